Context: an optimization exercise on an open-source flow, tuned for small area, a short achievable clock period and few clock cycles per item. The choices shown serve that exercise and are no tape-out recipe. At most, simulation tests tie the RTL to the original design; equivalence was not proved. Order is by start time. A run may have started before the one above it ended, and the first run may already hold edits. Some runs may be left out. An edit can pass the tests and still lose a function that they never use. For runs 2 and 3, only the layout was checked, not whether the RTL still works.

--- design/flow/design.v ---
`timescale 1ns / 1ps
module cordic_math_processor(
input clk,
input reset,
input start,
input [2:0] opcode,        
input [31:0] data_in,
output reg [31:0] result1,
output reg [31:0] result2,
output reg done
);
wire [31:0] sqrt_out;
wire sqrt_done;
wire signed [31:0] ln_out;
wire ln_done;
wire signed [31:0] exp_out;
wire exp_done;
wire signed [31:0] sinh_out;
wire signed [31:0] cosh_out;
wire hyp_done;
cordic_sqrt U1(
.clk(clk),
.reset(reset),
.start(start & (opcode==3'b000)),
.n_in(data_in),
.sqrt_out(sqrt_out),
.done(sqrt_done)
);
cordic_ln U2(
.clk(clk),
.reset(reset),
.start(start & (opcode==3'b001)),
.n_in(data_in),
.ln_out(ln_out),
.done(ln_done)
);
cordic_exp U3(
.clk(clk),
.reset(reset),
.start(start & (opcode==3'b010)),
.angle_in(data_in),
.exp_out(exp_out),
.done(exp_done)
);
cordic_hyperbolic U4(
.clk(clk),
.reset(reset),
.start(start & (opcode==3'b011)),
.angle_in(data_in),
.sinh(sinh_out),
.cosh(cosh_out),
.done(hyp_done)
);
always @(posedge clk or negedge reset)
begin
if(!reset)
begin
result1 <= 0;
result2 <= 0;
done <= 0;
end
else begin
case(opcode)
3'b000:
begin
result1 <= sqrt_out;
result2 <= 0;
done <= sqrt_done;
end
3'b001:
begin
result1 <= ln_out;
result2 <= 0;
done <= ln_done;
end
3'b010:
begin
result1 <= exp_out;
result2 <= 0;
done <= exp_done;
end
3'b011:
begin
result1 <= sinh_out;
result2 <= cosh_out;
done <= hyp_done;
end
default:
begin
result1 <= 0;
result2 <= 0;
done <= 0;
end
endcase
if(start)
done <= 0;
end
end
endmodule
module cordic_sqrt(
input clk,
input reset,
input start,
input [31:0] n_in,
output reg [31:0] sqrt_out,
output reg done
);
parameter ITER = 16;
parameter Q16 = 32'd65536;
parameter Q16_DIV4 = 32'd16384;
parameter INV_KH = 32'd79141;
reg signed [47:0] x;
reg signed [47:0] y;
reg signed [47:0] z;
reg signed [47:0] x_next;
reg signed [47:0] y_next;
reg signed [47:0] z_next;
reg [5:0] i;
reg repeat4;
reg [4:0] k;
wire [47:0] sqrt_norm = (x * INV_KH) >> 16;
reg signed [31:0] atanh_table [0:16];
initial begin
atanh_table[0]=0;
atanh_table[1]=35999;
atanh_table[2]=16739;
atanh_table[3]=8235;
atanh_table[4]=4101;
atanh_table[5]=2049;
atanh_table[6]=1024;
atanh_table[7]=512;
atanh_table[8]=256;
atanh_table[9]=128;
atanh_table[10]=64;
atanh_table[11]=32;
atanh_table[12]=16;
atanh_table[13]=8;
atanh_table[14]=4;
atanh_table[15]=2;
atanh_table[16]=1;
end
reg [31:0] norm_in;
reg [4:0] k_comb;
integer j;
always @(*) begin
norm_in = n_in;
k_comb = 0;
for(j=0;j<16;j=j+1)
if(norm_in >= Q16)
begin
norm_in = norm_in >> 2;
k_comb = k_comb + 1;
end
for(j=0;j<16;j=j+1)
if(norm_in < Q16_DIV4)
begin
norm_in = norm_in << 2;
k_comb = k_comb - 1;
end
end
always @(posedge clk or negedge reset)
begin
if(!reset)
begin
x <= 0;
y <= 0;
z <= 0;
i <= 0;
repeat4 <= 0;
k <= 0;
sqrt_out <= 0;
done <= 0;
end
else begin
if(start)
begin
x <= $signed({16'd0,norm_in}) + Q16_DIV4;
y <= $signed({16'd0,norm_in}) - Q16_DIV4;
z <= 0;
i <= 1;
repeat4 <= 0;
k <= k_comb;
done <= 0;
end
else if(i <= ITER)
begin
if(y[47] == 0)
begin
x_next = x - (y >>> i);
y_next = y - (x >>> i);
z_next = z + {{16{atanh_table[i][31]}},atanh_table[i]};
end
else
begin
x_next = x + (y >>> i);
y_next = y + (x >>> i);
z_next = z - {{16{atanh_table[i][31]}},atanh_table[i]};
end
x <= x_next;
y <= y_next;
z <= z_next;
if(i==4 && repeat4==0)
begin
repeat4 <= 1;
i <= 4;
end
else
i <= i + 1;
end
else
begin
if(k[4])
sqrt_out <= sqrt_norm >> (5'd0 - k);
else
sqrt_out <= sqrt_norm << k;
done <= 1;
end
end
end
endmodule
module cordic_ln(
input clk,
input reset,
input start,
input [31:0] n_in,
output reg signed [31:0] ln_out,
output reg done
);
parameter ITER = 16;
parameter Q16  = 32'd65536;
parameter LN2  = 32'd45426;
reg signed [47:0] x;
reg signed [47:0] y;
reg signed [47:0] z;
reg signed [47:0] x_next;
reg signed [47:0] y_next;
reg signed [47:0] z_next;
reg [5:0] i;
reg repeat4;
reg signed [31:0] shift_corr;
reg signed [31:0] atanh_table [0:16];
initial begin
atanh_table[0]  = 0;
atanh_table[1]  = 35999;
atanh_table[2]  = 16739;
atanh_table[3]  = 8235;
atanh_table[4]  = 4101;
atanh_table[5]  = 2049;
atanh_table[6]  = 1024;
atanh_table[7]  = 512;
atanh_table[8]  = 256;
atanh_table[9]  = 128;
atanh_table[10] = 64;
atanh_table[11] = 32;
atanh_table[12] = 16;
atanh_table[13] = 8;
atanh_table[14] = 4;
atanh_table[15] = 2;
atanh_table[16] = 1;
end
reg [31:0] norm_in;
reg signed [31:0] k;
integer j;
always @(*) begin
norm_in = n_in;
k = 0;
for(j=0;j<32;j=j+1)
if(norm_in > (2*Q16)) begin
norm_in = norm_in >> 1;
k = k + 1;
end
for(j=0;j<32;j=j+1)
if(norm_in < (Q16>>1)) begin
norm_in = norm_in << 1;
k = k - 1;
end
end
always @(posedge clk or negedge reset)
begin
if(!reset)
begin
x <= 0;
y <= 0;
z <= 0;
i <= 0;
repeat4 <= 0;
shift_corr <= 0;
done <= 0;
ln_out <= 0;
end
else begin
if(start)
begin
x <= {{16{norm_in[31]}}, norm_in} + Q16;
y <= {{16{norm_in[31]}}, norm_in} - Q16;
z <= 0;
i <= 1;
repeat4 <= 0;
shift_corr <= $signed(k) * $signed(LN2);
done <= 0;
end
else if(i <= ITER)
begin
if(y[47] == 0)
begin
x_next = x - (y >>> i);
y_next = y - (x >>> i);
z_next = z + atanh_table[i];
end
else
begin
x_next = x + (y >>> i);
y_next = y + (x >>> i);
z_next = z - atanh_table[i];
end
x <= x_next;
y <= y_next;
z <= z_next;
if(i == 4 && repeat4 == 0)
begin
repeat4 <= 1;
i <= 4;
end
else
i <= i + 1;
end
else
begin
ln_out <= (z[31:0] <<< 1) + shift_corr;
done <= 1;
end
end
end
endmodule
module cordic_exp(
input clk,
input reset,
input start,
input signed [31:0] angle_in,
output reg signed [31:0] exp_out,
output reg done
);
parameter ITER = 16;
reg signed [47:0] x;
reg signed [47:0] y;
reg signed [47:0] z;
reg signed [47:0] x_next;
reg signed [47:0] y_next;
reg signed [47:0] z_next;
reg [5:0] i;
reg repeat4;
reg signed [31:0] atanh_table [0:16];
initial begin
atanh_table[0]  = 0;
atanh_table[1]  = 35999;
atanh_table[2]  = 16739;
atanh_table[3]  = 8235;
atanh_table[4]  = 4101;
atanh_table[5]  = 2049;
atanh_table[6]  = 1024;
atanh_table[7]  = 512;
atanh_table[8]  = 256;
atanh_table[9]  = 128;
atanh_table[10] = 64;
atanh_table[11] = 32;
atanh_table[12] = 16;
atanh_table[13] = 8;
atanh_table[14] = 4;
atanh_table[15] = 2;
atanh_table[16] = 1;
end
always @(posedge clk or negedge reset)
begin
if(!reset)
begin
x <= 0;
y <= 0;
z <= 0;
i <= 0;
repeat4 <= 0;
done <= 0;
exp_out <= 0;
end
else begin
if(start)
begin
x <= 48'd79141;
y <= 0;
z <= {{16{angle_in[31]}}, angle_in};
i <= 1;
repeat4 <= 0;
done <= 0;
end
else if(i <= ITER)
begin
if(z[47] == 0)
begin
x_next = x + (y >>> i);
y_next = y + (x >>> i);
z_next = z - atanh_table[i];
end
else
begin
x_next = x - (y >>> i);
y_next = y - (x >>> i);
z_next = z + atanh_table[i];
end
x <= x_next;
y <= y_next;
z <= z_next;
if(i == 4 && repeat4 == 0)
begin
repeat4 <= 1;
i <= 4;
end
else
i <= i + 1;
end
else
begin
exp_out <= (x + y);
done <= 1;
end
end
end
endmodule
module cordic_hyperbolic(
input clk,
input reset,
input start,
input signed [31:0] angle_in,
output reg signed [31:0] sinh,
output reg signed [31:0] cosh,
output reg done
);
parameter ITER = 16;
reg signed [47:0] x;
reg signed [47:0] y;
reg signed [47:0] z;
reg signed [47:0] x_next;
reg signed [47:0] y_next;
reg signed [47:0] z_next;
reg [5:0] i;
reg repeat4;
reg signed [31:0] atanh_table [0:16];
initial begin
atanh_table[0]  = 0;
atanh_table[1]  = 35999;
atanh_table[2]  = 16739;
atanh_table[3]  = 8235;
atanh_table[4]  = 4101;
atanh_table[5]  = 2049;
atanh_table[6]  = 1024;
atanh_table[7]  = 512;
atanh_table[8]  = 256;
atanh_table[9]  = 128;
atanh_table[10] = 64;
atanh_table[11] = 32;
atanh_table[12] = 16;
atanh_table[13] = 8;
atanh_table[14] = 4;
atanh_table[15] = 2;
atanh_table[16] = 1;
end
always @(posedge clk or negedge reset)
begin
if(!reset)
begin
x <= 0;
y <= 0;
z <= 0;
i <= 0;
repeat4 <= 0;
done <= 0;
sinh <= 0;
cosh <= 0;
end
else begin
if(start)
begin
x <= 48'd79141;
y <= 0;
z <= {{16{angle_in[31]}}, angle_in};
i <= 1;
repeat4 <= 0;
done <= 0;
end
else if(i <= ITER)
begin
if(z[47] == 0)
begin
x_next = x + (y >>> i);
y_next = y + (x >>> i);
z_next = z - {{16{atanh_table[i][31]}}, atanh_table[i]};
end
else
begin
x_next = x - (y >>> i);
y_next = y - (x >>> i);
z_next = z + {{16{atanh_table[i][31]}}, atanh_table[i]};
end
x <= x_next;
y <= y_next;
z <= z_next;
if(i == 4 && repeat4 == 0)
begin
repeat4 <= 1;
i <= 4;
end
else
i <= i + 1;
end
else
begin
cosh <= x[31:0];
sinh <= y[31:0];
done <= 1;
end
end
end
endmodule
--- design/flow/run.sh ---
#!/bin/bash
# synth_recipe.tcl (not shown) runs the flow's synth.tcl, then flattens the netlist and writes it again
# the make line also repeats each setting of config.mk as NAME=value (left out here)
make -C /OpenROAD-flow-scripts/flow DESIGN_CONFIG=/design/flow/config.mk WORK_HOME=/design/flow/orfs CLKGATE_MAP_FILE= SYNTH_SCRIPT=/design/flow/synth_recipe.tcl finish
--- design/flow/constraint.sdc ---
create_clock -name core_clock -period 45.0 [get_ports {clk}]
set_input_delay 9.0000 -clock core_clock [delete_from_list [all_inputs] [get_ports {clk}]]
set_output_delay 9.0000 -clock core_clock [all_outputs]
set_load 0.01 [all_outputs]
--- design/flow/config.mk ---
export PLATFORM = sky130hd
export DESIGN_NAME = cordic_math_processor
export DESIGN_NICKNAME = cordic_math_processor
export VERILOG_FILES = /design/flow/design.v
export SDC_FILE = /design/flow/constraint.sdc
export NUM_CORES = 4
export LEC_CHECK = 0
export CAP_MARGIN = 20
export CORE_MARGIN = 2
export CORE_UTILIZATION = 40
export SLEW_MARGIN = 20
==> results.txt, run 1 <==
Outcome:
- The flow ran to the end and the layout has no timing, DRC or antenna violations.

Yosys:
- The cell area that synthesis handed to floorplanning was 126500 um2.
- By count the netlist is led by 2141 x nand2_1, 1564 x a21oi_1, 1423 x nor2_1.
- The cell count after synthesis came out at 16.61k.
- The largest area contributor in the synthesized netlist is dfrtp_1.
- The post-synthesis area per instance is 7.617 um2.
- The cell with the most instances after synthesis is nand2_1.
- The total number of yosys warnings is 5.
- Among all flip-flop cells after synthesis, the most frequent one is dfrtp_1.
- The proportion of netlist area held by the largest area contributor is 0.1588.
- The number of synthesized flops with an enable pin is 0.
- Counting flops with an async set or reset pin after synthesis yields a share of 1.000.
- The share of the Yosys chip area taken by registers is 0.1588.
- By area the synthesized netlist is led by dfrtp_1 16%, ha_1 10%, nand2_1 6.4%, a21oi_1 6.2%, fa_1 5.3%.
- The register bit total from synthesis is 803.
- The unique cell type count in the Yosys netlist is 133.

Finish:
- The core utilization of the finished layout is 0.4384.
- Of the cells placed in the final design, the portion with a size suffix greater than 1 is 0.09739.
- The post-layout instance area is 138100 um2.
- For this run, the number of standard cells in the final layout without fillers is 20.75k.
- The net count of the finished layout is 17.91k.
- From synthesis to final layout, the design area changed by 9.128%.

Critical path:
- The delay of the slowest cell on the worst path is 0.75 ns.
- Tracing the worst setup path back leads to its startpoint at data_in[26].
- The worst setup path is captured at a flop.
- In this run the critical register-to-register path is launched from U3.i[1].
- For the worst flop-to-flop path, the logic depth is 69.
- On the critical path, the stage with the largest delay is an instance of nor3_1.
- The required arrival time at the worst endpoint is 45.66 ns.
- Setup slack on the worst reg-to-reg path comes out at 30.55 ns.
- Following the worst setup path forward leads to its endpoint at U2.shift_corr[31].
- The destination of the worst register-to-register timing path is U3.x[47].
- The most repeated library cell on the critical path is ha_1.
- Along the worst path, the maximum fanout reaches 7.
- Data arrives at the worst endpoint at 43.59 ns.
- The critical path in this run is classified as in -> reg.
- The sort of element at the start of the critical path is a primary input.

Clock tree:
- The clock latency of the later-clocked register in the worst-skew pair is 0.79 ns.
- The maximum count of clock buffers along a single path is 3.
- TritonCTS built the clock tree.
- The H-tree was split into 3 levels.
- The number of hold buffers added after CTS is 0.
- The root buffer cell is clkbuf_16.
- After clock tree synthesis, the clock-pin slew on the worst setup and hold paths is 0.07 ns.
- The total CTS buffers is 99.
- For this design, the sink count on the clock tree is 803.

Detailed routing:
- In this run, the number of DRC markers left after iteration 0 of detailed routing was 12.14k.
- The antenna violation net count after detailed routing is 0.
- The routed layout has 123.1k vias.
- After detailed routing, the number of remaining DRC violations is 0.
- Wires add up to 458800 um.
- After detailed routing, the average wire length per cell comes to 22.11 um.
- The first-pass iteration count of the detailed router is 9.
- The via count normalized by instance count is 5.932.

Hold path:
- The tightest min-delay check is of the reg -> reg type.
- The cell depth of the worst hold path is 1.
- The startpoint identified for the worst hold timing path is U4.cosh[2].

STA:
- The final setup violation count is 0.
- The count of endpoints failing hold in the final timing report is 0.
- The headroom to the max-slew limit is 0.2585.
- The part of the cycle the worst path needs is 0.9541.
- Hold timing on the final database bottoms out at a slack of 0.4669 ns.
- Static timing analysis puts the maximum clock frequency at 23.29 MHz.
- Clock skew on the completed layout was measured at 0.07707 ns.
- Counting I/O delays and the setup requirement, the final critical path takes 42.93 ns.
- The pin slew with the least headroom to its limit is 1.101 ns.
- The number of pins exceeding their max-slew limit in the final report is 0.

Placed design:
- The count of buffers from port buffering is 102.
- The wire-length estimate of the detail-placed layout is 356400 um.
- In this run, placement finished with an instance count of 20.54k.
- The routability congestion estimate is 1.006.
- The instance area at placement is 134200 um2.

Global routing:
- The total congestion overflow after global routing is 0.
- The via count of the first global-routing pass is 116.6k.
- The met1 track demand over resource in global routing is 0.3803.
- The global-route wire length before repair is 705500 um.
- The global routing met3 resource utilization is 0.03741.
- The initial antenna violation count is 31.
- The most crowded layer after global routing is met2.
- In the global route stage, overall resource usage came out at 0.2754.
- The pin count of the biggest net entering global routing is 139.
- The met2 track demand over resource in global routing is 0.4321.

Floorplanning:
- The number of top-level design ports is 103.
- The die covers 320900 um2.
- The chip height is 566.5 um.
- The die outline width is 566.5 um.
- The number of placement rows is 206.
- The standard cell core area is 315000 um2.
- For this configuration, the core starts out at a cell density of 0.4018.

Flow run:
- The number of maximum-capacitance constraint violations is 0.
-- placed cells by master, fill, tap and decap left out, types with 409 or more instances in the layout --
cell     count
nand2_1   2131
a21oi_1   1554
nor2_1    1415
o21ai_0   1196
ha_1      1052
inv_1      915
dfrtp_1    774
xnor2_1    716
buf_4      663
mux2i_1    475
xor2_1     409
-- sequential cells by signal, indices dropped and copies added (netlist names), 31 cells and up --
register / flops
U2.ln_out: 31
U3.z: 48
U4.cosh: 32
U3.x: 48
U4.x: 48
U2.shift_corr: 31
U4.sinh: 32
U2.y: 48
U4.z: 48
U2.z: 31
U1.sqrt_out: 32
U1.x: 48
result2: 32
result1: 32
U3.exp_out: 32
U2.x: 48
U4.y: 48
U1.y: 48
U3.y: 48
-- routing by layer --
metal / vias up / share of wire
met2: 4218 / 0.44
li1: 58870 / -
met3: 759 / 0.067
met1: 59260 / 0.45
met4: 8 / 0.046
met5: - / 0.00012
-- layout make-up --
class | count | area (um2)
Clock buffer | 134 | 2840
Clock inverter | 52 | 744.5
Timing Repair Buffer | 768 | 6065
Antenna cell | 21 | 52.55
Multi-Input combinational cell | 13880 | 99510
Inverter | 934 | 3513
Sequential cell | 803 | 20170
Tap cell | 4160 | 5205
Fill cell | 32390 | 176900
-- how the worst min path moves through the flow --
stage | slack (ns) | to
6_report | 0.47 | result2[2]
5_1_grt | 0.49 | result2[22]
4_1_cts | 0.47 | result2[2]
3_5_place_dp | 0.46 | result2[2]
3_3_place_gp | 0.45 | result2[2]
2_1_floorplan | 0.44 | U4.cosh[0]
-- stage by stage --
stage | setup WS, ns | setup TNS [ns]
2_1_floorplan | 1.781 | 0
3_3_place_gp | 0.5655 | 0
3_5_place_dp | 0.5656 | 0
4_1_cts | 1.230 | 0
5_1_grt | -0.09423 | -0.09423
6_report | 2.067 | 0
-- worst max-delay path: cells and delay by family --
kind            cells  cell delay (ns)
fa+ha+maj          41            12.61
buf+inv            12             1.86
xor+xnor            3             0.41
compound gates     56            10.03
simple gates       39             7.74
mux                 8             1.93
-- logic make-up (layout without fill, tap and decap cells) --
logic type,count (synthesis),after routing,synth area share
flip-flops,803,803,0.1588
AND/OR/NAND/NOR,5481,5481,0.1984
other,2,24,0.00005935
multiplexers,955,955,0.1037
AO/OA/AOI/OAI,4880,4880,0.2391
XOR/XNOR,1168,1168,0.08403
adder cells (fa/ha/maj),1394,1394,0.1577
buffers and inverters,1930,1888,0.05824
-- what timing repair did --
item / CTS / global route
resized for setup: 0 / 43
setup endpoints to repair: 0 / 6
buffers inserted: 0 / 3
Testbench counts, summed over its fixed seeds: cycles 25,600, ops 1,280.
Power of run 1 is left out: the tool's default activity adds up to more than one toggle a clock period on the data nets, which glitch-free logic cannot reach.
==> run 2: changes to the inputs <==
==> design/flow/design.v (replaced) <==
`timescale 1ns / 1ps
module cordic_rca #(parameter W = 18) (
  input  [W-1:0] a,
  input  [W-1:0] b,
  input          ci,
  output [W-1:0] s
);
  wire [W:0] c;
  assign c[0] = ci;
  genvar g;
  generate
    for (g = 0; g < W; g = g + 1) begin : bit_
      assign s[g]   = a[g] ^ b[g] ^ c[g];
      assign c[g+1] = (a[g] & b[g]) | (a[g] & c[g]) | (b[g] & c[g]);
    end
  endgenerate
endmodule
module cordic_math_processor(
  input             clk,
  input             reset,
  input             start,
  input      [2:0]  opcode,
  input      [31:0] data_in,
  output reg [31:0] result1,
  output reg [31:0] result2,
  output reg        done
);
  localparam ST_IDLE = 3'd0, ST_PREP = 3'd1, ST_ITER = 3'd2, ST_XPOST = 3'd3,
             ST_LPOST = 3'd4, ST_MUL = 3'd5, ST_SHIFT = 3'd6;
  reg [2:0]  st;
  reg [4:0]  cnt;
  reg [3:0]  sh4;              
  reg        sh0;              
  reg        frst;             
  reg [1:0]  op;
  reg [5:0]  kk;               
  reg        kneg;             
  reg [17:0] x;                
  reg [17:0] y;                
  reg [25:0] z;                
  wire rot = op[1];
  wire [31:0] d = {x[7:0], z[23:0]};    
  wire [5:0] kbit = kk & (~kk + 6'd1);
  reg [15:0] atab;
  reg [21:0] ctab;
  always @(*) begin
    case (cnt)
      5'd0: atab = 16'd35999;  5'd1: atab = 16'd16739;  5'd2: atab = 16'd8235;
      5'd3: atab = 16'd4101;   5'd4: atab = 16'd4101;   5'd5: atab = 16'd2049;
      5'd6: atab = 16'd1024;   5'd7: atab = 16'd512;    5'd8: atab = 16'd256;
      5'd9: atab = 16'd128;    5'd10: atab = 16'd64;    5'd11: atab = 16'd32;
      5'd12: atab = 16'd16;    5'd13: atab = 16'd8;     5'd14: atab = 16'd4;
      5'd15: atab = 16'd2;     default: atab = 16'd1;
    endcase
    if (st == ST_LPOST) begin
      ctab = 22'd0;
      if (kbit[0]) ctab = ctab | 22'd45426;
      if (kbit[1]) ctab = ctab | 22'd90852;
      if (kbit[2]) ctab = ctab | 22'd181704;
      if (kbit[3]) ctab = ctab | 22'd363408;
      if (kbit[4]) ctab = ctab | 22'd726816;
      if (kbit[5]) ctab = ctab | 22'd1453632;
    end else if (op == 2'd1)
      ctab = {5'd0, atab, 1'b0};
    else
      ctab = {6'd0, atab};
  end
  wire        l16 = (d[31:16] == 16'd0);
  wire [31:0] na  = l16 ? {d[15:0], 16'd0} : d;
  wire        l8  = (na[31:24] == 8'd0);
  wire [31:0] nb  = l8 ? {na[23:0], 8'd0} : na;
  wire        l4  = (nb[31:28] == 4'd0);
  wire [31:0] nc  = l4 ? {nb[27:0], 4'd0} : nb;
  wire        l2  = (nc[31:30] == 2'd0);
  wire [31:0] ne  = l2 ? {nc[29:0], 2'd0} : nc;
  wire        l1  = ~ne[31];
  wire        nzero = (ne[31:30] == 2'd0);
  wire [31:0] nl  = l1 ? {ne[30:0], 1'b0} : ne;
  wire [4:0]  lsh = {l16, l8, l4, l2, l1};
  wire [3:0]  le2 = {l16, l8, l4, l2};
  reg  [17:0] x0, y0;
  reg  [5:0]  kn;
  always @(*) begin
    if (!op[0]) begin
      x0 = {1'b0, {1'b0, ne[31:30]} + 3'd1, ne[29:16]};
      y0 = {2'b00, ne[31:30] - 2'd1, ne[29:16]};
      kn = 6'd8 - {2'b00, le2};
      if (nzero) begin
        x0 = 18'd16384;
        y0 = -18'sd16384;
        kn = -6'sd16;
      end
    end else begin
      if (nzero) begin
        x0 = 18'd65536;
        y0 = -18'sd65536;
        kn = -6'sd32;
      end else if (l16) begin
        x0 = {2'b01, nl[31:16]};
        y0 = {2'b11, nl[31:16]};
        kn = 6'd16 - {1'b0, lsh};
      end else if (lsh <= 5'd14 && nl[30:14] == 17'd0) begin
        x0 = 18'd196608;
        y0 = 18'd65536;
        kn = 6'd14 - {1'b0, lsh};
      end else begin
        x0 = {2'b10, nl[30:15]};
        y0 = {2'b00, nl[30:15]};
        kn = 6'd15 - {1'b0, lsh};
      end
    end
  end
  wire [5:0] kabs = (op[0] & kn[5]) ? (6'd0 - kn) : kn;
  wire        dsat = ~((&d[31:17]) | ~(|d[31:17]));
  wire [21:0] zc   = dsat ? (d[31] ? -22'sd131072 : 22'sd131071) : {{4{d[17]}}, d[17:0]};
  wire it   = (st == ST_ITER);
  wire dir  = rot ? (frst ? ~d[31] : ~z[18]) : y[17];      
  wire adds = ~it | dir;
  wire zsub = it ? dir : kneg;
  wire [17:0] ysh = $signed({y[17], y[17:1]}) >>> sh4;
  wire [17:0] xs1 = {1'b0, x[17:1]} >> sh4;
  wire [17:0] xsh = sh0 ? x : xs1;
  wire [17:0] xsum, ysum;
  wire [21:0] zsum;
  cordic_rca #(18) ax (.a(x), .b(ysh ^ {18{~adds}}), .ci(~adds), .s(xsum));
  cordic_rca #(18) ay (.a(y), .b(xsh ^ {18{~adds}}), .ci(~adds), .s(ysum));
  wire [21:0] za = frst ? zc : z[21:0];
  cordic_rca #(22) az (.a(za), .b(ctab ^ {22{zsub}}), .ci(zsub), .s(zsum));
  reg [4:0] sh_n;
  always @(*) begin
    sh_n = 5'd1;
    case (st)
      ST_ITER:
        if (cnt == 5'd16) sh_n = (op == 2'd2) ? 5'd0 : 5'd2;
        else if (cnt <= 5'd2) sh_n = cnt + 5'd2;
        else sh_n = cnt + 5'd1;
      ST_MUL:
        case (cnt)
          5'd0: sh_n = 5'd3;  5'd1: sh_n = 5'd3;  5'd2: sh_n = 5'd2;
          5'd3: sh_n = 5'd2;  5'd4: sh_n = 5'd1;  default: sh_n = 5'd3;
        endcase
      default: sh_n = 5'd1;
    endcase
  end
  wire last = (cnt == 5'd16);
  reg  fin;                    
  always @(*) begin
    case (st)
      ST_ITER:  fin = last & (op[1] ? op[0] : (op[0] & (kk == 6'd0)));
      ST_XPOST: fin = 1'b1;
      ST_LPOST: fin = ((kk & (kk - 6'd1)) == 6'd0);
      ST_MUL:   fin = (cnt == 5'd6) & (kk == 6'd0);
      ST_SHIFT: fin = (kk == 6'd1) | (kk == 6'h3f);
      default:  fin = 1'b0;
    endcase
  end
  always @(posedge clk or negedge reset) begin
    if (!reset) begin
      st   <= ST_IDLE;
      done <= 1'b0;
    end else if (start) begin
      st   <= opcode[1] ? ST_ITER : ST_PREP;
      done <= 1'b0;
    end else begin
      done <= done | fin;
      if (fin) st <= ST_IDLE;
      else case (st)
        ST_PREP: st <= ST_ITER;
        ST_ITER:
          if (last) st <= (op == 2'd0) ? ST_MUL : (op == 2'd2) ? ST_XPOST : ST_LPOST;
        ST_MUL:
          if (cnt == 5'd6) st <= ST_SHIFT;
        default: ;
      endcase
    end
  end
  always @(posedge clk) begin
    if (start) begin
      op   <= opcode[1:0];
      cnt  <= 5'd0;
      frst <= opcode[1];
    end else begin
      frst <= 1'b0;
      if (st == ST_ITER || st == ST_MUL)
        cnt <= last ? 5'd0 : cnt + 5'd1;
      else
        cnt <= 5'd0;
    end
  end
  always @(posedge clk) begin
    sh4 <= sh_n[3:0] - 4'd1;
    sh0 <= (sh_n == 5'd0);
    case (st)
      ST_PREP: begin
        x    <= x0;
        y    <= y0;
        kk   <= kabs;
        kneg <= kn[5];
      end
      ST_ITER: begin
        if (frst) begin
          x <= 18'd79141;
          y <= d[31] ? -18'sd39570 : 18'sd39570;
        end else begin
          x <= xsum;
          y <= (last && op == 2'd0) ? xsum : ysum;
        end
      end
      ST_XPOST: y <= ysum;
      ST_MUL:
        if (!cnt[0]) begin y <= ysum; x <= y; end
        else begin x <= xsum; y <= x; end
      ST_SHIFT:
        kk <= kk[5] ? kk + 6'd1 : kk - 6'd1;
      ST_LPOST:
        kk <= kk & (kk - 6'd1);
      default: ;
    endcase
    if (fin && op != 2'd3) x <= 18'd0;
    if (start) x[7:0] <= data_in[31:24];
  end
  always @(posedge clk) begin
    if (start)
      z <= {2'b00, data_in[23:0]};
    else case (st)
      ST_PREP:  z <= 26'd0;
      ST_ITER:
        if (last && op[1]) z <= {{8{ysum[17] & op[0]}}, ysum};    
        else z <= {{4{zsum[21]}}, zsum};
      ST_LPOST: z <= {{4{zsum[21]}}, zsum};
      ST_XPOST: z <= {8'd0, ysum};
      ST_MUL:   if (cnt == 5'd6) z <= {8'd0, ysum};
      ST_SHIFT: z <= kk[5] ? (z >> 1) : (z << 1);
      default: ;
    endcase
  end
  always @(*) begin
    result1 = {{6{z[25]}}, z};
    result2 = {14'd0, x};
  end
endmodule
--- a/design/flow/config.mk
+++ b/design/flow/config.mk
@@ -5,6 +5,7 @@
 export SDC_FILE = /design/flow/constraint.sdc
 export NUM_CORES = 4
 export LEC_CHECK = 0
+export ABC_AREA = 1
 export CAP_MARGIN = 20
 export CORE_MARGIN = 2
 export CORE_UTILIZATION = 40
==> run 2 against run 1 <==
  * Register-to-register slack improved by 2.6 ns
  * Still clean on timing, DRC and antenna
  * Final area fell by 90%
  * Global-route usage rose by 0.69 points
  * Highest routed layer is now met4
  * First-iteration DRC count fell by 87%
  * Die area fell by 90%
  * Critical path depth fell by 125
  * Routed wire length fell by 90%
==> results.txt, run 2 <==
Global routing:
- The via count of the first global-routing pass is 12.24k.
- The first global-routing pass estimated 71700 um of wire.
- The initial antenna violation count came to 0.
- The global-route usage over all layers is 0.2823.
- The total congestion overflow after global routing is 0.
- Entering global routing, the biggest net connects 58 pins.

Placed design:
- The count of buffers from port buffering is 87.
- The routability congestion estimate is 0.9563.
- The half-perimeter wire length of the detailed placement result is 36280 um.

Finish:
- The fraction of final layout cells sized beyond drive strength 1 is 0.05334.
- In the layout the commonest cells are 442 x nand2_1, 227 x o21ai_0, 202 x inv_1.
- 0 antenna diodes ended up in the layout.
- The area growth from synthesis to layout is 10.60%.
- The library cell used most frequently in the layout, excluding fill and tap cells, is nand2_1.
- The final layout contains 1967 nets.

Detailed routing:
- The total vias in the final route is 13.11k.
- The number of remaining DRC errors is 0.
- For this block, the routed nets add up to 46320 um of wire.
- The via count normalized by instance count is 5.822.
- The detail route stage leaves a number of antenna-violating nets equal to 0.
- The first detailed-routing pass ran for 5 iterations.
- In the final routed layout, each cell accounts on average for 20.57 um.
- After the first detailed-routing iteration, the DRC count stood at 1586.

Critical path:
- In this run the worst path has a maximum fanout of 23.
- The endpoint kind of the worst setup timing path is a flop.
- The delay of the slowest cell on the worst path is 0.95 ns.
- The sort of element at the start of the critical path is a flop.
- The critical path is of the reg -> reg type.
- The required arrival time at the worst endpoint is 45.14 ns.
- Data arrives at the worst endpoint at 12.02 ns.
- On the critical path, the stage with the largest delay is an instance of dfxtp_1.
- The cell that appears most often on the critical path is fa_1.

Floorplanning:
- The total die area is 32300 um2.
- The die outline width is 179.7 um.
- The standard cell core area is 30510 um2.
- The chip height is 179.7 um.
- The starting density of the core is 0.4048.
- 103 I/O pins were placed.
- The number of placement rows is 64.

STA:
- The worst clock skew on the final layout is 0.01503 ns.
- In the finished design, the share of the clock period the worst path needs comes to 0.2640.
- The worst path needs 11.88 ns of the cycle, external delays included.
- Headroom to the max-slew limit came out at 0.2659.
- For the pin with the worst max-slew slack, the measured transition is 1.101 ns.
- The final total negative setup slack is 0 ns.
- The final setup violation count is 0.
- The count of endpoints failing hold in the final timing report is 0.
- Derived from the worst setup path, the maximum achievable clock frequency is 84.16 MHz.
- Setup repair after global routing left no endpoint under its margin.
- The number of pins exceeding their max-slew limit in the final report is 0.

Yosys:
- The post-synthesis instance total is 1833.
- The cell area that synthesis handed to floorplanning was 12350 um2.
- The share of the Yosys chip area taken by registers is 0.2148.
- The total number of yosys warnings is 1.
- Of all flip-flops after synthesis, the portion carrying an async set or reset was 0.03922.
- The most frequently used flop master after synthesis is edfxtp_1.
- Sorting the synthesized cells by area gives the leading types as edfxtp_1 14%, nand2_1 13%, o21ai_0 9.2%, fa_1 8.4%, dfxtp_1 6.3%.
- Each instance of the synthesized netlist takes up on average 6.738 um2.
- Counting instances in the post-synthesis netlist gives the leading cell types as 442 x nand2_1, 228 x o21ai_0, 202 x inv_1.
- The largest area contributor in the synthesized netlist is edfxtp_1.
- The netlist uses 59 different library cells.
- The synthesized design contains 59 enable-type register cells.
- Synthesis inferred 102 register bits.
- In the post-synthesis netlist, the cell with the most instances is nand2_1.
- The proportion of netlist area held by the largest area contributor is 0.1435.

Clock tree:
- The maximum level of the CTS H-tree is 3.
- The tree built by TritonCTS fans out to 102 sinks.
- The TritonCTS clock tree is yes.
- The clock latency of the later-clocked register in the worst-skew pair is 0.38 ns.
- In this run, post-CTS repair resized a total of 0 instances.
- The root buffer cell chosen for the clock tree is clkbuf_16.
- The clock transition at the registers of the reported paths is 0.08 ns.
- TritonCTS created 9 clock buffers.
- The number of hold buffers added after CTS is 0.
- The maximum count of clock buffers along a single path is 2.
- Post-CTS timing repair inserted 0 buffers for setup.

Flow run:
- The number of maximum-capacitance constraint violations is 0.

Hold path:
- In this run the worst hold path is classified as reg -> reg.

Outcome:
- The flow ran to the end and the layout has no timing, DRC or antenna violations.
run 2: changes by cell type after synthesis, sizes merged, moves of 370 or more:
cell	change
mux2i	-469
a21o	-372
xnor2	-720
a21oi	-1492
inv	-720
nor2	-1302
xor2	-370
dfrtp	-799
nand2	-1679
o21ai	-999
nor3	-410
clkbuf	-685
ha	-1026
run 2: metal layers:
metal	wire length [um]	vias up	track usage
met5	0	-	0
met4	1903	0	0.1200
met3	4088	116	0.04660
met2	20340	691	0.4297
met1	19980	6106	0.3957
li1	-	6198	-
run 2: critical path, delay by kind of cell, from the launching register on:
family,cells,cell delay [ns]
AOI/OAI and AO/OA,3,0.94
xor gates and xnor gates,2,0.37
adders and majority gates,16,6.79
buffers and inverters,6,1.63
DFF,1,0.95
muxes,1,0.20
and+or+nand+nor,6,0.74
run 2: cell families (layout without fill, tap and decap cells):
kind of cell,Yosys count,count (layout),synth area share
buffers and inverters,328,338,0.1117
adder cells (fa/ha/maj),78,78,0.1106
XOR/XNOR,67,67,0.04751
AO/OA/AOI/OAI,501,501,0.2437
flip-flops,102,102,0.2148
AND/OR/NAND/NOR,746,746,0.2632
other,1,14,0.0003036
multiplexers,10,10,0.008105
run 2: final cells by class:
class	count	area (um2)
Clock inverter	6	50.05
Tap cell	396	495.5
Timing Repair Buffer	111	1046
Inverter	211	802.0
Multi-Input combinational cell	1416	8374
Fill cell	3212	16850
Clock buffer	10	239.0
Sequential cell	102	2653
run 2: through the flow:
step / worst slack [ns] / utilization / area, um2 / hold WS (ns) / cells
after floorplan: 34.32 / - / 12400 / 0.4863 / 1846
after global placement: 33.32 / 0.4382 / 13370 / 0.5123 / 2236
after detailed placement: 33.24 / 0.4382 / 13370 / 0.5228 / 2236
after CTS: 33.26 / 0.4477 / 13660 / 0.5451 / 2252
after global routing: 32.56 / 0.4477 / 13660 / 0.5952 / 2252
final: 33.12 / 0.4477 / 13660 / 0.5354 / 2252
run 2: final timing paths:
kind	start	endpoint	slack (ns)	depth (start not counted)
max	frst	z[23]	33.12	34
min	done	done	0.54	2
max reg2reg	frst	z[23]	33.12	34
min reg2reg	done	done	0.54	2
max in group asynchronous	reset	st[2]	35.98	1
min in group asynchronous	reset	done	8.84	1
Power of run 2 is left out for the same reason.
==> run 3: changes to the inputs <==
--- a/design/flow/design.v
+++ b/design/flow/design.v
@@ -14,6 +14,26 @@
       assign c[g+1] = (a[g] & b[g]) | (a[g] & c[g]) | (b[g] & c[g]);
     end
   endgenerate
+endmodule
+module cordic_csa #(parameter W = 18, parameter L = 12) (
+  input  [W-1:0] a,
+  input  [W-1:0] b,
+  input          ci,
+  output [W-1:0] s
+);
+  wire [L:0] cl;
+  wire [W-1:L] s0, s1;
+  cordic_rca #(L) lo (.a(a[L-1:0]), .b(b[L-1:0]), .ci(ci), .s(s[L-1:0]));
+  assign cl[0] = ci;
+  genvar g;
+  generate
+    for (g = 0; g < L; g = g + 1) begin : cy_
+      assign cl[g+1] = (a[g] & b[g]) | (a[g] & cl[g]) | (b[g] & cl[g]);
+    end
+  endgenerate
+  cordic_rca #(W-L) h0 (.a(a[W-1:L]), .b(b[W-1:L]), .ci(1'b0), .s(s0));
+  cordic_rca #(W-L) h1 (.a(a[W-1:L]), .b(b[W-1:L]), .ci(1'b1), .s(s1));
+  assign s[W-1:L] = cl[L] ? s1 : s0;
 endmodule
 module cordic_math_processor(
   input             clk,
@@ -32,6 +52,8 @@
   reg [3:0]  sh4;              
   reg        sh0;              
   reg        frst;             
+  reg        satf;             
+  reg        sgnf;             
   reg [1:0]  op;
   reg [5:0]  kk;               
   reg        kneg;             
@@ -112,9 +134,8 @@
   end
   wire [5:0] kabs = (op[0] & kn[5]) ? (6'd0 - kn) : kn;
   wire        dsat = ~((&d[31:17]) | ~(|d[31:17]));
-  wire [21:0] zc   = dsat ? (d[31] ? -22'sd131072 : 22'sd131071) : {{4{d[17]}}, d[17:0]};
   wire it   = (st == ST_ITER);
-  wire dir  = rot ? (frst ? ~d[31] : ~z[18]) : y[17];      
+  wire dir  = rot ? (frst ? ~d[31] : satf ? ~sgnf : ~z[18]) : y[17];      
   wire adds = ~it | dir;
   wire zsub = it ? dir : kneg;
   wire [17:0] ysh = $signed({y[17], y[17:1]}) >>> sh4;
@@ -122,10 +143,9 @@
   wire [17:0] xsh = sh0 ? x : xs1;
   wire [17:0] xsum, ysum;
   wire [21:0] zsum;
-  cordic_rca #(18) ax (.a(x), .b(ysh ^ {18{~adds}}), .ci(~adds), .s(xsum));
-  cordic_rca #(18) ay (.a(y), .b(xsh ^ {18{~adds}}), .ci(~adds), .s(ysum));
-  wire [21:0] za = frst ? zc : z[21:0];
-  cordic_rca #(22) az (.a(za), .b(ctab ^ {22{zsub}}), .ci(zsub), .s(zsum));
+  cordic_csa #(18, 12) ax (.a(x), .b(ysh ^ {18{~adds}}), .ci(~adds), .s(xsum));
+  cordic_csa #(18, 12) ay (.a(y), .b(xsh ^ {18{~adds}}), .ci(~adds), .s(ysum));
+  cordic_csa #(22, 13) az (.a(z[21:0]), .b(ctab ^ {22{zsub}}), .ci(zsub), .s(zsum));
   reg [4:0] sh_n;
   always @(*) begin
     sh_n = 5'd1;
@@ -181,6 +201,10 @@
       frst <= opcode[1];
     end else begin
       frst <= 1'b0;
+      if (frst) begin
+        satf <= dsat;
+        sgnf <= d[31];
+      end
       if (st == ST_ITER || st == ST_MUL)
         cnt <= last ? 5'd0 : cnt + 5'd1;
       else
--- a/design/flow/config.mk
+++ b/design/flow/config.mk
@@ -8,5 +8,5 @@
 export ABC_AREA = 1
 export CAP_MARGIN = 20
 export CORE_MARGIN = 2
-export CORE_UTILIZATION = 40
+export CORE_UTILIZATION = 65
 export SLEW_MARGIN = 20
==> run 3 against run 2 <==
  * Still clean
  * Die area shrank 34%
  * Sequential cell count rose by 2
  * Routed wire length fell by 0.70%
  * Cell count increased by 0.62%
  * Worst hold slack about the same
  * Critical path depth shrank 33
  * Register-to-register slack better by 1.3 ns
  * Final area up 3.5%
  * Largest cell class unchanged
==> results.txt, run 3 <==
Detailed routing:
- The number of remaining DRC errors is 0.
- The final routed wire length divided by cell count is 20.30 um.
- The number of design-rule violations left by the first detailed-router iteration is 2295.
- The via count normalized by instance count is 6.409.
- The pre-antenna-repair detailed-routing pass consisted of 7 iterations.
- Detailed routing inserted a total of 14.52k vias.
- The total detailed-routing wirelength is 45990 um.
- The antenna violation net count after detailed routing is 0.

Critical path:
- The required arrival time at the worst endpoint is 36.00 ns.
- The delay of the slowest cell on the worst path is 0.81 ns.
- Counting both buffers and inverters, the worst setup path holds a total of 1.
- Walking the worst path, the cells encountered are clkdlybuf4s50_1.
- The type of the setup path with the least slack is reg -> out.
- The worst endpoint data arrival time is 1.83 ns.
- STA classifies the critical path endpoint as an output port.
- The largest fanout on the critical path is 10.
- STA classifies the critical path startpoint as a flop.
- The critical-path cell with the highest stage delay is edfxtp_1.
- In this design, the largest share of critical-path delay is due to flip-flops.

Yosys:
- For this run, the number of Yosys warnings is 1.
- The number of synthesized flops with an enable pin is 61.
- The largest area contributor in the synthesized netlist is nand2_1.
- For this run, the register share of the synthesized area comes to 0.2075.
- The cell count after synthesis came out at 1981.
- By area the synthesized netlist is led by nand2_1 16%, edfxtp_1 14%, o21ai_0 7.7%, inv_1 6.1%, dfxtp_1 6.0%.
- Among all flip-flop cells after synthesis, the most frequent one is edfxtp_1.
- The mapped netlist covers 13080 um2.
- The proportion of netlist area held by the largest area contributor is 0.1605.
- The post-synthesis area per instance is 6.600 um2.
- Yosys instantiated no cell more often than nand2_1.
- By count the netlist is led by 559 x nand2_1, 213 x inv_1, 202 x o21ai_0.
- The number of different library cells used by synthesis comes to 63.
- The share of synthesized registers carrying an async set or reset is 0.03846.
- After synthesis the netlist holds a flip-flop and latch count of 104.

Floorplanning:
- The core region is 19590 um2.
- The total die area is 21270 um2.
- The starting density of the core is 0.6674.
- During I/O placement, the number of pins put on the boundary was 103.
- The chip height is 145.8 um.
- The floorplan has 51 rows.
- The die is 145.8 um wide.

Flow run:
- The tool flagged a number of max-cap violations equal to 0.

Clock tree:
- The clock latency of the later-clocked register in the worst-skew pair is 0.37 ns.
- The total CTS buffers is 9.
- The number of hold buffers added after CTS is 0.
- The TritonCTS clock tree is yes.
- In this run the number of H-tree levels came out at 3.
- The root buffer cell is clkbuf_16.
- The number of cells upsized or downsized after cts is 0.
- Buffers added to address setup during post-CTS repair amount to 0.
- The clock transition at the registers of the reported paths is 0.08 ns.
- The longest clock path from root to sink contains 2 buffers.
- The clock sink total is 104.

Finish:
- The filler cells instantiated in the layout total 1694.
- The top cell types in the final layout, fill and taps aside, are 559 x nand2_1, 213 x inv_1, 202 x o21ai_0.
- In the final layout, the share of cells above drive strength 1 is 0.05350.
- From synthesis to final layout, the design area changed by 8.124%.
- The net count of the finished layout is 2114.
- Leaving out fill and tap cells, the most frequent cell in the layout is nand2_1.
- The finished cells cover 14140 um2.

STA:
- The minimum hold slack is 0.5355 ns.
- The count of endpoints failing hold in the final timing report is 0.
- The timing-limited maximum frequency is 92.36 MHz.
- Setup repair after global routing left no endpoint under its margin.
- The worst clock skew on the final layout is 0.01468 ns.
- Headroom to the max-slew limit came out at 0.2952.
- The number of pins exceeding their max-slew limit in the final report was 0.
- The final total negative setup slack is 0 ns.
- The final setup violation count is 0.
- Of the available clock period, the critical path in the final layout requires 0.2406.
- At the pin with the least slew margin, the transition time is 1.046 ns.
- For the finished layout, the period the worst path requires is 10.83 ns.

Global routing:
- The global-route usage over all layers is 0.4246.
- The pin count of the biggest net entering global routing is 59.
- The total overflow left after global routing is 0.
- The first global-routing pass estimated 71860 um of wire.
- The initial antenna violation count came to 2.
- The via count of the first global-routing pass is 13.10k.

Outcome:
- The flow ran to the end and the layout has no timing, DRC or antenna violations.

Hold path:
- The path class of the lowest-slack min-delay path is reg -> reg.

Placed design:
- The count of buffers from port buffering is 87.
- The half-perimeter wire length of the detailed placement result is 35890 um.
- The instance area at placement is 13840 um2.
- The congestion estimate from routability-driven global placement came to 1.018.
==> run 3: changes by cell type after synthesis, moves of 8 or more <==
cell,before,now
clkbuf_1,75,54
ha_1,26,47
nand2_1,442,559
fa_1,52,34
o21ai_0,228,202
nand3_1,114,102
xor2_1,46,67
nor2_1,115,124
buf_1,5,13
inv_1,202,213
==> run 3: cells by family after synthesis <==
logic type      count (synthesis)  share of synthesized area
mux                             9                   0.006890
compound gates                479                     0.2233
fa+ha+maj                      81                    0.09703
flops                         104                     0.2075
other cells                     1                  0.0002868
xor+xnor                       83                    0.05560
simple gates                  878                     0.2952
buf+inv                       346                     0.1143
==> run 3: path summary, 6_finish.rpt <==
path	start	to	slack [ns]	cells after the start
worst min-delay path	done	done	0.54	2
worst min register to register	done	done	0.54	2
min in group asynchronous	reset	st[0]	8.84	1
worst max register to register	st[1]	z[22]	34.45	35
worst max-delay path	x[7]	result2[7]	34.17	1
max in group asynchronous	reset	st[1]	36.00	1
==> run 3: layer usage <==
metal,global-route usage,vias to the layer above,share of wire
li1,-,6624,-
met1,0.5654,6560,0.38
met2,0.6559,1098,0.44
met3,0.1016,237,0.13
met4,0.1917,4,0.056
met5,0,-,0.0013
==> run 3: area by class of cell <==
| cell class | instances | area, um2 | area share |
|---|---|---|---|
| diodes | 1 | 2.502 | 0.0001770 |
| clock buffers | 9 | 225.2 | 0.01593 |
| clock inverters | 7 | 67.56 | 0.004779 |
| inverters | 233 | 884.6 | 0.06257 |
| multi-input cells | 1544 | 8927 | 0.6315 |
| flip-flops and latches | 104 | 2713 | 0.1919 |
| well taps | 265 | 331.6 | 0.02345 |
| repair buffers | 103 | 985.9 | 0.06974 |
==> run 3: stage by stage <==
step / util / cells / setup WS (ns)
after CTS: 0.7213 / 2265 / 34.25
after global placement: 0.7063 / 2249 / 34.01
after global routing: 0.7215 / 2265 / 34.05
after detailed placement: 0.7063 / 2249 / 33.91
final: 0.7217 / 2266 / 34.17
after floorplan: - / 1994 / 34.53
Power of run 3 is left out for the same reason.
==> run 4: changes to the inputs <==
--- a/design/flow/design.v
+++ b/design/flow/design.v
@@ -96,42 +96,21 @@
   wire        l2  = (nc[31:30] == 2'd0);
   wire [31:0] ne  = l2 ? {nc[29:0], 2'd0} : nc;
   wire        l1  = ~ne[31];
-  wire        nzero = (ne[31:30] == 2'd0);
-  wire [31:0] nl  = l1 ? {ne[30:0], 1'b0} : ne;
-  wire [4:0]  lsh = {l16, l8, l4, l2, l1};
-  wire [3:0]  le2 = {l16, l8, l4, l2};
-  reg  [17:0] x0, y0;
-  reg  [5:0]  kn;
-  always @(*) begin
-    if (!op[0]) begin
-      x0 = {1'b0, {1'b0, ne[31:30]} + 3'd1, ne[29:16]};
-      y0 = {2'b00, ne[31:30] - 2'd1, ne[29:16]};
-      kn = 6'd8 - {2'b00, le2};
-      if (nzero) begin
-        x0 = 18'd16384;
-        y0 = -18'sd16384;
-        kn = -6'sd16;
-      end
-    end else begin
-      if (nzero) begin
-        x0 = 18'd65536;
-        y0 = -18'sd65536;
-        kn = -6'sd32;
-      end else if (l16) begin
-        x0 = {2'b01, nl[31:16]};
-        y0 = {2'b11, nl[31:16]};
-        kn = 6'd16 - {1'b0, lsh};
-      end else if (lsh <= 5'd14 && nl[30:14] == 17'd0) begin
-        x0 = 18'd196608;
-        y0 = 18'd65536;
-        kn = 6'd14 - {1'b0, lsh};
-      end else begin
-        x0 = {2'b10, nl[30:15]};
-        y0 = {2'b00, nl[30:15]};
-        kn = 6'd15 - {1'b0, lsh};
-      end
-    end
-  end
+  wire        nzero = ~ne[31] & ~ne[30];
+  wire [4:0]  lsh = {l16, l8, l4, l2, l1};       
+  wire        sel2 = op[0] & l1 & ~l16;
+  wire        sel1 = op[0] & (l1 ^ ~l16);
+  wire [17:0] nw   = ne[31:14];
+  wire        lspec = op[0] & ~l16 & (lsh <= 5'd14) &
+                      ((l1 ? ne[29:13] : ne[30:14]) == 17'd0);
+  wire [17:0] nn   = lspec ? 18'h20000 :
+                     sel2 ? nw : sel1 ? {1'b0, nw[17:1]} : {2'b00, nw[17:2]};
+  wire [3:0]  cq = op[0] ? 4'd4 : 4'd1;
+  wire [17:0] x0 = {nn[17:14] + cq, nn[13:0]};
+  wire [17:0] y0 = {nn[17:14] - cq, nn[13:0]};
+  wire [5:0]  kn = !op[0] ? (nzero ? -6'sd16 : 6'd8 - {2'b00, l16, l8, l4, l2}) :
+                   nzero  ? -6'sd32 :
+                   6'd15 - {1'b0, lsh} + {5'd0, l16} - {5'd0, lspec};
   wire [5:0] kabs = (op[0] & kn[5]) ? (6'd0 - kn) : kn;
   wire        dsat = ~((&d[31:17]) | ~(|d[31:17]));
   wire it   = (st == ST_ITER);
--- a/design/flow/config.mk
+++ b/design/flow/config.mk
@@ -8,5 +8,5 @@
 export ABC_AREA = 1
 export CAP_MARGIN = 20
 export CORE_MARGIN = 2
-export CORE_UTILIZATION = 65
+export CORE_UTILIZATION = 55
 export SLEW_MARGIN = 20
==> run 4 against run 3 <==
  * Still clean on timing, DRC and antenna
  * Sequential share of layout area is 0.078 points lower
  * Core utilization is 11 points lower
  * Critical path depth is 5 higher
  * Highest routed layer is now met4
  * Sequential cell count stayed put
  * Worst setup slack worse by 0.12 ns
  * Clock skew is 0.0077 ns higher
  * Global-route usage is 4.9 points lower
  * Synthesized area is 0.68% lower
  * Synthesized cell count is 1.8% higher
  * Largest cell class unchanged
==> results.txt, run 4 <==
Outcome:
- The run finished with no timing, DRC or antenna violations.

Clock tree:
- The number of hold buffers added after CTS was 0.
- The TritonCTS clock tree is yes.
- The clock transition at the registers of the reported paths is 0.07 ns.
- The clock latency of the later-clocked register in the worst-skew pair is 0.37 ns.
- Gates resized during post-CTS repair numbered 0.
- The maximum level of the CTS H-tree is 3.
- The number of setup buffers added after CTS is 0.
- The maximum count of clock buffers along a single path is 2.
- The clock sink total is 104.
- The total CTS buffers is 9.
- The root buffer cell is clkbuf_16.

Yosys:
- Of the total synthesized cell area, the portion taken by XOR and XNOR cells is 0.05530.
- Of the post-synthesis cell area, the dominant cell type holds 0.1610.
- Counting flops and latches in the post-synthesis netlist gives 104.
- Counting every instance in the synthesized netlist gives 2016.
- Among all flip-flop cells after synthesis, the most frequent one is edfxtp_1.
- The synthesized-area fraction occupied by ao, oa, aoi and oai cells came to 0.2087.
- By instance count, the leading cell after synthesis is nand2_1.
- For this run, asynchronously set or reset flops after synthesis account for 0.03846.
- Each instance of the synthesized netlist takes up on average 6.442 um2.
- The synthesized design contains 61 enable-type register cells.
- The share of the yosys chip area belonging to registers is 0.2089.
- The largest area contributor in the synthesized netlist is nand2_1.
- Measured against the total synthesized area, the mux share comes to 0.004625.
- The unique cell type count in the Yosys netlist is 57.
- The adder and majority gate portion of the synthesized area is 0.1098.
- After synthesis, the largest family of logic cells by area is simple AND/OR/NAND/NOR gates.
- The commonest cells after synthesis are 557 x nand2_1, 236 x o21ai_0, 231 x inv_1.
- The total number of yosys warnings is 1.
- The mapped netlist covers 12990 um2.
- By area the synthesized netlist is led by nand2_1 16%, edfxtp_1 14%, o21ai_0 9.1%, inv_1 6.7%, dfxtp_1 6.0%.
- Of the total synthesized cell area, the portion taken by AND, OR, NAND and NOR gates is 0.2975.

Placed design:
- At the end of routability-driven placement, the weighted congestion stood at 0.9768.
- The count of buffers added on input and output ports is 87.
- The half-perimeter wire length of the detailed placement result is 36250 um.

Floorplanning:
- The die outline width is 157.7 um.
- The standard cell core area is 23330 um2.
- The starting density of the core is 0.5566.
- The chip height is 157.7 um.
- For this design the top-level I/O count stands at 103.
- After floorplanning, the core was divided into 56 placement rows.
- The die covers 24860 um2.

Global routing:
- The pin count of the biggest net entering global routing is 55.
- The via count of the first global-routing pass came to 12.66k.
- The global-route wire length before repair is 71710 um.
- The initial antenna violation count is 0.
- The global-route usage over all layers is 0.3751.
- After global routing the overflow that remains totals 0.

Critical path:
- The buffer and inverter count on the worst path is 4.
- The delay of the slowest cell on the worst path is 0.82 ns.
- The largest fanout on the critical path is 49.
- For this design, the slowest cell found on the critical path is inv_1.
- The worst setup path is launched from a primary input.
- Broken down by cell family, the worst path's largest delay share belongs to buffers and inverters.
- Among the stages of the critical path, the cell type that occurs most often is inv_1.
- The critical path is of the in -> reg type.
- STA classifies the critical path endpoint as a flop.
- The signal on the critical path passes through buf_2, buf_4, inv_1, nand2_1, inv_1, nand3_1.
- The worst endpoint data arrival time is 10.89 ns.
- Data on the critical path is required at its endpoint by 44.94 ns.
- The register-to-register setup slack is 35.04 ns.

Hold path:
- The path class of the lowest-slack min-delay path is reg -> reg.

Detailed routing:
- The first-pass iteration count of the detailed router is 10.
- The total vias in the final route is 14.09k.
- After detailed routing, the average wire length per cell comes to 19.74 um.
- After the first detailed-routing iteration, the DRC count stood at 1720.
- The total detailed-routing wirelength is 46510 um.
- The detail route stage leaves a number of antenna-violating nets equal to 0.
- The number of remaining DRC errors is 0.
- The via count normalized by instance count is 5.981.

Finish:
- The fraction of final layout cells sized beyond drive strength 1 is 0.04909.
- The top cell types in the final layout, fill and taps aside, are 557 x nand2_1, 234 x o21ai_0, 231 x inv_1.
- The number of filler cells placed in the layout is 2286.
- Leaving out fill and tap cells, the most frequent cell in the layout is nand2_1.
- Relative to the synthesized area, the layout overhead comes to 9.308%.
- At the end of the flow, the number of nets in the layout was 2163.
- The register area is 2713 um2.
- The multi-input combinational cells in the finished layout cover a total of 8846 um2.
- The repair_antennas step left the layout with diodes totalling 0.

STA:
- After routing, the total negative slack on setup checks comes to 0 ns.
- The clock arrives with 0.02243 ns of skew.
- At the pin with the least slew margin, the transition time is 1.032 ns.
- The part of the cycle the worst path needs is 0.2433.
- The number of pins exceeding their max-slew limit in the final report came to 0.
- The shortest period the worst path allows is 10.95 ns.
- The final setup violation count is 0.
- Headroom to the max-slew limit came out at 0.3111.
- The count of endpoints failing hold in the final timing report is 0.
- Setup repair after global routing left no endpoint under its margin.
- The timing-limited maximum frequency is 91.34 MHz.

Flow run:
- The tool flagged a number of max-cap violations equal to 0.
[run 4: cell types whose count changed after synthesis, sizes merged, moves of 12 or more]
cell	delta
inv	+16
nand3	+22
o22ai	-17
a22oi	-16
clkbuf	+12
o21ai	+35
[run 4: cell type report]
cell class	instances	area share
Sequential cell	104	0.1911
Clock inverter	4	0.002204
Tap cell	319	0.02812
Timing Repair Buffer	106	0.07104
Clock buffer	12	0.01886
Multi-Input combinational cell	1564	0.6232
Inverter	247	0.06549
[run 4: routing by layer]
metal	GRT usage	vias up	share of wire
met1	0.5443	6520	0.44
li1	-	6680	-
met2	0.5696	790	0.43
met4	0.1260	0	0.036
met5	0	-	0
met3	0.05448	101	0.098
[run 4: kinds of logic (layout without fill, tap and decap cells)]
family	Yosys count	count (layout)
other	1	14
flip-flops	104	104
adder cells (fa/ha/maj)	93	93
AO/OA/AOI/OAI	465	465
multiplexers	6	6
XOR/XNOR	82	82
AND/OR/NAND/NOR	904	904
buffers and inverters	361	369
[run 4: metrics by stage]
step                worst slack (ns)  hold slack [ns]  area (um2)  utilization  std cells
floorplan                      34.48           0.4863       13040            -       2029
global placement               33.80           0.5064       13890       0.5952       2339
detailed placement             33.77           0.4974       13890       0.5952       2339
CTS                            34.12           0.5192       14190       0.6081       2355
global route                   33.94           0.5704       14190       0.6084       2356
finish                         34.05           0.5213       14190       0.6084       2356
[run 4: final timing paths]
path	start	to	cells past startpoint
setup / recovery	start	x[5]	6
hold / removal	done	done	2
setup reg to reg	st[2]	y[17]	29
hold reg to reg	done	done	2
max in group asynchronous	reset	st[1]	1
min in group asynchronous	reset	st[0]	1
[run 4: worst reg2reg max path: cells and delay by family (launching register included)]
family | cells | cell delay, ns
fa+ha+maj | 11 | 4.76
compound gates | 7 | 1.70
simple gates | 7 | 1.28
buf+inv | 3 | 1.25
flops | 1 | 0.44
xor+xnor | 1 | 0.29
Testbench counts for the RTL of run 4, summed over its fixed seeds: cycles 27,985, ops 1,280.
Power of run 4 is left out for the same reason.
==> run 5: changes to the inputs <==
--- a/design/flow/design.v
+++ b/design/flow/design.v
@@ -45,22 +45,23 @@
   output reg [31:0] result2,
   output reg        done
 );
-  localparam ST_IDLE = 3'd0, ST_PREP = 3'd1, ST_ITER = 3'd2, ST_XPOST = 3'd3,
+  localparam ST_IDLE = 3'd0, ST_ITER = 3'd2, ST_XPOST = 3'd3,
              ST_LPOST = 3'd4, ST_MUL = 3'd5, ST_SHIFT = 3'd6;
+  reg        strt;             
   reg [2:0]  st;
   reg [4:0]  cnt;
   reg [3:0]  sh4;              
   reg        sh0;              
-  reg        frst;             
   reg        satf;             
   reg        sgnf;             
-  reg [1:0]  op;
+  reg [1:0]  op;               
   reg [5:0]  kk;               
   reg        kneg;             
   reg [17:0] x;                
   reg [17:0] y;                
   reg [25:0] z;                
-  wire rot = op[1];
+  wire rot  = op[1];
+  wire frst = strt & rot;
   wire [31:0] d = {x[7:0], z[23:0]};    
   wire [5:0] kbit = kk & (~kk + 6'd1);
   reg [15:0] atab;
@@ -74,7 +75,7 @@
       5'd12: atab = 16'd16;    5'd13: atab = 16'd8;     5'd14: atab = 16'd4;
       5'd15: atab = 16'd2;     default: atab = 16'd1;
     endcase
-    if (st == ST_LPOST) begin
+    if (st == ST_LPOST && !strt) begin
       ctab = 22'd0;
       if (kbit[0]) ctab = ctab | 22'd45426;
       if (kbit[1]) ctab = ctab | 22'd90852;
@@ -113,7 +114,7 @@
                    6'd15 - {1'b0, lsh} + {5'd0, l16} - {5'd0, lspec};
   wire [5:0] kabs = (op[0] & kn[5]) ? (6'd0 - kn) : kn;
   wire        dsat = ~((&d[31:17]) | ~(|d[31:17]));
-  wire it   = (st == ST_ITER);
+  wire it   = (st == ST_ITER) | frst;
   wire dir  = rot ? (frst ? ~d[31] : satf ? ~sgnf : ~z[18]) : y[17];      
   wire adds = ~it | dir;
   wire zsub = it ? dir : kneg;
@@ -128,7 +129,8 @@
   reg [4:0] sh_n;
   always @(*) begin
     sh_n = 5'd1;
-    case (st)
+    if (strt) sh_n = rot ? 5'd2 : 5'd1;
+    else case (st)
       ST_ITER:
         if (cnt == 5'd16) sh_n = (op == 2'd2) ? 5'd0 : 5'd2;
         else if (cnt <= 5'd2) sh_n = cnt + 5'd2;
@@ -144,7 +146,8 @@
   wire last = (cnt == 5'd16);
   reg  fin;                    
   always @(*) begin
-    case (st)
+    if (strt) fin = 1'b0;
+    else case (st)
       ST_ITER:  fin = last & (op[1] ? op[0] : (op[0] & (kk == 6'd0)));
       ST_XPOST: fin = 1'b1;
       ST_LPOST: fin = ((kk & (kk - 6'd1)) == 6'd0);
@@ -155,16 +158,15 @@
   end
   always @(posedge clk or negedge reset) begin
     if (!reset) begin
+      strt <= 1'b0;
       st   <= ST_IDLE;
       done <= 1'b0;
-    end else if (start) begin
-      st   <= opcode[1] ? ST_ITER : ST_PREP;
-      done <= 1'b0;
     end else begin
-      done <= done | fin;
-      if (fin) st <= ST_IDLE;
+      strt <= start;
+      done <= ~start & (done | fin);
+      if (strt) st <= ST_ITER;
+      else if (fin) st <= ST_IDLE;
       else case (st)
-        ST_PREP: st <= ST_ITER;
         ST_ITER:
           if (last) st <= (op == 2'd0) ? ST_MUL : (op == 2'd2) ? ST_XPOST : ST_LPOST;
         ST_MUL:
@@ -174,59 +176,59 @@
     end
   end
   always @(posedge clk) begin
-    if (start) begin
-      op   <= opcode[1:0];
-      cnt  <= 5'd0;
-      frst <= opcode[1];
-    end else begin
-      frst <= 1'b0;
-      if (frst) begin
-        satf <= dsat;
-        sgnf <= d[31];
-      end
-      if (st == ST_ITER || st == ST_MUL)
-        cnt <= last ? 5'd0 : cnt + 5'd1;
-      else
-        cnt <= 5'd0;
+    op <= opcode[1:0];
+    if (start)
+      cnt <= 5'd0;
+    else if (strt)
+      cnt <= {4'd0, rot};
+    else if (st == ST_ITER || st == ST_MUL)
+      cnt <= last ? 5'd0 : cnt + 5'd1;
+    else
+      cnt <= 5'd0;
+    if (frst) begin
+      satf <= dsat;
+      sgnf <= d[31];
     end
   end
   always @(posedge clk) begin
     sh4 <= sh_n[3:0] - 4'd1;
     sh0 <= (sh_n == 5'd0);
-    case (st)
-      ST_PREP: begin
+    if (strt) begin
+      if (rot) begin
+        x <= 18'd79141;
+        y <= d[31] ? -18'sd39570 : 18'sd39570;
+      end else begin
         x    <= x0;
         y    <= y0;
         kk   <= kabs;
         kneg <= kn[5];
       end
-      ST_ITER: begin
-        if (frst) begin
-          x <= 18'd79141;
-          y <= d[31] ? -18'sd39570 : 18'sd39570;
-        end else begin
+    end else begin
+      case (st)
+        ST_ITER: begin
           x <= xsum;
           y <= (last && op == 2'd0) ? xsum : ysum;
         end
-      end
-      ST_XPOST: y <= ysum;
-      ST_MUL:
-        if (!cnt[0]) begin y <= ysum; x <= y; end
-        else begin x <= xsum; y <= x; end
-      ST_SHIFT:
-        kk <= kk[5] ? kk + 6'd1 : kk - 6'd1;
-      ST_LPOST:
-        kk <= kk & (kk - 6'd1);
-      default: ;
-    endcase
-    if (fin && op != 2'd3) x <= 18'd0;
+        ST_XPOST: y <= ysum;
+        ST_MUL:
+          if (!cnt[0]) begin y <= ysum; x <= y; end
+          else begin x <= xsum; y <= x; end
+        ST_SHIFT:
+          kk <= kk[5] ? kk + 6'd1 : kk - 6'd1;
+        ST_LPOST:
+          kk <= kk & (kk - 6'd1);
+        default: ;
+      endcase
+      if (fin && op != 2'd3) x <= 18'd0;
+    end
     if (start) x[7:0] <= data_in[31:24];
   end
   always @(posedge clk) begin
     if (start)
       z <= {2'b00, data_in[23:0]};
+    else if (strt)
+      z <= rot ? {{4{zsum[21]}}, zsum} : 26'd0;
     else case (st)
-      ST_PREP:  z <= 26'd0;
       ST_ITER:
         if (last && op[1]) z <= {{8{ysum[17] & op[0]}}, ysum};    
         else z <= {{4{zsum[21]}}, zsum};
==> design/flow/flow/run.sh (new file) <==
#!/bin/bash
# Standard layout (standard.sh: ORFS synthesis through finish), with
# the resizer's setup repair asked to keep extra slack on every path, so that
# it sizes the critical paths for a shorter achieved period. The SDC, clock
# period and all constraints are the standard flow's own and unchanged.
set -euo pipefail
export SETUP_SLACK_MARGIN=35
bash standard.sh > flow_make.log 2>&1
==> design/flow/standard.sh (new file) <==
#!/bin/bash
# synth_recipe.tcl (not shown) runs the flow's synth.tcl, then flattens the netlist and writes it again
# the make line also repeats each setting of config.mk as NAME=value (left out here)
make -C /OpenROAD-flow-scripts/flow DESIGN_CONFIG=/design/flow/config.mk WORK_HOME=/design/flow/orfs CLKGATE_MAP_FILE= SYNTH_SCRIPT=/design/flow/synth_recipe.tcl "${@:-finish}"
removed: design/flow/run.sh
==> run 5 against run 4 <==
  * Still clean
  * Core utilization up 1.6 points
  * Final area decreased by 0.47%
  * Register-to-register slack better by 0.45 ns
  * Synthesized cell count fell by 3.3%
  * Sequential cell count shrank 16
==> results.txt, run 5 <==
STA:
- Setup repair after global routing could not meet its margin everywhere.
- The count of endpoints failing hold in the final timing report is 0.
- Final hold analysis gives a worst-case slack of 0.5284 ns.
- At the pin with the least slew margin, the transition time is 1.107 ns.
- The shortest period the worst path allows is 10.11 ns.
- The worst clock skew on the final layout is 0.01820 ns.
- For the final routed database, the setup TNS stands at 0 ns.
- Dividing the final minimum period by the clock period gives 0.2246.
- The number of pins exceeding their max-slew limit in the final report is 0.
- Setup violations remaining at the end of the flow were counted as 0.
- Measured against its own limit, the worst slew margin works out to 0.2560.
- Once routing completed, OpenROAD measured the worst setup slack at 34.89 ns.
- Static timing analysis puts the maximum clock frequency at 98.96 MHz.

Finish:
- The fraction of final layout cells sized beyond drive strength 1 is 0.1069.
- Fill cells in the final layout number 2236.
- Summing all flip-flop and latch instances after layout gives 2489 um2.
- Summing all multi-input logic gate instances after layout gives 8895 um2.
- The flip-flop count of the largest register after layout is 26.
- The post-layout instance area is 14130 um2.
- Relative to the synthesized area, the layout overhead comes to 11.36%.
- The library cells used most frequently in the layout, excluding fill and tap cells, are 477 x nand2_1, 245 x o21ai_0, 220 x inv_1.
- The most frequent standard cell in the layout excluding fill and tap cells is nand2_1.
- The largest registers in the layout are z (26), x (18), y (18).
- After the last flow step, the layout net total stands at 2147.
- The largest register by flop count is z.

Detailed routing:
- The total detailed-routing wirelength is 49120 um.
- The antenna violation net count after detailed routing is 0.
- The final routed wire length divided by cell count is 21.29 um.
- The total vias in the final route is 14.39k.
- The via count normalized by instance count is 6.237.
- The first-pass iteration count of the detailed router is 9.
- In the routed design, unresolved DRC markers number 0.
- For this block, the initial DRC count from the detailed router was 1892.

Outcome:
- The run finished with no timing, DRC or antenna violations.

Yosys:
- The post-synthesis instance total is 1949.
- The synthesized design spends more area on one cell type than any other, namely edfxtp_1.
- The synthesized design contains 88 register bits.
- The synthesized netlist occupies a cell area of 12690 um2.
- The cell with the most instances after synthesis is nand2_1.
- The unique cell type count in the Yosys netlist is 56.
- The most frequently used flop master after synthesis is edfxtp_1.
- The total number of yosys warnings is 1.
- By area the synthesized netlist is led by edfxtp_1 16%, nand2_1 14%, o21ai_0 9.7%, inv_1 6.6%, ha_1 5.8%.
- The share of the Yosys chip area taken by registers is 0.1953.
- In the synthesized netlist, the cells that appear most often are 481 x nand2_1, 246 x o21ai_0, 223 x inv_1.
- Of all flip-flops after synthesis, the portion carrying an async set or reset was 0.05682.
- The synthesized design contains 69 enable-type register cells.
- The post-synthesis area per instance is 6.510 um2.
- Of the post-synthesis cell area, the dominant cell type holds 0.1633.

Critical path:
- The signal on the critical path passes through buf_2.
- In this run the worst path has a maximum fanout of 3.
- Together, buffers and inverters on the worst path number 1.
- The delay of the slowest cell on the worst path is 0.53 ns.
- Data arrives at the worst endpoint at 1.11 ns.
- For the worst setup path, the data required time is 36.00 ns.
- The critical-path cell with the highest stage delay is edfxtp_1.
- The sort of element at the start of the critical path is a flop.
- The endpoint kind of the worst setup timing path is an output port.
- The type of the setup path with the least slack is reg -> out.
- On the critical path the largest part of the delay comes from flip-flops.

Floorplanning:
- From left edge to right edge, the die measures 155.9 um.
- The starting density of the core is 0.5604.
- After floorplanning, the core was sized to cover 22640 um2.
- The chip height is 155.9 um.
- The number of placement rows is 55.
- The total die area is 24300 um2.
- The number of top-level design ports is 103.

Clock tree:
- The total CTS buffers is 9.
- TritonCTS built the clock tree.
- Clock-pin slew was measured on the worst setup and hold paths at 0.09 ns.
- The clock latency of the later-clocked register in the worst-skew pair is 0.39 ns.
- The tree built by TritonCTS fans out to 88 sinks.
- Clock tree synthesis selected as its root buffer the cell clkbuf_16.
- In this run the deepest clock path goes through 2 buffers.
- The H-tree generated during clock tree synthesis spans 3 levels.

Flow run:
- The number of maximum-capacitance constraint violations is 0.

Global routing:
- The global-route usage over all layers is 0.4047.
- The via count of the first global-routing pass is 13.31k.
- The pin count of the biggest net entering global routing is 56.
- The initial antenna violation count came to 2.
- The global-route wire length before repair is 74900 um.
- After global routing the overflow that remains totals 0.

Placed design:
- The half-perimeter wire length of the detailed placement result is 36970 um.
- The count of buffers from port buffering is 87.
- The routability congestion estimate is 1.014.
- The instance area at placement is 13510 um2.
- Before CTS, the worst setup slack after placement is 33.80 ns.

Hold path:
- The min-delay analysis places its worst path in the category reg -> reg.
[run 5: cell type report]
cell class / instances / share of cell area
Clock buffer: 9 / 0.01594
Antenna cell: 2 / 0.0003542
Multi-Input combinational cell: 1522 / 0.6296
Inverter: 234 / 0.06350
Clock inverter: 7 / 0.005225
Timing Repair Buffer: 160 / 0.08404
Sequential cell: 88 / 0.1761
Tap cell: 285 / 0.02524
[run 5: metrics by stage]
step / cells / utilization
2_1_floorplan: 1962 / -
3_3_place_gp: 2232 / 0.5967
3_5_place_dp: 2232 / 0.5967
4_1_cts: 2294 / 0.6192
5_1_grt: 2305 / 0.6238
6_report: 2307 / 0.6240
[run 5: worst paths after layout]
kind | slack (ns) | start | cells past startpoint | to
worst min-delay path | 0.53 | done | 2 | done
worst min register to register | 0.53 | done | 2 | done
max in group asynchronous | 35.98 | reset | 1 | strt
worst max-delay path | 34.89 | z[13] | 1 | result1[13]
min in group asynchronous | 8.83 | reset | 1 | done
worst max register to register | 35.49 | x[7] | 44 | z[21]
[run 5: kinds of logic (layout without fill, tap and decap cells)]
logic type,after synthesis,count (layout),share of synthesized area
simple gates,804,804,0.2711
compound gates,514,514,0.2365
buf+inv,352,410,0.1160
fa+ha+maj,94,94,0.1134
flops,88,88,0.1953
xor+xnor,84,84,0.05799
mux,12,12,0.009468
other cells,1,16,0.0002956
[run 5: what timing repair did]
item	in CTS	in global routing
setup endpoints to repair	109	41
gates resized for setup	203	36
hold buffers	0	0
gates cloned	0	0
pin swaps	0	1
setup buffers	46	11
[run 5: per-layer routing]
layer / vias up / global-route usage / part of all wire
li1: 6679 / - / -
met1: 6688 / 0.4968 / 0.38
met2: 831 / 0.6551 / 0.45
met3: 189 / 0.09500 / 0.10
met4: 2 / 0.2276 / 0.069
met5: - / 0 / 0.00041
Testbench counts for the RTL of run 5, summed over its fixed seeds: cycles 27,985, ops 1,280.
Power of run 5 is left out for the same reason.
==> run 6: changes to the inputs <==
--- a/design/flow/design.v
+++ b/design/flow/design.v
@@ -109,10 +109,10 @@
   wire [3:0]  cq = op[0] ? 4'd4 : 4'd1;
   wire [17:0] x0 = {nn[17:14] + cq, nn[13:0]};
   wire [17:0] y0 = {nn[17:14] - cq, nn[13:0]};
-  wire [5:0]  kn = !op[0] ? (nzero ? -6'sd16 : 6'd8 - {2'b00, l16, l8, l4, l2}) :
-                   nzero  ? -6'sd32 :
-                   6'd15 - {1'b0, lsh} + {5'd0, l16} - {5'd0, lspec};
-  wire [5:0] kabs = (op[0] & kn[5]) ? (6'd0 - kn) : kn;
+  wire [5:0]  ksq  = nzero ? 6'b110000 : 6'd8 - {2'b00, l16, l8, l4, l2};
+  wire [5:0]  kln  = nzero ? 6'd32 : l16 ? {2'b00, lsh[3:0]} : {2'b00, ~lsh[3:0]} - {5'd0, lspec};
+  wire        klng = nzero | (l16 & (lsh[3:0] != 4'd0));
+  wire [5:0]  kabs = op[0] ? kln : ksq;
   wire        dsat = ~((&d[31:17]) | ~(|d[31:17]));
   wire it   = (st == ST_ITER) | frst;
   wire dir  = rot ? (frst ? ~d[31] : satf ? ~sgnf : ~z[18]) : y[17];      
@@ -126,21 +126,23 @@
   cordic_csa #(18, 12) ax (.a(x), .b(ysh ^ {18{~adds}}), .ci(~adds), .s(xsum));
   cordic_csa #(18, 12) ay (.a(y), .b(xsh ^ {18{~adds}}), .ci(~adds), .s(ysum));
   cordic_csa #(22, 13) az (.a(z[21:0]), .b(ctab ^ {22{zsub}}), .ci(zsub), .s(zsum));
-  reg [4:0] sh_n;
-  always @(*) begin
-    sh_n = 5'd1;
-    if (strt) sh_n = rot ? 5'd2 : 5'd1;
+  reg [3:0] sh4_n;
+  reg       sh0_n;
+  always @(*) begin
+    sh4_n = 4'd0;
+    sh0_n = 1'b0;
+    if (strt) sh4_n = {3'd0, rot};
     else case (st)
       ST_ITER:
-        if (cnt == 5'd16) sh_n = (op == 2'd2) ? 5'd0 : 5'd2;
-        else if (cnt <= 5'd2) sh_n = cnt + 5'd2;
-        else sh_n = cnt + 5'd1;
+        if (last) begin sh4_n = 4'd1; sh0_n = (op == 2'd2); end
+        else if (cnt <= 5'd2) sh4_n = cnt[3:0] + 4'd1;
+        else sh4_n = cnt[3:0];
       ST_MUL:
         case (cnt)
-          5'd0: sh_n = 5'd3;  5'd1: sh_n = 5'd3;  5'd2: sh_n = 5'd2;
-          5'd3: sh_n = 5'd2;  5'd4: sh_n = 5'd1;  default: sh_n = 5'd3;
+          5'd0: sh4_n = 4'd2;  5'd1: sh4_n = 4'd2;  5'd2: sh4_n = 4'd1;
+          5'd3: sh4_n = 4'd1;  5'd4: sh4_n = 4'd0;  default: sh4_n = 4'd2;
         endcase
-      default: sh_n = 5'd1;
+      default: ;
     endcase
   end
   wire last = (cnt == 5'd16);
@@ -191,8 +193,8 @@
     end
   end
   always @(posedge clk) begin
-    sh4 <= sh_n[3:0] - 4'd1;
-    sh0 <= (sh_n == 5'd0);
+    sh4 <= sh4_n;
+    sh0 <= sh0_n;
     if (strt) begin
       if (rot) begin
         x <= 18'd79141;
@@ -201,7 +203,7 @@
         x    <= x0;
         y    <= y0;
         kk   <= kabs;
-        kneg <= kn[5];
+        kneg <= klng;
       end
     end else begin
       case (st)
==> run 6 against run 5 <==
  * Worst hold slack got worse by 0.029 ns
  * Worst setup slack improved by 0.069 ns
  * Count of clock-buffer cells in the layout rose by 1
  * First-iteration DRC count fell by 6.0%
  * Routed wire length rose by 0.42%
  * Synthesized area fell by 3.1%
  * Maximum frequency rose by 0.69%
  * Critical path depth rose by 1
  * Die area fell by 3.0%
  * Clock skew fell by 0.0025 ns
  * Cell count fell by 1.3%
  * Sequential share of layout area rose by 0.33 points
==> results.txt, run 6 <==
Outcome:
- The flow ran to the end and the layout has no timing, DRC or antenna violations.

Yosys:
- The post-synthesis area per instance is 6.429 um2.
- The synthesized netlist occupies a cell area of 12290 um2.
- The number of synthesized flops with an enable pin is 69.
- After synthesis, the share of flip-flops with an asynchronous set or reset is 0.05682.
- For this run, the number of Yosys warnings is 1.
- Sorting the synthesized cells by how often they occur yields 494 x nand2_1, 219 x o21ai_0, 193 x inv_1.
- The most frequently used flop master after synthesis is edfxtp_1.
- The most common cell in the synthesized netlist is nand2_1.
- Ranked by total cell area, the synthesized netlist is headed by edfxtp_1 17%, nand2_1 15%, o21ai_0 8.9%, inv_1 5.9%, fa_1 5.5%.
- The largest area contributor in the synthesized netlist is edfxtp_1.
- The cell count after synthesis came out at 1912.
- For this run, the register share of the synthesized area comes to 0.2015.
- Yosys mapped the design onto 58 distinct sky130hd cell types.
- Synthesis inferred 88 register bits.
- The share of synthesized area in the top cell type comes to 0.1685.

STA:
- The count of endpoints failing hold in the final timing report is 0.
- The worst clock skew on the final layout is 0.01572 ns.
- Timing would allow up to 99.64 MHz.
- For the final routed database, the setup TNS stands at 0 ns.
- Setup repair after global routing could not meet its margin everywhere.
- In the finished design, the share of the clock period the worst path needs comes to 0.2230.
- The number of pins exceeding their max-slew limit in the final report was 0.
- Setup violations remaining at the end of the flow were counted as 0.
- The final worst setup slack is 34.96 ns.
- The shortest period the worst path allows is 10.04 ns.
- In this run the tightest slew margin relative to its limit is 0.3049.
- The pin slew with the least headroom to its limit is 1.040 ns.

Global routing:
- The initial antenna violation count is 0.
- The total congestion overflow after global routing is 0.
- The via count of the first global-routing pass came to 13.35k.
- The first global-routing pass estimated 75250 um of wire.
- The pin count of the biggest net entering global routing is 58.
- The global-route usage over all layers is 0.4093.

Detailed routing:
- Across all layers, the routed design uses 14.26k vias.
- The final layout contains routed wiring with a total length of 49320 um.
- The antenna violation net count after detailed routing is 0.
- The first-pass iteration count of the detailed router is 9.
- The number of design-rule violations left by the first detailed-router iteration is 1779.
- The final routed wire length divided by cell count is 21.67 um.
- The via count normalized by instance count is 6.265.
- The number of remaining DRC errors is 0.

Floorplanning:
- The initial utilization of the core area, before any placement, comes to 0.5616.
- The total die area is 23560 um2.
- The number of placement rows is 54.
- The number of top-level design ports is 103.
- The floorplan step set the die width to 153.5 um.
- The chip height is 153.5 um.
- The standard cell core area is 21890 um2.

Hold path:
- The path class of the lowest-slack min-delay path is reg -> reg.

Finish:
- The fraction of final layout cells sized beyond drive strength 1 is 0.1077.
- The library cell used most frequently in the layout, excluding fill and tap cells, is nand2_1.
- The largest register by flop count is z.
- In the layout the commonest cells are 493 x nand2_1, 216 x o21ai_0, 190 x inv_1.
- The flip-flop count of the largest register after layout is 26.
- In the final design database the tool counted 2110 nets.
- Once layout is complete, the cells apart from fillers number 2276.
- The synthesis-to-finish area growth is 12.54%.
- The number of antenna repair diodes is 0.
- The post-layout instance area is 13830 um2.
- In the final layout, the registers with the most flip-flops are z (26), x (18), y (18).

Placed design:
- In this run the tool buffered the top-level ports with 87 buffer cells.
- In this run, placement finished with an instance count of 2201.
- The worst setup timing slack at the placement stage is 34.01 ns.
- After legalization and detailed placement, the total HPWL measured 37140 um.
- The congestion estimate from routability-driven global placement came to 1.039.
- The instance area at placement is 13190 um2.

Clock tree:
- The clock latency of the later-clocked register in the worst-skew pair is 0.37 ns.
- TritonCTS built the clock tree.
- The clock tree synthesis step divided the H-tree into 3 levels.
- Clock tree synthesis selected as its root buffer the cell clkbuf_16.
- The maximum count of clock buffers along a single path is 2.
- The total CTS buffers is 9.
- The clock transition at the registers of the reported paths is 0.07 ns.
- For this design, the sink count on the clock tree is 88.

Critical path:
- The required arrival time at the worst endpoint is 36.00 ns.
- The worst setup path is launched from a flop.
- STA classifies the critical path endpoint as an output port.
- The type of the setup path with the least slack is reg -> out.
- Of all nets on the critical path, the largest fanout is 2.
- Data arrives at the worst endpoint at 1.04 ns.

Flow run:
- The number of maximum-capacitance constraint violations is 0.
-- run 6: changes by cell type in the layout (fill, tap and decap cells not counted), moves of 7 or more --
cell / change
nor2_1: +22
clkbuf_2: +7
o21ai_1: +12
inv_2: +15
o21ai_0: -29
nand2_2: -11
buf_2: -14
ha_1: -12
nand2_1: +16
nand3_1: +8
inv_1: -30
clkdlybuf4s15_2: +9
-- run 6: final timing paths --
path | start | end | slack, ns | cells after the start
worst min-delay path | done | done | 0.50 | 2
worst max register to register | sh4[3] | z[23] | 35.58 | 33
max in group asynchronous | reset | st[1] | 35.85 | 1
min in group asynchronous | reset | done | 8.90 | 1
worst min register to register | done | done | 0.50 | 2
worst max-delay path | x[7] | result2[7] | 34.96 | 2
-- run 6: cell families after synthesis --
logic type / count (synthesis) / share of synthesized area
flops: 88 / 0.2015
xor+xnor: 80 / 0.05700
other cells: 1 / 0.0003051
simple gates: 833 / 0.2873
compound gates: 487 / 0.2297
buf+inv: 331 / 0.1120
mux: 11 / 0.008957
fa+ha+maj: 81 / 0.1032
-- run 6: cell type report --
type	count	area (um2)
tap	280	350.3
fill	2125	8056
timing repair inverter	2	10.01
timing repair buffer	165	1338
clock inverter	6	43.79
clock buffer	10	239.0
inverter	219	837.1
multi-input combinational	1506	8534
sequential	88	2482
-- run 6: per-layer routing --
metal,wire length [um],global-route usage,vias to the layer above
met5,0,0,-
met1,18180,0.5067,6495
li1,-,-,6566
met2,22200,0.6582,976
met3,5173,0.07159,223
met4,3765,0.2669,0
-- run 6: worst max-delay path, stage by stage (launching register included) --
cell      delay (ns)
edfxtp_1        0.42
buf_12          0.15
buf_6           0.11
-- run 6: timing repair --
action                                  in CTS  in global routing
endpoints found under the setup margin     122                 61
gates resized for setup                    197                 21
hold buffers                                 0                  0
buffers inserted                            46                 10
pin swaps                                    0                  1
gates cloned                                 1                  2
-- run 6: per-stage QoR --
step	hold WS [ns]	util
after floorplan	0.5037	-
after global placement	0.4840	0.6024
after detailed placement	0.4875	0.6024
after CTS	0.5039	0.6293
after global routing	0.5188	0.6320
final	0.4992	0.6320
Testbench counts for the RTL of run 6, summed over its fixed seeds: cycles 27,985, ops 1,280.
Power of run 6 is not shown: the default activity estimate is doubtful for this run.
==> run 7: changes to the inputs <==
--- a/design/flow/config.mk
+++ b/design/flow/config.mk
@@ -6,7 +6,8 @@
 export NUM_CORES = 4
 export LEC_CHECK = 0
 export ABC_AREA = 1
-export CAP_MARGIN = 20
+export CAP_MARGIN = 10
 export CORE_MARGIN = 2
-export CORE_UTILIZATION = 55
-export SLEW_MARGIN = 20
+export CORE_UTILIZATION = 65
+export CTS_BUF_LIST = sky130_fd_sc_hd__clkbuf_4 sky130_fd_sc_hd__clkbuf_8
+export SLEW_MARGIN = 10
==> run 7 against run 6 <==
  * Maximum frequency fell by 0.65%
  * Still clean
  * Critical path depth did not move
  * Worst hold slack improved by 0.089 ns
  * Core utilization rose by 9.8 points
  * Non-clock buffer count rose by 1
  * Critical endpoint unchanged
==> results.txt, run 7 <==
Outcome:
- The run finished with no timing, DRC or antenna violations.

Finish:
- The flip-flop count of the largest register after layout is 26.
- The synthesis-to-finish area growth is 10.67%.
- Leaving out fill and tap cells, the most frequent cells in the layout are 493 x nand2_1, 219 x o21ai_0, 190 x inv_1.
- The register area is 2482 um2.
- Once layout is complete, the utilization of the core stands at 0.7297.
- The number of filler cells placed in the layout is 1622.
- The finished layout holds 2231 standard cells, fillers aside.
- After the last flow step, the layout net total stands at 2110.
- In the final layout, the share of cells above drive strength 1 is 0.1062.
- The area of the multi-input gates is 8518 um2.
- z holds more flip-flops than any other register.
- Leaving out fill and tap cells, the most frequent cell in the layout is nand2_1.
- The largest registers in the layout are z (26), x (18), y (18).

STA:
- For the pin with the worst max-slew slack, the measured transition is 1.241 ns.
- Setup violations remaining at the end of the flow were counted as 0.
- The shortest period the worst path allows is 10.10 ns.
- The timing-limited maximum frequency is 98.99 MHz.
- The count of endpoints failing hold in the final timing report was 0.
- The worst pin sits at a relative slew slack of 0.1639.
- Summed over all failing endpoints, the final setup total negative slack is 0 ns.
- Setup repair after global routing could not meet its margin everywhere.
- The worst clock skew on the final layout is 0.01381 ns.
- The part of the cycle the worst path needs is 0.2245.
- The number of pins exceeding their max-slew limit in the final report is 0.

Floorplanning:
- For this configuration, the core starts out at a cell density of 0.6594.
- Measured along the y axis, the die boundary spans 141.5 um.
- In this run the horizontal extent of the chip is 141.5 um.
- The standard cell core area is 18640 um2.
- The floorplan has 50 rows.
- During I/O placement, the number of pins put on the boundary was 103.
- The total die area is 20030 um2.

Critical path:
- At the worst endpoint, the required time is 36.00 ns.
- The type of the setup path with the least slack is reg -> out.
- The number of cells on the worst reg-to-reg path is 35.
- The destination of the worst register-to-register timing path is z[21].
- The largest fanout on the critical path is 2.
- The sort of element at the start of the critical path is a flop.
- The worst setup path is captured at an output port.
- For the worst setup path, the data arrival time is 1.10 ns.
- The worst reg2reg path startpoint is sh4[1].
- The register-to-register setup slack is 35.28 ns.

Detailed routing:
- For this run, design rule violations remaining after detail routing come to 0.
- Using the TritonRoute via totals, the vias-per-cell ratio works out to 6.540.
- The first-pass iteration count of the detailed router is 7.
- The highest metal layer with signal wires is met5.
- The first routing iteration left 2340 violations.
- The met3 routed wirelength is 6572 um.
- The met2 wire length is 20520 um.
- The antenna violation net count after detailed routing is 0.
- The total vias in the final route is 14.59k.
- The final layout contains routed wiring with a total length of 47630 um.
- The final routed wire length divided by cell count is 21.35 um.
- In the final routing, the length of wire on met1 measures 16630 um.

Clock tree:
- The H-tree was split into 3 levels.
- CTS saw 88 sinks.
- TritonCTS built the clock tree.
- Clock tree synthesis inserted a total of 9 buffers.
- The clock transition at the registers of the reported paths is 0.11 ns.
- For the worst-skew pair, the clock arrives at the later sink with an insertion delay of 0.41 ns.
- Clock tree synthesis selected as its root buffer the cell clkbuf_8.
- The clock passes through at most 2 buffers.
- The number of hold buffers added after CTS is 0.

Global routing:
- The initial antenna violation count is 4.
- For this run the aggregate overflow at the end of global routing stands at 0.
- The via count of the first global-routing pass is 13.15k.
- Entering global routing, the biggest net connects 58 pins.
- For this run, the total global-route usage over all layers was measured as 0.4671.
- The global-route wire length before repair is 71900 um.

Flow run:
- The number of maximum-capacitance constraint violations is 0.

Yosys:
- The number of synthesized flops with an enable pin is 69.
- For this run, the leading register cell type out of synthesis is edfxtp_1.
- The register bit total from synthesis is 88.
- Counting distinct cell types in the post-synthesis netlist gives 58.
- The share of the yosys chip area belonging to registers is 0.2015.
- In the post-synthesis netlist, the cell with the most instances is nand2_1.
- The total number of yosys warnings is 1.
- The commonest cells after synthesis are 494 x nand2_1, 219 x o21ai_0, 193 x inv_1.
- The share of synthesized area in the top cell type comes to 0.1685.
- The largest area contributor in the synthesized netlist is edfxtp_1.
- The post-synthesis area per instance is 6.429 um2.
- Counting flops with an async set or reset pin after synthesis yields a share of 0.05682.
- By area the synthesized netlist is led by edfxtp_1 17%, nand2_1 15%, o21ai_0 8.9%, inv_1 5.9%, fa_1 5.5%.
- The post-synthesis instance total is 1912.
- In this run the cell area of the synthesized design comes to 12290 um2.

Hold path:
- The path class of the lowest-slack min-delay path is reg -> reg.
- The destination of the worst hold path is st[1].
- The startpoint of the tightest hold check path is st[1].
- Along the worst hold path, the cell count comes to 2.

Placed design:
- Detailed placement ended at an HPWL of 34720 um.
- Including well taps, the total number of placed cells is 2152.
- Routability-driven placement finished with a final weighted congestion of 1.053.
- The count of buffers added on input and output ports is 87.
## run 7: changes by cell type in the layout (fill, tap and decap cells not counted), sizes merged, moves of 2 or more
cell and change:
buf +18, clkbuf -9, clkdlybuf4s15 -8, clkinv -2, clkinvlp -2, inv +3
## run 7: per-stage QoR
step | hold WS, ns | instance area, um2 | setup WS, ns
floorplan | 0.5037 | 12360 | 34.93
global placement | 0.5501 | 13100 | 34.12
detailed placement | 0.5557 | 13100 | 34.08
CTS | 0.5809 | 13450 | 34.91
global route | 0.6161 | 13600 | 34.90
finish | 0.5884 | 13600 | 34.90
## run 7: timing repair
item	in CTS	in global routing
gates cloned	0	1
resized for setup	214	11
buffers inserted	47	14
setup endpoints to repair	120	42
## run 7: metal layers
| metal | vias to the layer above | global-route usage |
|---|---|---|
| met5 | - | 0 |
| met4 | 2 | 0.3268 |
| met3 | 283 | 0.1353 |
| met2 | 1185 | 0.7092 |
| met1 | 6559 | 0.5715 |
| li1 | 6561 | - |
## run 7: critical path, cell delays in order (launching register included)
cell	delay, ns
edfxtp_1	0.43
buf_12	0.15
buf_6	0.11
## run 7: cells by family after synthesis
kind of cell / Yosys count / share of synthesized area
buffers and inverters: 331 / 0.1120
other: 1 / 0.0003051
flip-flops: 88 / 0.2015
AO/OA/AOI/OAI: 487 / 0.2297
multiplexers: 11 / 0.008957
AND/OR/NAND/NOR: 833 / 0.2873
adder cells (fa/ha/maj): 81 / 0.1032
XOR/XNOR: 80 / 0.05700
## run 7: worst max-delay path by stage
stage                      from     endpoint  slack [ns]  cells after the start
after global routing      x[11]  result2[11]       34.90                      1
final                      x[7]   result2[7]       34.90                      2
after CTS                  x[7]   result2[7]       34.91                      2
after floorplan           start        z[10]       34.93                      5
after detailed placement  start        z[18]       34.08                      6
after global placement    start        z[18]       34.12                      6
## run 7: cell type report
cell class              instances  share of cell area
multi-input cells            1506              0.6261
flip-flops and latches         88              0.1825
repair buffers                166             0.09317
inverters                     219             0.06144
well taps                     234             0.02152
clock buffers                   9            0.009105
clock inverters                 7            0.005610
repair inverters                1           0.0003679
diodes                          1           0.0001839
Power of run 7 is not shown: the default activity estimate is doubtful for this run.
==> run 8: changes to the inputs <==
==> design/flow/run.sh (new file) <==
#!/bin/bash
# synth_recipe.tcl (not shown) runs the flow's synth.tcl, then flattens the netlist and writes it again
# the make line also repeats each setting of config.mk as NAME=value (left out here)
make -C /OpenROAD-flow-scripts/flow DESIGN_CONFIG=/design/flow/config.mk WORK_HOME=/design/flow/orfs CLKGATE_MAP_FILE= SYNTH_SCRIPT=/design/flow/synth_recipe.tcl finish
==> design/flow/config.mk (replaced) <==
export PLATFORM = sky130hd
export DESIGN_NAME = cordic_math_processor
export DESIGN_NICKNAME = cordic_math_processor
export VERILOG_FILES = /design/flow/design.v
export SDC_FILE = /design/flow/constraint.sdc
export NUM_CORES = 4
export LEC_CHECK = 0
export ABC_AREA = 1
export CAP_MARGIN = 20
export CORE_MARGIN = 2
export CORE_UTILIZATION = 55
export SLEW_MARGIN = 20
removed: design/flow/flow/run.sh
removed: design/flow/standard.sh
==> run 8 against run 7 <==
  * Sequential cell count is the same
  * Register-to-register slack gained 0.02 ns
  * Count of clock-buffer cells in the layout grew 1
  * First-iteration DRC count shrank 25%
  * Global-route usage shrank 7.1 points
  * Synthesized cell count is the same
==> results.txt, run 8 <==
STA:
- At the pin with the least slew margin, the transition time is 1.031 ns.
- The part of the cycle the worst path needs is 0.2381.
- The timing-limited maximum frequency is 93.33 MHz.
- The final total negative setup slack is 0 ns.
- The minimum hold slack is 0.5022 ns.
- Setup violations remaining at the end of the flow were counted as 0.
- The headroom to the max-slew limit is 0.3104.
- The count of endpoints failing hold in the final timing report came to 0.
- The worst path needs 10.71 ns of the cycle, external delays included.
- Between clock sinks in the finished design, the worst skew comes to 0.01056 ns.
- Setup repair after global routing left no endpoint under its margin.
- The number of pins exceeding their max-slew limit in the final report is 0.

Yosys:
- The netlist uses 58 different library cells.
- The register bit total from synthesis is 88.
- The post-synthesis instance total is 1912.
- By area the synthesized netlist is led by edfxtp_1 17%, nand2_1 15%, o21ai_0 8.9%, inv_1 5.9%, fa_1 5.5%.
- The share of synthesized registers carrying an async set or reset is 0.05682.
- The number of synthesized flops with an enable pin is 69.
- The biggest area contributor in the post-synthesis netlist is edfxtp_1.
- The post-synthesis area per instance is 6.429 um2.
- For this run, the number of Yosys warnings is 1.
- The proportion of netlist area held by the largest area contributor is 0.1685.
- Counting instances in the post-synthesis netlist gives the leading cell types as 494 x nand2_1, 219 x o21ai_0, 193 x inv_1.
- The cell with the most instances after synthesis is nand2_1.
- The mapped netlist covers 12290 um2.
- The share of the yosys chip area belonging to registers is 0.2015.
- Among all flip-flop cells after synthesis, the most frequent one is edfxtp_1.

Clock tree:
- The number of cells upsized or downsized after cts is 0.
- The cell sitting at the root of the clock tree is a clkbuf_16.
- The clock transition at the registers of the reported paths is 0.07 ns.
- The clock sink total is 88.
- The later pin in the worst-skew pair is clocked with a latency of 0.36 ns.
- The maximum count of clock buffers along a single path is 2.
- The number of hold buffers added after CTS is 0.
- The TritonCTS clock tree is yes.
- The total CTS buffers is 9.
- The number of setup buffers added after CTS is 0.
- The maximum level of the CTS H-tree is 3.

Global routing:
- The most crowded layer after global routing is met2.
- The global-route usage over all layers is 0.3963.
- The met2 track demand over resource in global routing is 0.6444.
- The initial antenna violation count is 1.
- The global-route wire length before repair is 73080 um.
- The total congestion overflow after global routing is 0.
- The met1 track demand over resource in global routing is 0.4872.
- The global routing met3 resource utilization is 0.06962.
- The pin count of the biggest net entering global routing is 58.
- The via count of the first global-routing pass was 13.05k.

Critical path:
- The worst reg2reg path startpoint is strt.
- Counting both buffers and inverters, the worst setup path holds a total of 1.
- Walking the worst path, the cells encountered are clkdlybuf4s50_1.
- STA classifies the critical path endpoint as an output port.
- In this run the worst setup path begins at x[1].
- STA puts the critical path data arrival time at 1.71 ns.
- The largest fanout on the critical path is 8.
- The destination of the worst register-to-register timing path is z[22].
- The sort of element at the start of the critical path is a flop.
- In this run the number of cells on the critical path is 1.
- Among all stages on the critical path, the largest delay is contributed by edfxtp_1.
- STA puts the critical path data required time at 36.00 ns.
- The cell type group with the largest total delay on the critical path is flip-flops.
- The type of the setup path with the least slack is reg -> out.
- The register-to-register setup slack is 35.30 ns.
- The delay of the slowest cell on the worst path is 0.72 ns.
- The number of cell instances on the worst register-to-register path is 35.

Floorplanning:
- The total area inside the core boundary comes to 21890 um2.
- The die outline width is 153.5 um.
- 103 I/O pins were placed.
- The die is 153.5 um tall.
- The number of placement rows is 54.
- The floorplan step defined a die boundary enclosing 23560 um2.
- The starting density of the core is 0.5616.

Hold path:
- The worst hold path begins at done.
- The cell depth of the worst hold path is 2.
- The destination of the worst hold path is done.
- The path class of the lowest-slack min-delay path is reg -> reg.

Finish:
- The largest register by flop count is z.
- The top cell types in the final layout, fill and taps aside, are 493 x nand2_1, 219 x o21ai_0, 193 x inv_1.
- The register with the most flip-flops in the layout has 26 of them.
- The number of filler cells placed in the layout is 2140.
- Of the cells placed in the final design, the portion with a size suffix greater than 1 is 0.04845.
- The area growth from synthesis to layout is 9.618%.
- In the final layout, the registers with the most flip-flops are z (26), x (18), y (18).
- The net count of the finished layout is 2054.
- The core utilization of the finished layout is 0.6156.
- The library cell used most frequently in the layout, excluding fill and tap cells, is nand2_1.

Detailed routing:
- The number of remaining DRC errors is 0.
- In this run the remaining antenna-violating nets after routing total 0.
- The via count normalized by instance count is 6.281.
- The routed design has 47670 um of wire.
- The first TritonRoute pass finished after 8 iterations.
- In this run, the number of DRC markers left after iteration 0 of detailed routing was 1750.
- The final routed wire length divided by cell count is 21.46 um.
- The total vias in the final route is 13.95k.

Placed design:
- Input and output buffers added on the ports amount to 87.
- Summed over all nets, the half-perimeter wirelength after detailed placement is 37100 um.
- The routability congestion estimate is 1.039.

Outcome:
- The flow ran to the end and the layout has no timing, DRC or antenna violations.

Flow run:
- Across the run, the number of max-cap violations was 0.
==> run 8: per-layer routing <==
layer,wire length (um),vias to the layer above,part of all wire
li1,-,6451,-
met5,0,-,0
met4,3624,0,0.076
met1,17380,6376,0.36
met2,21670,913,0.45
met3,4997,209,0.10
==> run 8: through the flow <==
step / cells / instance area, um2 / worst slack [ns]
2_1_floorplan: 1925 / 12340 / 34.32
3_3_place_gp: 2204 / 13200 / 33.79
3_5_place_dp: 2204 / 13200 / 34.01
4_1_cts: 2220 / 13470 / 34.33
5_1_grt: 2220 / 13470 / 34.25
6_report: 2221 / 13480 / 34.29
==> run 8: kinds of logic after synthesis <==
| kind of cell | after synthesis | share of synthesized area |
|---|---|---|
| AO/OA/AOI/OAI | 487 | 0.2297 |
| buffers and inverters | 331 | 0.1120 |
| adder cells (fa/ha/maj) | 81 | 0.1032 |
| multiplexers | 11 | 0.008957 |
| other | 1 | 0.0003051 |
| AND/OR/NAND/NOR | 833 | 0.2873 |
| XOR/XNOR | 80 | 0.05700 |
| flip-flops | 88 | 0.2015 |
==> run 8: layout make-up <==
type | instances | area [um2] | area share
Antenna cell | 1 | 2.502 | 0.0001857
Clock buffer | 10 | 229.0 | 0.01699
Clock inverter | 6 | 45.04 | 0.003343
Inverter | 219 | 824.5 | 0.06119
Multi-Input combinational cell | 1506 | 8496 | 0.6305
Sequential cell | 88 | 2477 | 0.1838
Tap cell | 280 | 350.3 | 0.02600
Timing Repair Buffer | 111 | 1051 | 0.07799
==> run 8: worst max path at each step <==
stage	to	slack, ns
final	result2[1]	34.29
after CTS	result2[1]	34.33
after global placement	z[19]	33.79
after detailed placement	z[18]	34.01
after global routing	x[6]	34.25
after floorplan	z[0]	34.32
Power of run 8 is not shown: the default activity estimate is doubtful for this run.

==> static timing again, ports no longer ideal <==
In the flow no input, the clock included, has a driving cell. The finished layouts below were timed again as built, in two steps. Step 1: set_driving_cell puts a clkbuf_16 on clk and a buf_2 on each other input, an assumption about the parent block. Step 2 adds t to the input delays and takes it off the output delays; t is the mean of the earliest and latest rising clock arrival at the registers after step 1. Input paths then give back, and output paths get back, about the clock's delay inside the block. Slacks: ideal ports / drivers / drivers and shift; pairs: ideal ports / drivers.
run | shift t [ns] | setup slack, ns | hold slack, ns
run 1 | 0.846 | 2.067 / 2.043 / 1.198 | 0.467 / 0.467 / 0.467
run 2 | 0.417 | 33.118 / 33.118 / 33.118 | 0.535 / 0.535 / 0.535
run 3 | 0.410 | 34.172 / 34.122 / 33.823 | 0.536 / 0.536 / 0.536
run 4 | 0.414 | 34.052 / 34.081 / 33.667 | 0.521 / 0.521 / 0.521
run 5 | 0.424 | 34.895 / 34.846 / 34.632 | 0.528 / 0.528 / 0.528
run 6 | 0.413 | 34.963 / 34.911 / 34.668 | 0.499 / 0.499 / 0.499
run 7 | 0.446 | 34.898 / 34.852 / 34.558 | 0.588 / 0.588 / 0.588
run 8 | 0.400 | 34.285 / 34.240 / 33.953 | 0.502 / 0.502 / 0.502
After both steps every run listed still meets setup and hold. The setup slack of run 1, which loses most, moves by -0.024 ns with the drivers and by -0.869 ns with both steps.
